This design comes from an exercise in tuning for small area, a short achievable clock period and few clock cycles on the open sky130 flow, not from production work.
RTL that was checked went through simulation tests only; none was proved equivalent to the original.
Order is by start time. A run may have started before the one above it ended, and the first run may already hold edits.
The series may have gaps, and a smaller design here may also do less where the tests do not look.
Only the layout flow was run in run 3; the RTL was not checked for function there.
Power and IR drop assume default switching activity.

==> flow/design.v <==
`timescale 1ns/1ps
`timescale 1ns/1ps
module instruction_fetch (
    input  wire        clk,
    input  wire        rst_n,
    input  wire        stall,            
    input  wire        branch_taken,     
    input  wire [31:0] branch_target,    
    output reg  [31:0] pc_out,           
    output reg  [31:0] instruction,      
    output reg         valid,            
    output wire [31:0] imem_addr,
    input  wire [31:0] imem_rdata
);
    reg [31:0] pc;
    assign imem_addr = pc;
    always @(posedge clk or negedge rst_n) begin
        if (!rst_n) begin
            pc <= 32'h00000000;
        end else if (branch_taken) begin
            pc <= branch_target;
        end else if (!stall) begin
            pc <= pc + 4;
        end
    end
    always @(posedge clk or negedge rst_n) begin
        if (!rst_n) begin
            pc_out <= 32'h00000000;
            instruction <= 32'h00000013;   
            valid <= 1'b0;
        end else if (branch_taken) begin
            pc_out <= branch_target;
            instruction <= 32'h00000013;   
            valid <= 1'b0;
        end else if (!stall) begin
            pc_out <= pc;
            instruction <= imem_rdata;
            valid <= 1'b1;
        end
    end
endmodule
`timescale 1ns/1ps
 `timescale 1ns/1ps
module instruction_decode (
    input  wire        clk,
    input  wire        rst_n,
    input  wire        stall,
    input  wire        flush,
    input  wire [31:0] pc_in,
    input  wire [31:0] instruction_in,
    input  wire        valid_in,
    input  wire        wb_enable,
    input  wire [4:0]  wb_rd,
    input  wire [31:0] wb_data,
    output reg  [31:0] pc_out,
    output reg  [31:0] rs1_data,
    output reg  [31:0] rs2_data,
    output reg  [31:0] imm_out,
    output reg  [4:0]  rd_out,
    output reg  [4:0]  rs1_addr_out,
    output reg  [4:0]  rs2_addr_out,
    output reg  [3:0]  alu_op,
    output reg         alu_src,          
    output reg         pc_src,           
    output reg         mem_read,
    output reg         mem_write,
    output reg         reg_write,
    output reg         mem_to_reg,
    output reg         branch,
    output reg         jump,
    output reg  [2:0]  funct3_out,
    output reg         valid_out
);
    reg [31:0] regfile [0:31];
    wire [6:0]  opcode;
    wire [4:0]  rd, rs1, rs2;
    wire [2:0]  funct3;
    wire [6:0]  funct7;
    wire [31:0] imm_i, imm_s, imm_b, imm_u, imm_j;
    assign opcode = instruction_in[6:0];
    assign rd     = instruction_in[11:7];
    assign funct3 = instruction_in[14:12];
    assign rs1    = instruction_in[19:15];
    assign rs2    = instruction_in[24:20];
    assign funct7 = instruction_in[31:25];
    assign imm_i = {{20{instruction_in[31]}}, instruction_in[31:20]};
    assign imm_s = {{20{instruction_in[31]}}, instruction_in[31:25], instruction_in[11:7]};
    assign imm_b = {{19{instruction_in[31]}}, instruction_in[31], instruction_in[7], 
                   instruction_in[30:25], instruction_in[11:8], 1'b0};
    assign imm_u = {instruction_in[31:12], 12'b0};
    assign imm_j = {{11{instruction_in[31]}}, instruction_in[31], instruction_in[19:12],
                   instruction_in[20], instruction_in[30:21], 1'b0};
    always @(posedge clk) begin
        if (wb_enable && wb_rd != 5'b0) begin
            regfile[wb_rd] <= wb_data;
        end
    end
    always @(posedge clk or negedge rst_n) begin
        if (!rst_n) begin
            pc_out <= 32'b0;
            rs1_data <= 32'b0;
            rs2_data <= 32'b0;
            imm_out <= 32'b0;
            rd_out <= 5'b0;
            rs1_addr_out <= 5'b0;
            rs2_addr_out <= 5'b0;
            alu_op <= 4'b0;
            alu_src <= 1'b0;
            pc_src <= 1'b0;
            mem_read <= 1'b0;
            mem_write <= 1'b0;
            reg_write <= 1'b0;
            mem_to_reg <= 1'b0;
            branch <= 1'b0;
            jump <= 1'b0;
            funct3_out <= 3'b0;
            valid_out <= 1'b0;
        end else if (flush) begin
            pc_src <= 1'b0;
            pc_out <= 32'b0;
            rs1_data <= 32'b0;
            rs2_data <= 32'b0;
            imm_out <= 32'b0;
            rd_out <= 5'b0;
            rs1_addr_out <= 5'b0;
            rs2_addr_out <= 5'b0;
            alu_op <= 4'b0;
            alu_src <= 1'b0;
            mem_read <= 1'b0;
            mem_write <= 1'b0;
            reg_write <= 1'b0;
            mem_to_reg <= 1'b0;
            branch <= 1'b0;
            jump <= 1'b0;
            funct3_out <= 3'b0;
            valid_out <= 1'b0;
        end else if (!stall) begin
            pc_out <= pc_in;
            rs1_addr_out <= rs1;
            rs2_addr_out <= rs2;
            rd_out <= rd;
            funct3_out <= funct3;
            valid_out <= valid_in;
            rs1_data <= (rs1 == 5'b0) ? 32'b0 :
                        (wb_enable && wb_rd == rs1) ? wb_data : regfile[rs1];
            rs2_data <= (rs2 == 5'b0) ? 32'b0 :
                        (wb_enable && wb_rd == rs2) ? wb_data : regfile[rs2];
            pc_src <= (opcode == 7'b0010111) || (opcode == 7'b1101111);
            case (opcode)
                7'b0110111: begin
                    imm_out <= imm_u;
                    alu_op <= 4'b1010;
                    alu_src <= 1'b1;
                    mem_read <= 1'b0;
                    mem_write <= 1'b0;
                    reg_write <= 1'b1;
                    mem_to_reg <= 1'b0;
                    branch <= 1'b0;
                    jump <= 1'b0;
                end
                7'b0010111: begin
                    imm_out <= imm_u;
                    alu_op <= 4'b0000;
                    alu_src <= 1'b1;
                    mem_read <= 1'b0;
                    mem_write <= 1'b0;
                    reg_write <= 1'b1;
                    mem_to_reg <= 1'b0;
                    branch <= 1'b0;
                    jump <= 1'b0;
                end
                7'b1101111: begin
                    imm_out <= imm_j;
                    alu_op <= 4'b0000;
                    alu_src <= 1'b1;
                    mem_read <= 1'b0;
                    mem_write <= 1'b0;
                    reg_write <= 1'b1;
                    mem_to_reg <= 1'b0;
                    branch <= 1'b0;
                    jump <= 1'b1;
                end
                7'b1100111: begin
                    imm_out <= imm_i;
                    alu_op <= 4'b0000;
                    alu_src <= 1'b1;
                    mem_read <= 1'b0;
                    mem_write <= 1'b0;
                    reg_write <= 1'b1;
                    mem_to_reg <= 1'b0;
                    branch <= 1'b0;
                    jump <= 1'b1;
                end
                7'b1100011: begin
                    imm_out <= imm_b;
                    alu_op <= 4'b0001;
                    alu_src <= 1'b0;
                    mem_read <= 1'b0;
                    mem_write <= 1'b0;
                    reg_write <= 1'b0;
                    mem_to_reg <= 1'b0;
                    branch <= 1'b1;
                    jump <= 1'b0;
                end
                7'b0000011: begin
                    imm_out <= imm_i;
                    alu_op <= 4'b0000;
                    alu_src <= 1'b1;
                    mem_read <= 1'b1;
                    mem_write <= 1'b0;
                    reg_write <= 1'b1;
                    mem_to_reg <= 1'b1;
                    branch <= 1'b0;
                    jump <= 1'b0;
                end
                7'b0100011: begin
                    imm_out <= imm_s;
                    alu_op <= 4'b0000;
                    alu_src <= 1'b1;
                    mem_read <= 1'b0;
                    mem_write <= 1'b1;
                    reg_write <= 1'b0;
                    mem_to_reg <= 1'b0;
                    branch <= 1'b0;
                    jump <= 1'b0;
                end
                7'b0010011: begin
                    imm_out <= imm_i;
                    alu_src <= 1'b1;
                    mem_read <= 1'b0;
                    mem_write <= 1'b0;
                    reg_write <= 1'b1;
                    mem_to_reg <= 1'b0;
                    branch <= 1'b0;
                    jump <= 1'b0;
                    case (funct3)
                        3'b000: alu_op <= 4'b0000;    
                        3'b010: alu_op <= 4'b0011;    
                        3'b011: alu_op <= 4'b0100;   
                        3'b100: alu_op <= 4'b0101;    
                        3'b110: alu_op <= 4'b1000;     
                        3'b111: alu_op <= 4'b1001;    
                        3'b001: alu_op <= 4'b0010;    
                        3'b101: alu_op <= (funct7[5]) ? 4'b0111 : 4'b0110;   
                        default: alu_op <= 4'b0000;
                    endcase
                end
                7'b0110011: begin
                    imm_out <= 32'b0;
                    alu_src <= 1'b0;
                    mem_read <= 1'b0;
                    mem_write <= 1'b0;
                    reg_write <= 1'b1;
                    mem_to_reg <= 1'b0;
                    branch <= 1'b0;
                    jump <= 1'b0;
                    case (funct3)
                        3'b000: alu_op <= (funct7[5]) ? 4'b0001 : 4'b0000;
                        3'b001: alu_op <= 4'b0010;
                        3'b010: alu_op <= 4'b0011;
                        3'b011: alu_op <= 4'b0100;
                        3'b100: alu_op <= 4'b0101;
                        3'b101: alu_op <= (funct7[5]) ? 4'b0111 : 4'b0110;
                        3'b110: alu_op <= 4'b1000;
                        3'b111: alu_op <= 4'b1001;
                        default: alu_op <= 4'b0000;
                    endcase
                end
                default: begin
                    imm_out <= 32'b0;
                    alu_op <= 4'b0000;
                    alu_src <= 1'b0;
                    mem_read <= 1'b0;
                    mem_write <= 1'b0;
                    reg_write <= 1'b0;
                    mem_to_reg <= 1'b0;
                    branch <= 1'b0;
                    jump <= 1'b0;
                end
            endcase
        end
    end
endmodule
`timescale 1ns/1ps
 `timescale 1ns/1ps
module execute (
    input  wire        clk,
    input  wire        rst_n,
    input  wire        flush,
    input  wire [31:0] pc_in,
    input  wire [31:0] rs1_data_in,
    input  wire [31:0] rs2_data_in,
    input  wire [31:0] imm_in,
    input  wire [4:0]  rd_in,
    input  wire [4:0]  rs1_addr_in,
    input  wire [4:0]  rs2_addr_in,
    input  wire [3:0]  alu_op_in,
    input  wire        alu_src_in,
    input  wire        pc_src_in,        
    input  wire        mem_read_in,
    input  wire        mem_write_in,
    input  wire        reg_write_in,
    input  wire        mem_to_reg_in,
    input  wire        branch_in,
    input  wire        jump_in,
    input  wire [2:0]  funct3_in,
    input  wire        valid_in,
    input  wire [1:0]  forward_a,
    input  wire [1:0]  forward_b,
    input  wire [31:0] ex_mem_result,
    input  wire [31:0] mem_wb_result,
    output reg  [31:0] alu_result,
    output reg  [31:0] rs2_data_out,
    output reg  [4:0]  rd_out,
    output reg         mem_read_out,
    output reg         mem_write_out,
    output reg         reg_write_out,
    output reg         mem_to_reg_out,
    output reg  [2:0]  funct3_out,
    output reg         valid_out,
    output wire        branch_taken,
    output wire [31:0] branch_target,
    output wire [1:0]  fwd_a_sel,
    output wire [1:0]  fwd_b_sel
);
    reg [31:0] alu_operand_a;
    reg [31:0] alu_operand_b;
    reg [31:0] rs2_forwarded;
    reg [31:0] alu_out;
    reg branch_cmp;
    assign fwd_a_sel = forward_a;
    assign fwd_b_sel = forward_b;
    always @(*) begin
        case (forward_a)
            2'b01: alu_operand_a = ex_mem_result;
            2'b10: alu_operand_a = mem_wb_result;
            default:     alu_operand_a = rs1_data_in;
        endcase
        if (pc_src_in) alu_operand_a = pc_in;
    end
    always @(*) begin
        case (forward_b)
            2'b01: rs2_forwarded = ex_mem_result;
            2'b10: rs2_forwarded = mem_wb_result;
            default:     rs2_forwarded = rs2_data_in;
        endcase
    end
    always @(*) begin
        alu_operand_b = alu_src_in ? imm_in : rs2_forwarded;
    end
    always @(*) begin
        case (alu_op_in)
            4'b0000:    alu_out = alu_operand_a + alu_operand_b;
            4'b0001:    alu_out = alu_operand_a - alu_operand_b;
            4'b0010:    alu_out = alu_operand_a << alu_operand_b[4:0];
            4'b0011:    alu_out = ($signed(alu_operand_a) < $signed(alu_operand_b)) ? 32'd1 : 32'd0;
            4'b0100:   alu_out = (alu_operand_a < alu_operand_b) ? 32'd1 : 32'd0;
            4'b0101:    alu_out = alu_operand_a ^ alu_operand_b;
            4'b0110:    alu_out = alu_operand_a >> alu_operand_b[4:0];
            4'b0111:    alu_out = $signed(alu_operand_a) >>> alu_operand_b[4:0];
            4'b1000:     alu_out = alu_operand_a | alu_operand_b;
            4'b1001:    alu_out = alu_operand_a & alu_operand_b;
            4'b1010: alu_out = alu_operand_b;
            default:     alu_out = 32'b0;
        endcase
    end
    always @(*) begin
        case (funct3_in)
            3'b000:  branch_cmp = (alu_operand_a == rs2_forwarded);
            3'b001:  branch_cmp = (alu_operand_a != rs2_forwarded);
            3'b100:  branch_cmp = ($signed(alu_operand_a) < $signed(rs2_forwarded));
            3'b101:  branch_cmp = ($signed(alu_operand_a) >= $signed(rs2_forwarded));
            3'b110: branch_cmp = (alu_operand_a < rs2_forwarded);
            3'b111: branch_cmp = (alu_operand_a >= rs2_forwarded);
            default:  branch_cmp = 1'b0;
        endcase
    end
    assign branch_taken = valid_in && (jump_in || (branch_in && branch_cmp));
    assign branch_target = jump_in ? alu_out : (pc_in + imm_in);
    always @(posedge clk or negedge rst_n) begin
        if (!rst_n) begin
            alu_result <= 32'b0;
            rs2_data_out <= 32'b0;
            rd_out <= 5'b0;
            mem_read_out <= 1'b0;
            mem_write_out <= 1'b0;
            reg_write_out <= 1'b0;
            mem_to_reg_out <= 1'b0;
            funct3_out <= 3'b0;
            valid_out <= 1'b0;
        end else if (flush) begin
            alu_result <= 32'b0;
            rs2_data_out <= 32'b0;
            rd_out <= 5'b0;
            mem_read_out <= 1'b0;
            mem_write_out <= 1'b0;
            reg_write_out <= 1'b0;
            mem_to_reg_out <= 1'b0;
            funct3_out <= 3'b0;
            valid_out <= 1'b0;
        end else begin
            alu_result <= jump_in ? (pc_in + 4) : alu_out;   
            rs2_data_out <= rs2_forwarded;
            rd_out <= rd_in;
            mem_read_out <= mem_read_in;
            mem_write_out <= mem_write_in;
            reg_write_out <= reg_write_in;
            mem_to_reg_out <= mem_to_reg_in;
            funct3_out <= funct3_in;
            valid_out <= valid_in;   
        end
    end
endmodule
`timescale 1ns/1ps
module memory_stage (
    input  wire        clk,
    input  wire        rst_n,
    input  wire [31:0] alu_result_in,
    input  wire [31:0] rs2_data_in,
    input  wire [4:0]  rd_in,
    input  wire        mem_read_in,
    input  wire        mem_write_in,
    input  wire        reg_write_in,
    input  wire        mem_to_reg_in,
    input  wire [2:0]  funct3_in,
    input  wire        valid_in,
    output reg  [31:0] alu_result_out,
    output reg  [31:0] mem_data_out,
    output reg  [4:0]  rd_out,
    output reg         reg_write_out,
    output reg         mem_to_reg_out,
    output reg         valid_out,
    output wire [31:0] mem_result,
    output wire [31:0] dmem_addr,
    output wire [31:0] dmem_wdata,
    output wire [1:0]  dmem_size,
    output wire        dmem_we,
    input  wire [31:0] dmem_rdata
);
    reg [31:0] read_data;
    assign mem_result = alu_result_in;
    assign dmem_addr  = alu_result_in;
    assign dmem_wdata = rs2_data_in;
    assign dmem_size  = funct3_in[1:0];
    assign dmem_we    = mem_write_in && valid_in &&
                        (funct3_in == 3'b000 || funct3_in == 3'b001 || funct3_in == 3'b010);
    always @(*) begin
        if (mem_read_in && valid_in) begin
            case (funct3_in)
                3'b000: read_data = {{24{dmem_rdata[7]}}, dmem_rdata[7:0]};      
                3'b001: read_data = {{16{dmem_rdata[15]}}, dmem_rdata[15:0]};    
                3'b010: read_data = dmem_rdata;                                  
                3'b100: read_data = {24'b0, dmem_rdata[7:0]};                    
                3'b101: read_data = {16'b0, dmem_rdata[15:0]};                   
                default: read_data = 32'b0;
            endcase
        end else begin
            read_data = 32'b0;
        end
    end
    always @(posedge clk or negedge rst_n) begin
        if (!rst_n) begin
            alu_result_out <= 32'b0;
            mem_data_out <= 32'b0;
            rd_out <= 5'b0;
            reg_write_out <= 1'b0;
            mem_to_reg_out <= 1'b0;
            valid_out <= 1'b0;
        end else begin
            alu_result_out <= alu_result_in;
            mem_data_out <= read_data;
            rd_out <= rd_in;
            reg_write_out <= reg_write_in;
            mem_to_reg_out <= mem_to_reg_in;
            valid_out <= valid_in;
        end
    end
endmodule
`timescale 1ns/1ps
module writeback (
    input  wire [31:0] alu_result_in,
    input  wire [31:0] mem_data_in,
    input  wire [4:0]  rd_in,
    input  wire        reg_write_in,
    input  wire        mem_to_reg_in,
    input  wire        valid_in,
    output wire        wb_enable,
    output wire [4:0]  wb_rd,
    output wire [31:0] wb_data
);
    assign wb_data = mem_to_reg_in ? mem_data_in : alu_result_in;
    assign wb_enable = reg_write_in && valid_in && (rd_in != 5'b0);
    assign wb_rd = rd_in;
endmodule
`timescale 1ns/1ps
module hazard_unit (
    input  wire [4:0] if_id_rs1,
    input  wire [4:0] if_id_rs2,
    input  wire [4:0] id_ex_rd,
    input  wire       id_ex_mem_read,
    input  wire       id_ex_valid,
    output wire       stall_if,
    output wire       stall_id,
    output wire       flush_id
);
    wire load_use_hazard;
    assign load_use_hazard = id_ex_mem_read && id_ex_valid && (id_ex_rd != 5'b0) &&
                            ((id_ex_rd == if_id_rs1) || (id_ex_rd == if_id_rs2));
    assign stall_if = load_use_hazard;
    assign stall_id = 1'b0;
    assign flush_id = load_use_hazard;
endmodule
`timescale 1ns/1ps
 `timescale 1ns/1ps
module forwarding_unit (
    input  wire [4:0] id_ex_rs1,
    input  wire [4:0] id_ex_rs2,
    input  wire [4:0] ex_mem_rd,
    input  wire       ex_mem_reg_write,
    input  wire       ex_mem_valid,
    input  wire [4:0] mem_wb_rd,
    input  wire       mem_wb_reg_write,
    input  wire       mem_wb_valid,
    output reg  [1:0] forward_a,
    output reg  [1:0] forward_b
);
    always @(*) begin
        if (ex_mem_reg_write && ex_mem_valid && 
            (ex_mem_rd != 5'b0) && (ex_mem_rd == id_ex_rs1)) begin
            forward_a = 2'b01;
        end else if (mem_wb_reg_write && mem_wb_valid && 
                    (mem_wb_rd != 5'b0) && (mem_wb_rd == id_ex_rs1)) begin
            forward_a = 2'b10;
        end else begin
            forward_a = 2'b00;
        end
    end
    always @(*) begin
        if (ex_mem_reg_write && ex_mem_valid && 
            (ex_mem_rd != 5'b0) && (ex_mem_rd == id_ex_rs2)) begin
            forward_b = 2'b01;
        end else if (mem_wb_reg_write && mem_wb_valid && 
                    (mem_wb_rd != 5'b0) && (mem_wb_rd == id_ex_rs2)) begin
            forward_b = 2'b10;
        end else begin
            forward_b = 2'b00;
        end
    end
endmodule
`timescale 1ns/1ps
module riscv_cpu (
    input  wire        clk,
    input  wire        rst_n,
    output wire [31:0] imem_addr,
    input  wire [31:0] imem_rdata,
    output wire [31:0] dmem_addr,
    output wire [31:0] dmem_wdata,
    output wire [1:0]  dmem_size,
    output wire        dmem_we,
    input  wire [31:0] dmem_rdata
);
    wire [31:0] if_pc;
    wire [31:0] if_instruction;
    wire        if_valid;
    wire [31:0] id_pc;
    wire [31:0] id_rs1_data;
    wire [31:0] id_rs2_data;
    wire [31:0] id_imm;
    wire [4:0]  id_rd;
    wire [4:0]  id_rs1_addr;
    wire [4:0]  id_rs2_addr;
    wire [3:0]  id_alu_op;
    wire        id_alu_src;
    wire        id_pc_src;
    wire        id_mem_read;
    wire        id_mem_write;
    wire        id_reg_write;
    wire        id_mem_to_reg;
    wire        id_branch;
    wire        id_jump;
    wire [2:0]  id_funct3;
    wire        id_valid;
    wire [31:0] ex_alu_result;
    wire [31:0] ex_rs2_data;
    wire [4:0]  ex_rd;
    wire        ex_mem_read;
    wire        ex_mem_write;
    wire        ex_reg_write;
    wire        ex_mem_to_reg;
    wire [2:0]  ex_funct3;
    wire        ex_valid;
    wire        branch_taken;
    wire [31:0] branch_target;
    wire [1:0]  fwd_a_sel;
    wire [1:0]  fwd_b_sel;
    wire [31:0] mem_alu_result;
    wire [31:0] mem_mem_data;
    wire [4:0]  mem_rd;
    wire        mem_reg_write;
    wire        mem_mem_to_reg;
    wire        mem_valid;
    wire [31:0] mem_forward_result;
    wire        wb_enable;
    wire [4:0]  wb_rd;
    wire [31:0] wb_data;
    wire        stall_if;
    wire        stall_id;
    wire        flush_id;
    wire [1:0]  forward_a;
    wire [1:0]  forward_b;
    instruction_fetch u_if (
        .clk           (clk),
        .rst_n         (rst_n),
        .stall         (stall_if),
        .branch_taken  (branch_taken),
        .branch_target (branch_target),
        .pc_out        (if_pc),
        .instruction   (if_instruction),
        .valid         (if_valid),
        .imem_addr     (imem_addr),
        .imem_rdata    (imem_rdata)
    );
    instruction_decode u_id (
        .clk            (clk),
        .rst_n          (rst_n),
        .stall          (stall_id),
        .flush          (branch_taken | flush_id),
        .pc_in          (if_pc),
        .instruction_in (if_instruction),
        .valid_in       (if_valid),
        .wb_enable      (wb_enable),
        .wb_rd          (wb_rd),
        .wb_data        (wb_data),
        .pc_out         (id_pc),
        .rs1_data       (id_rs1_data),
        .rs2_data       (id_rs2_data),
        .imm_out        (id_imm),
        .rd_out         (id_rd),
        .rs1_addr_out   (id_rs1_addr),
        .rs2_addr_out   (id_rs2_addr),
        .alu_op         (id_alu_op),
        .alu_src        (id_alu_src),
        .pc_src         (id_pc_src),
        .mem_read       (id_mem_read),
        .mem_write      (id_mem_write),
        .reg_write      (id_reg_write),
        .mem_to_reg     (id_mem_to_reg),
        .branch         (id_branch),
        .jump           (id_jump),
        .funct3_out     (id_funct3),
        .valid_out      (id_valid)
    );
    execute u_ex (
        .clk            (clk),
        .rst_n          (rst_n),
        .flush          (1'b0),
        .pc_in          (id_pc),
        .rs1_data_in    (id_rs1_data),
        .rs2_data_in    (id_rs2_data),
        .imm_in         (id_imm),
        .rd_in          (id_rd),
        .rs1_addr_in    (id_rs1_addr),
        .rs2_addr_in    (id_rs2_addr),
        .alu_op_in      (id_alu_op),
        .alu_src_in     (id_alu_src),
        .pc_src_in      (id_pc_src),
        .mem_read_in    (id_mem_read),
        .mem_write_in   (id_mem_write),
        .reg_write_in   (id_reg_write),
        .mem_to_reg_in  (id_mem_to_reg),
        .branch_in      (id_branch),
        .jump_in        (id_jump),
        .funct3_in      (id_funct3),
        .valid_in       (id_valid),
        .forward_a      (forward_a),
        .forward_b      (forward_b),
        .ex_mem_result  (mem_forward_result),
        .mem_wb_result  (wb_data),
        .alu_result     (ex_alu_result),
        .rs2_data_out   (ex_rs2_data),
        .rd_out         (ex_rd),
        .mem_read_out   (ex_mem_read),
        .mem_write_out  (ex_mem_write),
        .reg_write_out  (ex_reg_write),
        .mem_to_reg_out (ex_mem_to_reg),
        .funct3_out     (ex_funct3),
        .valid_out      (ex_valid),
        .branch_taken   (branch_taken),
        .branch_target  (branch_target),
        .fwd_a_sel      (fwd_a_sel),
        .fwd_b_sel      (fwd_b_sel)
    );
    memory_stage u_mem (
        .clk            (clk),
        .rst_n          (rst_n),
        .alu_result_in  (ex_alu_result),
        .rs2_data_in    (ex_rs2_data),
        .rd_in          (ex_rd),
        .mem_read_in    (ex_mem_read),
        .mem_write_in   (ex_mem_write),
        .reg_write_in   (ex_reg_write),
        .mem_to_reg_in  (ex_mem_to_reg),
        .funct3_in      (ex_funct3),
        .valid_in       (ex_valid),
        .alu_result_out (mem_alu_result),
        .mem_data_out   (mem_mem_data),
        .rd_out         (mem_rd),
        .reg_write_out  (mem_reg_write),
        .mem_to_reg_out (mem_mem_to_reg),
        .valid_out      (mem_valid),
        .mem_result     (mem_forward_result),
        .dmem_addr      (dmem_addr),
        .dmem_wdata     (dmem_wdata),
        .dmem_size      (dmem_size),
        .dmem_we        (dmem_we),
        .dmem_rdata     (dmem_rdata)
    );
    writeback u_wb (
        .alu_result_in  (mem_alu_result),
        .mem_data_in    (mem_mem_data),
        .rd_in          (mem_rd),
        .reg_write_in   (mem_reg_write),
        .mem_to_reg_in  (mem_mem_to_reg),
        .valid_in       (mem_valid),
        .wb_enable      (wb_enable),
        .wb_rd          (wb_rd),
        .wb_data        (wb_data)
    );
    hazard_unit u_hazard (
        .if_id_rs1      (if_instruction[19:15]),
        .if_id_rs2      (if_instruction[24:20]),
        .id_ex_rd       (id_rd),
        .id_ex_mem_read (id_mem_read),
        .id_ex_valid    (id_valid),
        .stall_if       (stall_if),
        .stall_id       (stall_id),
        .flush_id       (flush_id)
    );
    forwarding_unit u_forward (
        .id_ex_rs1        (id_rs1_addr),
        .id_ex_rs2        (id_rs2_addr),
        .ex_mem_rd        (ex_rd),
        .ex_mem_reg_write (ex_reg_write),
        .ex_mem_valid     (ex_valid),
        .mem_wb_rd        (mem_rd),
        .mem_wb_reg_write (mem_reg_write),
        .mem_wb_valid     (mem_valid),
        .forward_a        (forward_a),
        .forward_b        (forward_b)
    );
endmodule
==> flow/run.sh <==
#!/bin/bash
# synth_recipe.tcl (not shown) runs the flow's synth.tcl, then flattens the netlist and writes it again
# the make line also repeats each setting of config.mk as NAME=value (left out here)
make -C /OpenROAD-flow-scripts/flow DESIGN_CONFIG=/design/flow/config.mk WORK_HOME=/design/flow/orfs CLKGATE_MAP_FILE= SYNTH_SCRIPT=/design/flow/synth_recipe.tcl finish
==> flow/config.mk <==
export PLATFORM = sky130hd
export DESIGN_NAME = riscv_cpu
export DESIGN_NICKNAME = riscv_cpu
export VERILOG_FILES = /design/flow/design.v
export SDC_FILE = /design/flow/constraint.sdc
export NUM_CORES = 4
export LEC_CHECK = 0
export CAP_MARGIN = 20
export CORE_MARGIN = 2
export CORE_UTILIZATION = 40
export PLACE_DENSITY = 0.6
export SLEW_MARGIN = 20
==> flow/constraint.sdc <==
create_clock -name core_clock -period 9.0 [get_ports {clk}]
set_input_delay 1.8000 -clock core_clock [delete_from_list [all_inputs] [get_ports {clk}]]
set_output_delay 1.8000 -clock core_clock [all_outputs]
set_load 0.01 [all_outputs]
==> run notes, run 1 <==
startpoint types register; Top Layer Used met5; count of cell types in the netlist 108; Total Routing Usage GR 0.2932; min cycle time layout between 7000 and 8000 ps; critical path class reg -> reg; clock power share 0.303; most area-consuming cells after synthesis edfxtp_1 (40%), mux4_2 (18%), dfrtp_1 (13%); proportion of layout cells with a drive suffix above 1 0.2051; Core Region between 150,000 and 200,000 sq um; vias per cell approximately 6.5; Power Density roughly 250 nW/um^2; YS warnings 5; Root Buffer clkbuf_16; Main synth FF type edfxtp_1; Total Die Area 196,400 sq um; EDFF count, synth approximately 1,000; # IOs between 150 and 200; worst endpoint data arrival time 8310 ps; largest net degree at the start of global routing 147; post-route cell area a little under 90,000 sq um; Die Y 443.2 microns; Clock transition at path regs 60 ps; post-synthesis cell count about 5,600; Syn Area/Cell 13.75 sq um; CP max-delay cell or3_1; Area growth, synth to finish 13.12%; P_leak 31.24 nW; GP Congestion about 1.1; initial antenna violation count 8; fin crit share 0.8391; FMAX 132.4 MHz; # setup viols final 0; worst-path fanout max 35; sequential power share 0.429; P_int 14.02 mW; Worst-Margin Slew around 1300 ps; Max Clock Skew between 80 and 90 ps; Sw Share 0.3491; Slew headroom 0.1543; Max clock buf depth 3; Final Hold Viols 0; CP Capture Type register; htree depth 4; nets@finish 5,945; total of max-cap violations 0; worst vdd ir about 0.00021 V; Inserted Clock Buffers between 150 and 200; # DRC 0; clk sinks ~1,400; non-filler cells in the finished layout about 8,400; hold path startpoint u_id.reg_write; status timing/DRC/antenna clean; Switch Pwr roughly 7.5 mW; cell mode on critical path nand2_1; Detail Route Antenna Nets 0; CTS tree yes; critical-path cell list or3_1 > o311a_1 > nand2_2 > buf_4 > a21oi_1 > o21ai_0 > inv_1 > ha_1 > nand2_1 > nor4_1 > o311ai_0 > and4_1 > nor3_1 > o211ai_1 > nand2_4 > nand2_1 > nor2_1 > and2_1 > a21o_1; detailed router's first-iteration violation count roughly 6,400; width of the chip approximately 440 microns; GRT Residual Overflow 0; WL met1 109.2 mm; DRT Wirelength between 200 and 300 mm; reg-to-reg startpoint u_mem.rd_out[2]; Worst Hold Path Cells 0; DP Cell Count 8,080; met3 WL post-DR about 25 mm; Largest Register u_id.regfile; WL met2 135.7 mm; latest clock arrival within the worst-skew pair between 800 and 900 ps; RSZ-0062 raised after global routing no; WHS Endpoint u_ex.reg_write_out; flop-to-flop setup slack about 1400 ps; Mapped Area about 77,000 sq um; setup total negative slack 0 ps; Synth top area share 0.3985; Starting Density 0.4015; Worst Path Required 9760 ps; Via Count ~54,000; Max Slew Vio Count 0; via count of the first global-routing pass 53,530; Combinational Power Share 0.269; Initial DRT Pass Iterations 6; first-pass GRT wire length roughly 400 mm; Synth area leader edfxtp_1; #FFs+latches synth around 1,400; CTS-repair resized insts 0; post-DP HPWL between 150 and 200 mm; Avg WL per Cell about 35 microns; number of flip-flops in the largest register around 1,000; hold crit path type reg -> reg; num rows around 160; post-CTS setup buffers 0; post-cts hold buffer count 0; sequential cell area fraction in the yosys report 0.5293; # port buffers around 160; Placed Instance Area 82,000 sq um; reg2reg end u_id.imm_out[21]; max incr delay on CP roughly 660 ps; asr flop ratio synth 0.2824; Reg2Reg Depth 19
## power groups by stage
stage | registers, mW | clock network (mW) | logic (mW)
2_1_floorplan | 8.76 | 0 | 3.33
3_3_place_gp | 9.31 | 0 | 5.58
3_5_place_dp | 9.30 | 0 | 5.63
4_1_cts | 9.17 | 6.61 | 5.65
5_1_grt | 9.22 | 6.88 | 6.12
6_report | 9.23 | 6.52 | 5.79
## Yosys cell counts (all sizes together), types with 25 or more instances
library cell	instances
a21oi	324
a31oi	38
mux4	612
inv	171
o211ai	50
a22oi	62
dfrtp	400
nand2	362
buf	141
xnor2	71
a211oi	164
clkbuf	265
nor3	86
xor2	57
and2	32
nor2b	54
o22ai	32
edfxtp	1024
mux2i	277
o221ai	25
nand4	38
nor2	347
mux2	66
a21o	56
ha	162
nand3	72
and3	87
o21ai	178
## routing by layer
| layer | track usage | vias up |
|---|---|---|
| li1 | - | 22390 |
| met1 | 0.3719 | 28170 |
| met2 | 0.4620 | 2886 |
| met3 | 0.05643 | 769 |
| met4 | 0.1885 | 6 |
| met5 | 0 | - |
## metrics by stage
step                        util  hold WS [ps]  power [mW]  worst slack (ps)
after global placement    0.4266         339.5       14.89              1769
after CTS                 0.4539         359.3       21.43              1610
after floorplan                -         331.2       12.09              3204
after detailed placement  0.4267         340.2       14.93              1582
final                     0.4542         355.1       21.54              1448
after global routing      0.4541         375.2       22.22              1051
## critical path, delay by kind of cell, from the launching register on
kind	cells	cell delay [ps]
fa+ha+maj	1	400
flops	1	520
compound gates	6	2120
simple gates	10	4100
buf+inv	2	340
## worst max-delay path by stage
stage                                from          endpoint  slack (ps)  depth (start not counted)
after detailed placement  u_mem.rd_out[2]  u_id.imm_out[21]        1580                         19
after floorplan            u_ex.rd_out[0]   u_if.pc_out[25]        3200                         23
after global placement    u_mem.rd_out[2]   u_if.pc_out[31]        1770                         22
after CTS                 u_mem.rd_out[2]  u_id.imm_out[21]        1610                         19
final                     u_mem.rd_out[2]  u_id.imm_out[21]        1450                         19
after global routing      u_mem.rd_out[2]  u_id.imm_out[30]        1050                         19
## layout make-up
type                       count  area (sq um)
sequential                  1427         40880
tap                         2526          3161
fill                       16950        104900
multi-input combinational   3637         34450
timing repair buffer         320          2912
antenna                        3         7.507
inverter                     172         650.6
clock inverter                92          1074
clock buffer                 198          4154
## cell usage in the layout, fill, tap and decap left out, types with 61 or more instances in the layout
| cell type | n |
|---|---|
| clkbuf_16 | 158 |
| o21ai_0 | 148 |
| nand2_1 | 359 |
| ha_1 | 162 |
| edfxtp_1 | 1024 |
| nor3_1 | 82 |
| buf_4 | 147 |
| a211oi_1 | 162 |
| a21oi_1 | 324 |
| dfrtp_1 | 388 |
| a22oi_1 | 61 |
| nand3_1 | 71 |
| and3_1 | 86 |
| nor2_1 | 314 |
| xnor2_1 | 71 |
| inv_1 | 164 |
| mux4_2 | 612 |
| mux2i_1 | 275 |
| mux2_2 | 65 |
| clkdlybuf4s50_1 | 163 |
## cells by family (layout without fill, tap and decap cells)
group | Yosys count | in the layout | synth area share
flops | 1427 | 1427 | 0.5293
simple gates | 1195 | 1195 | 0.07292
compound gates | 1162 | 1162 | 0.1016
mux | 955 | 955 | 0.2243
buf+inv | 578 | 782 | 0.03023
fa+ha+maj | 165 | 165 | 0.02705
xor+xnor | 128 | 128 | 0.01453
other cells | 1 | 35 | 0.00004860
Testbench counts, summed over its fixed seeds: cycles 58,680.
==> run 2, diff against run 1 <==
==> flow/design.v (replaced) <==
`timescale 1ns/1ps
module riscv_cpu (
    input  wire        clk,
    input  wire        rst_n,
    output wire [31:0] imem_addr,
    input  wire [31:0] imem_rdata,
    output wire [31:0] dmem_addr,
    output wire [31:0] dmem_wdata,
    output wire [1:0]  dmem_size,
    output wire        dmem_we,
    input  wire [31:0] dmem_rdata
);
    reg  [31:0] pc;
    reg         x_valid;
    reg  [31:0] x_a, x_b;         
    reg  [11:0] x_imm;            
    reg  [31:0] x_alt;            
    reg  [4:0]  x_rd;
    reg         x_wen;            
    reg         x_fa, x_fb;       
    reg         x_use_imm;
    reg         x_sub;            
    reg  [2:0]  x_f3;             
    reg  [2:0]  x_fn;             
    reg         x_f7;             
    reg         x_alu;            
    reg         x_load, x_store, x_br, x_jalr, x_pred;
    reg         m_valid;
    reg  [31:0] m_res;
    reg  [31:0] m_sdata;
    reg  [4:0]  m_rd;
    reg         m_wen;
    reg         m_load, m_store;
    reg  [2:0]  m_f3;
    wire [31:0] rf [0:31];
    assign rf[0] = 32'b0;
    reg  [31:0] ld_data;
    always @(*) begin
        case (m_f3)
            3'b000:  ld_data = {{24{dmem_rdata[7]}}, dmem_rdata[7:0]};
            3'b001:  ld_data = {{16{dmem_rdata[15]}}, dmem_rdata[15:0]};
            3'b100:  ld_data = {24'b0, dmem_rdata[7:0]};
            3'b101:  ld_data = {16'b0, dmem_rdata[15:0]};
            default: ld_data = dmem_rdata;
        endcase
    end
    wire [31:0] wb_data = m_load ? ld_data : m_res;
    assign imem_addr  = pc;
    assign dmem_addr  = m_res;
    assign dmem_wdata = m_sdata;
    assign dmem_size  = m_f3[1:0];
    assign dmem_we    = m_valid & m_store;
    genvar gi;
    generate
        for (gi = 1; gi < 32; gi = gi + 1) begin : g_rf
            reg [31:0] r;
            always @(posedge clk)
                if (m_wen && m_rd == gi) r <= wb_data;
            assign rf[gi] = r;
        end
    endgenerate
    wire [31:0] a  = x_fa ? m_res : x_a;
    wire [31:0] b  = x_fb ? m_res : x_b;
    wire [31:0] bi = x_use_imm ? {{20{x_imm[11]}}, x_imm} : b;
    wire [32:0] sum = {1'b0, a} + {1'b0, bi ^ {32{x_sub}}} + {32'b0, x_sub};
    wire        ltu = ~sum[32];
    wire        lts = (a[31] ^ bi[31]) ? a[31] : sum[31];
    wire        eq  = (a == b);
    wire        sl = (x_fn == 3'b001);
    wire [4:0]  shamt = bi[4:0];
    reg  [31:0] a_rev, sh_rev;
    integer j;
    always @(*) for (j = 0; j < 32; j = j + 1) a_rev[j] = a[31 - j];
    wire [31:0] sh_in = sl ? a_rev : a;
    wire signed [32:0] sh_ext = {x_f7 & ~sl & a[31], sh_in};
    wire [31:0] sh_out = sh_ext >>> shamt;
    always @(*) for (j = 0; j < 32; j = j + 1) sh_rev[j] = sh_out[31 - j];
    reg  [31:0] alu_out;
    always @(*) begin
        case (x_fn)
            3'b000:  alu_out = sum[31:0];
            3'b001:  alu_out = sh_rev;
            3'b010:  alu_out = {31'b0, lts};
            3'b011:  alu_out = {31'b0, ltu};
            3'b100:  alu_out = a ^ bi;
            3'b101:  alu_out = sh_out;
            3'b110:  alu_out = a | bi;
            default: alu_out = a & bi;
        endcase
    end
    reg taken;
    always @(*) begin
        case (x_f3)
            3'b000:  taken = eq;
            3'b001:  taken = ~eq;
            3'b100:  taken = lts;
            3'b101:  taken = ~lts;
            3'b110:  taken = ltu;
            default: taken = ~ltu;
        endcase
    end
    wire        redirect    = x_valid & ((x_br & (taken ^ x_pred)) | x_jalr);
    wire [31:0] redirect_pc = x_jalr ? {sum[31:1], 1'b0} : x_alt;
    always @(posedge clk or negedge rst_n) begin
        if (!rst_n) begin
            m_valid <= 1'b0;
            m_wen   <= 1'b0;
            m_load  <= 1'b0;
            m_store <= 1'b0;
        end else begin
            m_valid <= x_valid;
            m_wen   <= x_valid & x_wen;
            m_load  <= x_valid & x_load;
            m_store <= x_valid & x_store;
        end
    end
    always @(posedge clk) begin
        m_res   <= x_alu ? alu_out : x_alt;
        m_sdata <= b;
        m_rd    <= x_rd;
        m_f3    <= x_f3;
    end
    wire [31:0] ins = imem_rdata;
    wire [4:0]  opc = ins[6:2];
    wire [4:0]  rs1 = ins[19:15];
    wire [4:0]  rs2 = ins[24:20];
    wire [4:0]  rd  = ins[11:7];
    wire [2:0]  f3  = ins[14:12];
    wire op_lui   = (opc == 5'b01101);
    wire op_auipc = (opc == 5'b00101);
    wire op_jal   = (opc == 5'b11011);
    wire op_jalr  = (opc == 5'b11001);
    wire op_br    = (opc == 5'b11000);
    wire op_load  = (opc == 5'b00000);
    wire op_store = (opc == 5'b01000);
    wire op_imm   = (opc == 5'b00100);
    wire op_reg   = (opc == 5'b01100);
    wire use_rs1 = op_jalr | op_br | op_load | op_store | op_imm | op_reg;
    wire use_rs2 = op_br | op_store | op_reg;
    wire wr_rd   = (op_lui | op_auipc | op_jal | op_jalr | op_load | op_imm | op_reg) & (rd != 5'd0);
    reg  [31:0] timm;
    always @(*) begin
        timm = 32'b0;
        if (op_br)
            timm = {{20{ins[31]}}, ins[7], ins[30:25], ins[11:8], 1'b0};
        else if (op_jal)
            timm = {{12{ins[31]}}, ins[19:12], ins[20], ins[30:21], 1'b0};
        else
            timm = {ins[31:12], 12'b0};
    end
    wire [31:0] tgt = (op_lui ? 32'b0 : pc) + timm;
    wire [31:0] pc4 = pc + 32'd4;
    wire pred = op_jal | (op_br & ins[31]);
    wire [31:0] rf1 = rf[rs1];
    wire [31:0] rf2 = rf[rs2];
    wire [31:0] ra  = (m_wen && m_rd == rs1) ? wb_data : rf1;
    wire [31:0] rb  = (m_wen && m_rd == rs2) ? wb_data : rf2;
    wire stall = x_valid & x_load & x_wen &
                 ((use_rs1 & (rs1 == x_rd)) | (use_rs2 & (rs2 == x_rd)));
    always @(posedge clk or negedge rst_n) begin
        if (!rst_n) begin
            pc      <= 32'b0;
            x_valid <= 1'b0;
        end else begin
            if (redirect)
                pc <= redirect_pc;
            else if (!stall)
                pc <= pred ? tgt : pc4;
            x_valid <= ~redirect & ~stall;
        end
    end
    always @(posedge clk) begin
        x_a       <= ra;
        x_b       <= rb;
        x_imm     <= op_store ? {ins[31:25], ins[11:7]} : ins[31:20];
        x_alt     <= ((op_br & ~ins[31]) | op_auipc | op_lui) ? tgt : pc4;
        x_rd      <= rd;
        x_wen     <= wr_rd;
        x_fa      <= x_valid & x_wen & (rs1 == x_rd);
        x_fb      <= x_valid & x_wen & (rs2 == x_rd);
        x_use_imm <= ~(op_reg | op_br);
        x_sub     <= op_br | (op_reg & ins[30] & (f3 == 3'b000)) |
                     ((op_reg | op_imm) & (f3 == 3'b010 || f3 == 3'b011));
        x_f3      <= f3;
        x_fn      <= (op_imm | op_reg) ? f3 : 3'b000;
        x_f7      <= ins[30];
        x_alu     <= ~(op_lui | op_auipc | op_jal | op_jalr);
        x_load    <= op_load;
        x_store   <= op_store & ~f3[2] & ~(f3[1] & f3[0]);
        x_br      <= op_br;
        x_jalr    <= op_jalr;
        x_pred    <= pred;
    end
endmodule
==> run notes, run 2 <==
status timing/DRC/antenna clean; Worst-Margin Slew roughly 1300 ps; #FFs+latches synth approximately 1,200; Area growth, synth to finish 16.13%; Die Y 392.4 microns; largest net degree at the start of global routing 49; Clock transition at path regs around 60 ps; P_leak approximately 24 nW; Sequential Area roughly 35,000 sq um; worst-path fanout max 13; # DRC 0; leading cell type in the layout, fill and taps excluded edfxtp_1; min cycle time layout 6815 ps; detailed router's first-iteration violation count between 10,000 and 15,000; DP Cell Count around 7,000; latest clock arrival within the worst-skew pair around 800 ps; via count of the first global-routing pass just under 50,000; startpoint types input pin; Largest Register g_rf.r; nets@finish roughly 5,300; post-CTS setup buffers 0; Initial DRT Pass Iterations 8; first-pass GRT wire length slightly above 400 mm; GP Congestion approximately 1; reg2reg end pc[5]; Synth top area share 0.4936; sequential cell area fraction in the yosys report 0.5760; Mapped Area ~60,000 sq um; YS warnings 1; count of cell types in the netlist 99; Slew headroom 0.09663; Starting Density 0.4029; GRT met2 Usage 0.5516; commonest cells after routing, fill and taps aside edfxtp_1 (992), a22oi_1 (425), a221oi_1 (249); Inserted Clock Buffers 133; DRT Wirelength between 300 and 400 mm; top cells by count, synth edfxtp_1 (992), a22oi_1 (425), clkbuf_1 (287); CTS tree yes; setup total negative slack 0 ps; Syn Area/Cell 12.09 sq um; non-filler cells in the finished layout 7,268; WHS Endpoint m_rd[4]; width of the chip roughly 390 microns; EDFF count, synth around 990; GRT Residual Overflow 0; critical path class in -> reg; fin crit share 0.7572; CP max-delay cell o41ai_1; # port buffers 162; flop-to-flop setup slack around 2700 ps; post-cts hold buffer count 0; hold path startpoint x_rd[4]; Worst Hold Path Cells 0; CTS-repair resized insts 0; reg-to-reg startpoint x_fb; FMAX 146.7 MHz; Main synth FF type edfxtp_1; total of max-cap violations 0; max incr delay on CP 850 ps; RSZ-0062 raised after global routing no; worst endpoint data arrival time 7480 ps; proportion of layout cells with a drive suffix above 1 0.1221; critical-path cell list clkdlybuf4s50_1 > nand3b_1 > or3_1 > clkinv_1 > nor2_1 > buf_4 > nor2b_1 > ha_1 > a21o_1 > a21o_1 > o41ai_1 > o211ai_1 > o21ai_0 > o221ai_1 > a21oi_1 > xnor2_1 > o21ai_0 > a221o_1; number of flip-flops in the largest register between 900 and 1,000; initial antenna violation count 18; Core Region between 100,000 and 150,000 sq um; Power Density about 260 nW/um^2; clk sinks 1,231; # setup viols final 0; vias per cell roughly 7.3; asr flop ratio synth 0.03006; post-synthesis cell count ~5,000; Total Die Area 154,000 sq um; Filler cells 13,420; Avg WL per Cell roughly 42 microns; CP Capture Type register; Max Slew Vio Count 0; htree depth 4; Worst Path Required between 9000 and 10,000 ps; met3 Usage GRT 0.1581; Detail Route Antenna Nets 0; worst vdd ir between 0.0002 and 0.00025 V; Max Clock Skew 66.23 ps; hold crit path type reg -> reg; Final Hold Viols 0; # IOs roughly 170; Total Routing Usage GR 0.3829; Root Buffer clkbuf_16; met1 Use GR 0.4677; most area-consuming cells after synthesis edfxtp_1 (49%), dfxtp_1 (6.7%), a22oi_1 (5.3%); cell with the most instances after synthesis edfxtp_1; Via Count 52,960; Reg2Reg Depth 16; num rows about 140; Multi-input gate area 24,540 sq um; post-DP HPWL roughly 190 mm; Synth area leader edfxtp_1; Max clock buf depth 3; GRT busiest layer met2
==> run 2: cell count changes after synthesis, moves of 71 or more <==
cell | before | now
mux4_2 | 612 | 2
a22oi_1 | 61 | 425
dfrtp_1 | 400 | 37
a22o_1 | 12 | 247
a221oi_1 | 20 | 249
dfxtp_1 | 0 | 202
a21oi_1 | 324 | 160
nand2_1 | 361 | 197
a211oi_1 | 162 | 25
mux2i_1 | 275 | 153
nand3_1 | 72 | 179
and3_1 | 87 | 14
xnor2_1 | 71 | 143
nor2_1 | 346 | 275
==> run 2: how the worst max path moves through the flow <==
stage              to          start  slack [ps]  cells after the start
6_report       pc[31]  imem_rdata[5]        2180                     18
5_1_grt        pc[31]  imem_rdata[4]        1850                     18
4_1_cts        pc[31]  imem_rdata[4]        2320                     18
3_5_place_dp   pc[31]  imem_rdata[4]        1520                     18
3_3_place_gp   pc[31]  imem_rdata[4]        1620                     18
2_1_floorplan  pc[31]  imem_rdata[4]        3330                     18
==> run 2: routing by layer <==
layer,vias up,wire (microns)
li1,20340,-
met1,25530,102100
met2,5453,125000
met3,1615,49790
met4,22,25820
met5,-,188
==> run 2: critical path, delay by kind of cell <==
| family | cells | cell delay [ps] |
|---|---|---|
| buffers and inverters | 3 | 1250 |
| AND/OR/NAND/NOR | 4 | 1080 |
| AO/OA/AOI/OAI | 9 | 2820 |
| adder cells (fa/ha/maj) | 1 | 340 |
| XOR/XNOR | 1 | 180 |
==> run 2: cell type report <==
| type | count | share of cell area |
|---|---|---|
| multi-input cells | 3276 | 0.3502 |
| flip-flops and latches | 1231 | 0.4961 |
| diodes | 11 | 0.0003928 |
| inverters | 135 | 0.007231 |
| well taps | 2016 | 0.03599 |
| repair buffers | 355 | 0.04506 |
| clock buffers | 164 | 0.05019 |
| clock inverters | 80 | 0.01485 |
==> run 2: metrics by stage <==
step | util | setup slack (ps) | total power, mW | area, sq um | hold WS, ps
floorplan | - | 3330 | 9.946 | 60350 | 351.9
global placement | 0.4369 | 1618 | 12.02 | 65430 | 390.8
detailed placement | 0.4369 | 1520 | 12.03 | 65440 | 389.9
CTS | 0.4673 | 2325 | 17.70 | 70000 | 403.0
global route | 0.4677 | 1854 | 18.35 | 70060 | 414.9
finish | 0.4679 | 2185 | 17.93 | 70080 | 401.9
==> run 2: logic make-up after synthesis <==
| kind of cell | synth area share |
|---|---|
| AOI/OAI and AO/OA | 0.2074 |
| xor gates and xnor gates | 0.02990 |
| adders and majority gates | 0.02679 |
| buffers and inverters | 0.03127 |
| DFF | 0.5760 |
| muxes | 0.04559 |
| and+or+nand+nor | 0.08310 |
==> run 2: power breakdown <==
group | total (mW) | internal [mW] | switching [mW]
registers | 7.78 | 7.14 | 0.641
logic | 4.36 | 1.48 | 2.89
clock network | 5.79 | 3.30 | 2.49
total | 17.9 | 11.9 | 6.02
Testbench counts for the RTL of run 2, summed over its fixed seeds: cycles 49,879.
==> run 3, diff against run 2 <==
--- a/flow/design.v
+++ b/flow/design.v
@@ -17,7 +17,6 @@
     reg  [31:0] x_alt;            
     reg  [4:0]  x_rd;
     reg         x_wen;            
-    reg         x_fa, x_fb;       
     reg         x_use_imm;
     reg         x_sub;            
     reg  [2:0]  x_f3;             
@@ -32,8 +31,8 @@
     reg         m_wen;
     reg         m_load, m_store;
     reg  [2:0]  m_f3;
-    wire [31:0] rf [0:31];
-    assign rf[0] = 32'b0;
+    wire [32*32-1:0] rf_q;
+    assign rf_q[31:0] = 32'b0;
     reg  [31:0] ld_data;
     always @(*) begin
         case (m_f3)
@@ -56,11 +55,11 @@
             reg [31:0] r;
             always @(posedge clk)
                 if (m_wen && m_rd == gi) r <= wb_data;
-            assign rf[gi] = r;
+            assign rf_q[gi*32 +: 32] = r;
         end
     endgenerate
-    wire [31:0] a  = x_fa ? m_res : x_a;
-    wire [31:0] b  = x_fb ? m_res : x_b;
+    wire [31:0] a  = x_a;
+    wire [31:0] b  = x_b;
     wire [31:0] bi = x_use_imm ? {{20{x_imm[11]}}, x_imm} : b;
     wire [32:0] sum = {1'b0, a} + {1'b0, bi ^ {32{x_sub}}} + {32'b0, x_sub};
     wire        ltu = ~sum[32];
@@ -114,8 +113,9 @@
             m_store <= x_valid & x_store;
         end
     end
+    wire [31:0] x_res = x_alu ? alu_out : x_alt;
     always @(posedge clk) begin
-        m_res   <= x_alu ? alu_out : x_alt;
+        m_res   <= x_res;
         m_sdata <= b;
         m_rd    <= x_rd;
         m_f3    <= x_f3;
@@ -138,23 +138,35 @@
     wire use_rs1 = op_jalr | op_br | op_load | op_store | op_imm | op_reg;
     wire use_rs2 = op_br | op_store | op_reg;
     wire wr_rd   = (op_lui | op_auipc | op_jal | op_jalr | op_load | op_imm | op_reg) & (rd != 5'd0);
-    reg  [31:0] timm;
-    always @(*) begin
-        timm = 32'b0;
-        if (op_br)
-            timm = {{20{ins[31]}}, ins[7], ins[30:25], ins[11:8], 1'b0};
-        else if (op_jal)
-            timm = {{12{ins[31]}}, ins[19:12], ins[20], ins[30:21], 1'b0};
-        else
-            timm = {ins[31:12], 12'b0};
-    end
-    wire [31:0] tgt = (op_lui ? 32'b0 : pc) + timm;
+    wire        sj = ins[3];
+    wire        su = ins[2] & ~ins[3];
+    wire        sg = ins[31];
+    wire [31:0] timm;
+    assign timm[0]     = 1'b0;
+    assign timm[4:1]   = su ? 4'b0 : sj ? ins[24:21] : ins[11:8];
+    assign timm[10:5]  = su ? 6'b0 : ins[30:25];
+    assign timm[11]    = su ? 1'b0 : sj ? ins[20] : ins[7];
+    assign timm[19:12] = (sj | su) ? ins[19:12] : {8{sg}};
+    assign timm[30:20] = su ? ins[30:20] : {11{sg}};
+    assign timm[31]    = sg;
+    wire [31:0] tgt = pc + timm;
     wire [31:0] pc4 = pc + 32'd4;
     wire pred = op_jal | (op_br & ins[31]);
-    wire [31:0] rf1 = rf[rs1];
-    wire [31:0] rf2 = rf[rs2];
-    wire [31:0] ra  = (m_wen && m_rd == rs1) ? wb_data : rf1;
-    wire [31:0] rb  = (m_wen && m_rd == rs2) ? wb_data : rf2;
+    wire [31:0] sel1, sel2;
+    genvar gs;
+    generate
+        for (gs = 0; gs < 32; gs = gs + 1) begin : g_sel
+            assign sel1[gs] = (rs1 == gs);
+            assign sel2[gs] = (rs2 == gs);
+        end
+    endgenerate
+    wire [31:0] rf1, rf2;
+    rf_rd u_rd1 (.q(rf_q), .sel(sel1), .y(rf1));
+    rf_rd u_rd2 (.q(rf_q), .sel(sel2), .y(rf2));
+    wire [31:0] ra  = (x_valid && x_wen && x_rd == rs1) ? x_res :
+                      (m_wen && m_rd == rs1) ? wb_data : rf1;
+    wire [31:0] rb  = (x_valid && x_wen && x_rd == rs2) ? x_res :
+                      (m_wen && m_rd == rs2) ? wb_data : rf2;
     wire stall = x_valid & x_load & x_wen &
                  ((use_rs1 & (rs1 == x_rd)) | (use_rs2 & (rs2 == x_rd)));
     always @(posedge clk or negedge rst_n) begin
@@ -173,11 +185,10 @@
         x_a       <= ra;
         x_b       <= rb;
         x_imm     <= op_store ? {ins[31:25], ins[11:7]} : ins[31:20];
-        x_alt     <= ((op_br & ~ins[31]) | op_auipc | op_lui) ? tgt : pc4;
+        x_alt     <= op_lui ? {ins[31:12], 12'b0} :
+                     ((op_br & ~ins[31]) | op_auipc) ? tgt : pc4;
         x_rd      <= rd;
         x_wen     <= wr_rd;
-        x_fa      <= x_valid & x_wen & (rs1 == x_rd);
-        x_fb      <= x_valid & x_wen & (rs2 == x_rd);
         x_use_imm <= ~(op_reg | op_br);
         x_sub     <= op_br | (op_reg & ins[30] & (f3 == 3'b000)) |
                      ((op_reg | op_imm) & (f3 == 3'b010 || f3 == 3'b011));
@@ -192,3 +203,15 @@
         x_pred    <= pred;
     end
 endmodule
+module rf_rd (
+    input  wire [32*32-1:0] q,
+    input  wire [31:0]      sel,
+    output reg  [31:0]      y
+);
+    integer i;
+    always @(*) begin
+        y = 32'b0;
+        for (i = 1; i < 32; i = i + 1)
+            y = y | ({32{sel[i]}} & q[i*32 +: 32]);
+    end
+endmodule
==> run notes, run 3 <==
critical path class reg -> reg; sequential power share 0.438; Worst-Margin Slew 1285 ps; post-DP HPWL about 180 mm; post-synthesis cell count between 4,000 and 5,000; Root Buffer clkbuf_16; worst vdd ir around 0.00022 V; Max Slew Vio Count 0; leading cell type in the layout, fill and taps excluded edfxtp_1; Combinational Power Share 0.251; CP Capture Type register; vias per cell about 7.3; Synth area leader edfxtp_1; sequential cell area fraction in the yosys report 0.5834; status timing/DRC/antenna clean; worst-path fanout max 40; Core Region between 100,000 and 150,000 sq um; Worst Setup Slack, final 2383 ps; Clock transition at path regs about 60 ps; DRT Wirelength 295.3 mm; # DRC 0; Slew headroom 0.1414; Power Density ~250 nW/um^2; Die Y 389.7 microns; flop-to-flop setup slack around 2400 ps; Mapped Area a little under 60,000 sq um; GRT Residual Overflow 0; min cycle time layout 6617 ps; # setup viols final 0; Max Clock Skew about 42 ps; Area growth, synth to finish 15.80%; Inserted Clock Buffers ~130; Syn Area/Cell 12.05 sq um; fin crit share 0.7352; Reg2Reg Depth 18; Max clock buf depth 3; Filler cells roughly 13,000; Switch Pwr between 5 and 6 mW; P_leak between 20 and 25 nW; count of cell types in the netlist 82; Total Die Area about 150,000 sq um; Worst Path Required just under 10,000 ps; P_int 11.63 mW; asr flop ratio synth 0.03011; GP Congestion 1.005; RSZ-0062 raised after global routing no; via count of the first global-routing pass approximately 49,000; Via Count ~52,000; Starting Density 0.4030; # port buffers 162; YS warnings 2; largest net degree at the start of global routing 66; Critical Path Start x_use_imm; setup total negative slack 0 ps; CTS tree yes; post-route cell area approximately 70,000 sq um; most area-consuming cells after synthesis edfxtp_1 (50%), dfxtp_1 (6.7%), a22oi_1 (6.5%); total of max-cap violations 0; CTS-repair resized insts 0; Placed Instance Area approximately 65,000 sq um; htree depth 4; crit path capture pc[13]; Synth top area share 0.5005; Sw Share 0.3352; Initial DRT Pass Iterations 10; hold crit path type reg -> reg; cell with the most instances after synthesis edfxtp_1; FMAX around 150 MHz; Final Hold Viols 0; num rows approximately 140; Largest Register g_rf.r; reg-to-reg startpoint x_use_imm; # IOs about 170; Main synth FF type edfxtp_1; worst endpoint data arrival time between 7000 and 8000 ps; Total Routing Usage GR 0.3772; width of the chip 389.7 microns; Detail Route Antenna Nets 0; non-filler cells in the finished layout around 7,000; first-pass GRT wire length 396.4 mm; post-cts hold buffer count 0; nets@finish between 5,000 and 6,000; EDFF count, synth 992; latest clock arrival within the worst-skew pair 800 ps; commonest cells after routing, fill and taps aside edfxtp_1 (992), a22oi_1 (517), nor2_1 (279); reg2reg end pc[13]; #FFs+latches synth around 1,200; top cells by count, synth edfxtp_1 (992), a22oi_1 (517), nor2_1 (374); number of flip-flops in the largest register 992; initial antenna violation count 12; pre-CTS setup slack approximately 2400 ps; clk sinks approximately 1,200; DP Cell Count approximately 6,900; clock power share 0.311; Avg WL per Cell just over 40 microns; detailed router's first-iteration violation count roughly 10,000; worst hold margin roughly 370 ps; startpoint types register; proportion of layout cells with a drive suffix above 1 0.1189; post-CTS setup buffers 0
-- run 3: layout make-up --
class | count | area [sq um] | share of cell area
Clock buffer | 169 | 3640 | 0.05282
Inverter | 118 | 442.9 | 0.006427
Timing Repair Buffer | 371 | 3248 | 0.04713
Multi-Input combinational cell | 3229 | 23850 | 0.3460
Sequential cell | 1229 | 34720 | 0.5038
Tap cell | 1930 | 2415 | 0.03504
Antenna cell | 8 | 20.02 | 0.0002905
Clock inverter | 67 | 580.6 | 0.008424
-- run 3: worst min-delay path by stage --
stage,from,endpoint,cells after the start
final,x_f3[2],m_f3[2],0
after global routing,x_f3[2],m_f3[2],0
after CTS,x_f3[2],m_f3[2],0
after detailed placement,x_f3[2],m_f3[2],0
after global placement,x_f3[2],m_f3[2],0
after floorplan,x_f3[2],m_f3[2],0
-- run 3: cell families (layout without fill, tap and decap cells) --
logic type,Yosys count,in the layout,share of synthesized area
DFF,1229,1229,0.5834
adders and majority gates,128,128,0.02716
and+or+nand+nor,1030,1030,0.08141
xor gates and xnor gates,171,171,0.02517
buffers and inverters,481,725,0.03128
AOI/OAI and AO/OA,1670,1670,0.2058
muxes,230,230,0.04577
other,0,8,0
-- run 3: layer usage --
layer / track usage / wire (microns) / up-vias
met5: 0 / 187 / -
met4: 0.2795 / 29100 / 28
met3: 0.1639 / 48230 / 1667
met2: 0.5393 / 119800 / 5268
met1: 0.4490 / 98020 / 25170
li1: - / - / 20090
-- run 3: metrics by stage --
step,util,total power [mW]
2_1_floorplan,-,9.869
3_3_place_gp,0.4379,11.94
3_5_place_dp,0.4380,11.97
4_1_cts,0.4666,17.29
5_1_grt,0.4666,17.91
6_report,0.4667,17.49
-- run 3: power by group through the flow --
stage	Combinational [mW]	Clock, mW	Sequential [mW]
2_1_floorplan	2.31	0	7.56
3_3_place_gp	4.18	0	7.76
3_5_place_dp	4.21	0	7.76
4_1_cts	4.23	5.42	7.65
5_1_grt	4.60	5.64	7.67
6_report	4.39	5.43	7.67
-- run 3: worst max-delay path, stage by stage (launching register included) --
cell	delay (ps)
dfxtp_1	990
mux2i_4	370
buf_4	510
nor2_1	80
a21oi_1	190
fa_1	240
nor2b_1	70
o31a_1	280
o311ai_0	600
a31oi_1	270
nand4b_1	290
a21oi_1	210
nor2_1	130
xnor2_1	150
mux2i_1	270
mux2i_1	320
a21o_1	740
buf_4	500
mux2i_1	270
==> run 4, diff against run 3 <==
--- a/flow/design.v
+++ b/flow/design.v
@@ -19,11 +19,13 @@
     reg         x_wen;            
     reg         x_use_imm;
     reg         x_sub;            
+    reg         x_uns;            
+    reg         x_sra;            
+    reg         x_sl;             
+    reg         x_r_add, x_r_slt, x_r_xor, x_r_or, x_r_and, x_r_sh, x_r_alt;
     reg  [2:0]  x_f3;             
-    reg  [2:0]  x_fn;             
-    reg         x_f7;             
-    reg         x_alu;            
-    reg         x_load, x_store, x_br, x_jalr, x_pred;
+    reg         x_load, x_store, x_br, x_jalr;
+    reg         x_blt, x_bsg, x_binv;
     reg         m_valid;
     reg  [31:0] m_res;
     reg  [31:0] m_sdata;
@@ -64,41 +66,27 @@
     wire [32:0] sum = {1'b0, a} + {1'b0, bi ^ {32{x_sub}}} + {32'b0, x_sub};
     wire        ltu = ~sum[32];
     wire        lts = (a[31] ^ bi[31]) ? a[31] : sum[31];
+    wire        slt = x_uns ? ltu : lts;
     wire        eq  = (a == b);
-    wire        sl = (x_fn == 3'b001);
+    wire        lt  = $signed({x_bsg & a[31], a}) < $signed({x_bsg & b[31], b});
+    wire        taken = (x_blt ? lt : eq) ^ x_binv;
     wire [4:0]  shamt = bi[4:0];
     reg  [31:0] a_rev, sh_rev;
     integer j;
     always @(*) for (j = 0; j < 32; j = j + 1) a_rev[j] = a[31 - j];
-    wire [31:0] sh_in = sl ? a_rev : a;
-    wire signed [32:0] sh_ext = {x_f7 & ~sl & a[31], sh_in};
+    wire [31:0] sh_in = x_sl ? a_rev : a;
+    wire signed [32:0] sh_ext = {x_sra & a[31], sh_in};
     wire [31:0] sh_out = sh_ext >>> shamt;
     always @(*) for (j = 0; j < 32; j = j + 1) sh_rev[j] = sh_out[31 - j];
-    reg  [31:0] alu_out;
-    always @(*) begin
-        case (x_fn)
-            3'b000:  alu_out = sum[31:0];
-            3'b001:  alu_out = sh_rev;
-            3'b010:  alu_out = {31'b0, lts};
-            3'b011:  alu_out = {31'b0, ltu};
-            3'b100:  alu_out = a ^ bi;
-            3'b101:  alu_out = sh_out;
-            3'b110:  alu_out = a | bi;
-            default: alu_out = a & bi;
-        endcase
-    end
-    reg taken;
-    always @(*) begin
-        case (x_f3)
-            3'b000:  taken = eq;
-            3'b001:  taken = ~eq;
-            3'b100:  taken = lts;
-            3'b101:  taken = ~lts;
-            3'b110:  taken = ltu;
-            default: taken = ~ltu;
-        endcase
-    end
-    wire        redirect    = x_valid & ((x_br & (taken ^ x_pred)) | x_jalr);
+    wire [31:0] sh_res = x_sl ? sh_rev : sh_out;
+    wire [31:0] x_res = ({32{x_r_add}} & sum[31:0]) |
+                        ({32{x_r_slt}} & {31'b0, slt}) |
+                        ({32{x_r_xor}} & (a ^ bi)) |
+                        ({32{x_r_or}}  & (a | bi)) |
+                        ({32{x_r_and}} & (a & bi)) |
+                        ({32{x_r_sh}}  & sh_res) |
+                        ({32{x_r_alt}} & x_alt);
+    wire        redirect    = x_valid & ((x_br & taken) | x_jalr);
     wire [31:0] redirect_pc = x_jalr ? {sum[31:1], 1'b0} : x_alt;
     always @(posedge clk or negedge rst_n) begin
         if (!rst_n) begin
@@ -113,7 +101,6 @@
             m_store <= x_valid & x_store;
         end
     end
-    wire [31:0] x_res = x_alu ? alu_out : x_alt;
     always @(posedge clk) begin
         m_res   <= x_res;
         m_sdata <= b;
@@ -135,9 +122,10 @@
     wire op_store = (opc == 5'b01000);
     wire op_imm   = (opc == 5'b00100);
     wire op_reg   = (opc == 5'b01100);
-    wire use_rs1 = op_jalr | op_br | op_load | op_store | op_imm | op_reg;
+    wire op_alu   = op_imm | op_reg;
+    wire use_rs1 = op_jalr | op_br | op_load | op_store | op_alu;
     wire use_rs2 = op_br | op_store | op_reg;
-    wire wr_rd   = (op_lui | op_auipc | op_jal | op_jalr | op_load | op_imm | op_reg) & (rd != 5'd0);
+    wire wr_rd   = (op_lui | op_auipc | op_jal | op_jalr | op_load | op_alu) & (rd != 5'd0);
     wire        sj = ins[3];
     wire        su = ins[2] & ~ins[3];
     wire        sg = ins[31];
@@ -160,9 +148,16 @@
             assign sel2[gs] = (rs2 == gs);
         end
     endgenerate
-    wire [31:0] rf1, rf2;
-    rf_rd u_rd1 (.q(rf_q), .sel(sel1), .y(rf1));
-    rf_rd u_rd2 (.q(rf_q), .sel(sel2), .y(rf2));
+    reg  [31:0] rf1, rf2;
+    integer i;
+    always @(*) begin
+        rf1 = 32'b0;
+        rf2 = 32'b0;
+        for (i = 1; i < 32; i = i + 1) begin
+            rf1 = rf1 | ({32{sel1[i]}} & rf_q[i*32 +: 32]);
+            rf2 = rf2 | ({32{sel2[i]}} & rf_q[i*32 +: 32]);
+        end
+    end
     wire [31:0] ra  = (x_valid && x_wen && x_rd == rs1) ? x_res :
                       (m_wen && m_rd == rs1) ? wb_data : rf1;
     wire [31:0] rb  = (x_valid && x_wen && x_rd == rs2) ? x_res :
@@ -190,28 +185,25 @@
         x_rd      <= rd;
         x_wen     <= wr_rd;
         x_use_imm <= ~(op_reg | op_br);
-        x_sub     <= op_br | (op_reg & ins[30] & (f3 == 3'b000)) |
-                     ((op_reg | op_imm) & (f3 == 3'b010 || f3 == 3'b011));
+        x_sub     <= op_reg & ins[30] & (f3 == 3'b000) |
+                     op_alu & (f3 == 3'b010 || f3 == 3'b011);
+        x_uns     <= f3[0];
+        x_sra     <= ins[30];
+        x_sl      <= ~f3[2];
+        x_r_add   <= (op_alu & (f3 == 3'b000)) | op_load | op_store;
+        x_r_slt   <= op_alu & (f3 == 3'b010 || f3 == 3'b011);
+        x_r_xor   <= op_alu & (f3 == 3'b100);
+        x_r_or    <= op_alu & (f3 == 3'b110);
+        x_r_and   <= op_alu & (f3 == 3'b111);
+        x_r_sh    <= op_alu & (f3 == 3'b001 || f3 == 3'b101);
+        x_r_alt   <= op_lui | op_auipc | op_jal | op_jalr;
         x_f3      <= f3;
-        x_fn      <= (op_imm | op_reg) ? f3 : 3'b000;
-        x_f7      <= ins[30];
-        x_alu     <= ~(op_lui | op_auipc | op_jal | op_jalr);
         x_load    <= op_load;
         x_store   <= op_store & ~f3[2] & ~(f3[1] & f3[0]);
         x_br      <= op_br;
         x_jalr    <= op_jalr;
-        x_pred    <= pred;
+        x_blt     <= f3[2];
+        x_bsg     <= ~f3[1];
+        x_binv    <= f3[0] ^ ins[31];    
     end
 endmodule
-module rf_rd (
-    input  wire [32*32-1:0] q,
-    input  wire [31:0]      sel,
-    output reg  [31:0]      y
-);
-    integer i;
-    always @(*) begin
-        y = 32'b0;
-        for (i = 1; i < 32; i = i + 1)
-            y = y | ({32{sel[i]}} & q[i*32 +: 32]);
-    end
-endmodule
--- a/flow/config.mk
+++ b/flow/config.mk
@@ -9,4 +9,5 @@
 export CORE_MARGIN = 2
 export CORE_UTILIZATION = 40
 export PLACE_DENSITY = 0.6
+export SETUP_SLACK_MARGIN = 3.5
 export SLEW_MARGIN = 20
==> run notes, run 4 <==
status timing/DRC/antenna clean; Synth area leader edfxtp_1; post-synthesis cell count ~5,400; GP Congestion just over 1; count of cell types in the netlist 87; via count of the first global-routing pass between 50,000 and 60,000; flop-to-flop setup slack 3660 ps; # setup viols final 0; FMAX between 150 and 200 MHz; initial antenna violation count 21; Detail Route Antenna Nets 0; worst-path fanout max 28; Worst Hold Path Cells 0; Root Buffer clkbuf_16; clk sinks between 1,000 and 1,500; worst vdd ir 0.0001871 V; largest net degree at the start of global routing 50; fin crit share 0.6292; DRT Wirelength between 300 and 400 mm; sequential cell area fraction in the yosys report 0.5693; latest clock arrival within the worst-skew pair approximately 830 ps; Core Region ~150,000 sq um; RSZ-0062 raised after global routing no; # port buffers approximately 160; hold path startpoint x_f3[1]; Die Y 395.0 microns; Max clock buf depth 3; Synth top area share 0.4871; # IOs about 170; Avg WL per Cell approximately 40 microns; #FFs+latches synth roughly 1,200; P_leak ~26 nW; Max Clock Skew around 53 ps; Power Density 229.3 nW/um^2; commonest cells after routing, fill and taps aside edfxtp_1 (992), a22oi_1 (847), nand2_1 (623); Reg2Reg Depth 17; Filler cells approximately 14,000; total of max-cap violations 0; startpoint types input pin; post-cts hold buffer count 0; detailed router's first-iteration violation count 11,040; XOR/XNOR Fraction of Synth Area 0.01919; critical path class in -> reg; GRT Residual Overflow 0; worst endpoint data arrival time about 6400 ps; top cells by count, synth edfxtp_1 (992), a22oi_1 (847), nand2_1 (623); Synth Area in Adders 0.03298; WHS Endpoint m_f3[1]; setup total negative slack 0 ps; Initial DRT Pass Iterations 9; Syn Area/Cell approximately 11 sq um; Total Die Area between 150,000 and 200,000 sq um; post-DP HPWL between 150 and 200 mm; first-pass GRT wire length approximately 420 mm; Slew headroom 0.1290; power after layout 16.28 mW; asr flop ratio synth 0.02998; nets@finish a little under 6,000; pre-CTS setup slack 2332 ps; # DRC 0; post-route cell area around 71,000 sq um; Final Hold Viols 0; Worst-Margin Slew roughly 1300 ps; Post-Synth Simple-Gate Area 0.1057; number of flip-flops in the largest register between 900 and 1,000; Area growth, synth to finish 16.09%; Via Count 55,140; YS warnings 1; Mapped Area between 60,000 and 70,000 sq um; reg2reg end m_res[0]; Largest Register g_rf.r; Synth Area in Compound Gates 0.2046; cell with the most instances after synthesis edfxtp_1; htree depth 4; width of the chip roughly 400 microns; Worst Setup Slack, final approximately 3300 ps; proportion of layout cells with a drive suffix above 1 0.1131; leading cell type in the layout, fill and taps excluded edfxtp_1; Main synth FF type edfxtp_1; hold crit path type reg -> reg; Max Slew Vio Count 0; Starting Density 0.4026; Clock transition at path regs approximately 60 ps; Critical Path Start imem_rdata[20]; num rows between 100 and 150; reg-to-reg startpoint x_use_imm; largest family of logic cells by synthesized area compound AO/OA/AOI/OAI gates; most area-consuming cells after synthesis edfxtp_1 (49%), a22oi_1 (10%), dfxtp_1 (6.7%); post-synthesis mux area share 0.03412; Placed Instance Area between 60,000 and 70,000 sq um; Inserted Clock Buffers roughly 130; min cycle time layout between 5000 and 6000 ps; vias per cell about 7.2; Worst Path Required around 9700 ps; CTS tree yes; Total Routing Usage GR 0.3851; EDFF count, synth between 900 and 1,000; CP Capture Type register
-- run 4: changes by cell type in the layout (fill, tap and decap cells not counted), moves of 61 or more --
cell      before  now
a22o_1       200   41
nand3_1      172   94
nand2_1      189  623
nand4_1      145   53
nor4_1         7   68
a22oi_1      517  847
mux2i_1      171  104
a221oi_1     199   53
-- run 4: per-layer routing --
metal  share of wire  track usage
met1            0.33       0.4545
met2            0.42       0.5697
met3            0.15       0.1432
met4           0.098       0.2921
met5         0.00081     0.003079
-- run 4: timing repair --
item | CTS | global route
pin swaps | 0 | 3
gates resized for setup | 5 | 9
endpoints found under the setup margin | 11 | 31
setup buffers | 0 | 12
-- run 4: area by class of cell --
class,count,area (sq um),area share
Sequential cell,1234,34820,0.4905
Multi-Input combinational cell,3643,25210,0.3551
Clock buffer,176,3627,0.05109
Timing Repair Buffer,373,3413,0.04808
Tap cell,2030,2540,0.03577
Clock inverter,66,734.5,0.01034
Inverter,168,630.6,0.008882
Antenna cell,8,20.02,0.0002820
-- run 4: critical path, stage by stage --
cell,delay [ps]
clkdlybuf4s50_1,1100
or3b_2,640
nor2_4,390
buf_4,780
a22oi_1,160
nand2_1,130
nor4_1,50
and3_1,180
a31oi_1,890
nor2_1,80
a21oi_1,140
-- run 4: power breakdown --
part / total (mW) / internal, mW / switching (mW)
Combinational: 3.56 / 1.28 / 2.28
Sequential: 7.14 / 6.57 / 0.570
Clock: 5.58 / 3.16 / 2.42
Total: 16.3 / 11.0 / 5.27
-- run 4: kinds of logic (layout without fill, tap and decap cells) --
| logic type | after synthesis | count (layout) |
|---|---|---|
| AOI/OAI and AO/OA | 1737 | 1737 |
| and+or+nand+nor | 1451 | 1451 |
| other | 0 | 8 |
| buffers and inverters | 535 | 783 |
| DFF | 1234 | 1234 |
| muxes | 161 | 161 |
| xor gates and xnor gates | 134 | 134 |
| adders and majority gates | 160 | 160 |
-- run 4: per-stage QoR --
step,utilization,instances,hold slack [ps]
floorplan,-,5412,309.6
finish,0.4674,7698,329.1
global route,0.4673,7690,344.6
global placement,0.4372,7434,316.2
CTS,0.4661,7677,331.1
detailed placement,0.4373,7435,318.8
-- run 4: worst max-delay path by stage --
stage               endpoint  slack (ps)  cells past startpoint
finish               x_b[31]        3340                     11
floorplan             pc[28]        3860                     15
detailed placement    pc[28]        2330                     14
CTS                 m_res[0]        3530                     17
global route          x_b[1]        3500                     10
global placement      pc[28]        2400                     14
Testbench counts for the RTL of run 4, summed over its fixed seeds: cycles 49,879.
==> run 5, diff against run 4 <==
--- a/flow/design.v
+++ b/flow/design.v
@@ -13,11 +13,10 @@
     reg  [31:0] pc;
     reg         x_valid;
     reg  [31:0] x_a, x_b;         
-    reg  [11:0] x_imm;            
+    reg  [31:0] x_bi;             
     reg  [31:0] x_alt;            
     reg  [4:0]  x_rd;
     reg         x_wen;            
-    reg         x_use_imm;
     reg         x_sub;            
     reg         x_uns;            
     reg         x_sra;            
@@ -33,19 +32,17 @@
     reg         m_wen;
     reg         m_load, m_store;
     reg  [2:0]  m_f3;
+    reg         m_res_sel, m_lbh, m_lh, m_lw, m_lbs, m_lhs;
     wire [32*32-1:0] rf_q;
     assign rf_q[31:0] = 32'b0;
-    reg  [31:0] ld_data;
-    always @(*) begin
-        case (m_f3)
-            3'b000:  ld_data = {{24{dmem_rdata[7]}}, dmem_rdata[7:0]};
-            3'b001:  ld_data = {{16{dmem_rdata[15]}}, dmem_rdata[15:0]};
-            3'b100:  ld_data = {24'b0, dmem_rdata[7:0]};
-            3'b101:  ld_data = {16'b0, dmem_rdata[15:0]};
-            default: ld_data = dmem_rdata;
-        endcase
-    end
-    wire [31:0] wb_data = m_load ? ld_data : m_res;
+    wire        s7  = dmem_rdata[7];
+    wire        s15 = dmem_rdata[15];
+    wire [31:0] wb_data;
+    assign wb_data[7:0]   = ({8{m_lbh}}  & dmem_rdata[7:0])   | ({8{m_res_sel}} & m_res[7:0]);
+    assign wb_data[15:8]  = ({8{m_lh}}   & dmem_rdata[15:8])  | ({8{m_lbs}} & {8{s7}}) |
+                            ({8{m_res_sel}} & m_res[15:8]);
+    assign wb_data[31:16] = ({16{m_lw}}  & dmem_rdata[31:16]) | ({16{m_lbs}} & {16{s7}}) |
+                            ({16{m_lhs}} & {16{s15}}) | ({16{m_res_sel}} & m_res[31:16]);
     assign imem_addr  = pc;
     assign dmem_addr  = m_res;
     assign dmem_wdata = m_sdata;
@@ -62,7 +59,7 @@
     endgenerate
     wire [31:0] a  = x_a;
     wire [31:0] b  = x_b;
-    wire [31:0] bi = x_use_imm ? {{20{x_imm[11]}}, x_imm} : b;
+    wire [31:0] bi = x_bi;
     wire [32:0] sum = {1'b0, a} + {1'b0, bi ^ {32{x_sub}}} + {32'b0, x_sub};
     wire        ltu = ~sum[32];
     wire        lts = (a[31] ^ bi[31]) ? a[31] : sum[31];
@@ -106,6 +103,12 @@
         m_sdata <= b;
         m_rd    <= x_rd;
         m_f3    <= x_f3;
+        m_res_sel <= ~x_load;
+        m_lbh     <= x_load;                                    
+        m_lh      <= x_load & (x_f3[1:0] != 2'b00);             
+        m_lw      <= x_load & x_f3[1];                          
+        m_lbs     <= x_load & (x_f3 == 3'b000);                 
+        m_lhs     <= x_load & (x_f3 == 3'b001);                 
     end
     wire [31:0] ins = imem_rdata;
     wire [4:0]  opc = ins[6:2];
@@ -126,19 +129,20 @@
     wire use_rs1 = op_jalr | op_br | op_load | op_store | op_alu;
     wire use_rs2 = op_br | op_store | op_reg;
     wire wr_rd   = (op_lui | op_auipc | op_jal | op_jalr | op_load | op_alu) & (rd != 5'd0);
-    wire        sj = ins[3];
-    wire        su = ins[2] & ~ins[3];
     wire        sg = ins[31];
-    wire [31:0] timm;
-    assign timm[0]     = 1'b0;
-    assign timm[4:1]   = su ? 4'b0 : sj ? ins[24:21] : ins[11:8];
-    assign timm[10:5]  = su ? 6'b0 : ins[30:25];
-    assign timm[11]    = su ? 1'b0 : sj ? ins[20] : ins[7];
-    assign timm[19:12] = (sj | su) ? ins[19:12] : {8{sg}};
-    assign timm[30:20] = su ? ins[30:20] : {11{sg}};
-    assign timm[31]    = sg;
-    wire [31:0] tgt = pc + timm;
-    wire [31:0] pc4 = pc + 32'd4;
+    wire [20:0] immb = {{9{sg}}, ins[7], ins[30:25], ins[11:8], 1'b0};
+    wire [20:0] immj = {sg, ins[19:12], ins[20], ins[30:21], 1'b0};
+    wire [21:0] tb_lo  = {1'b0, pc[20:0]} + {1'b0, immb};
+    wire [21:0] tj_lo  = {1'b0, pc[20:0]} + {1'b0, immj};
+    wire [10:0] pc_hi  = pc[31:21];
+    wire [10:0] pc_inc, pc_dec;
+    incdec u_incdec (.x(pc_hi), .inc(pc_inc), .dec(pc_dec));
+    wire [10:0] tb_hi  = (tb_lo[21] == sg) ? pc_hi : tb_lo[21] ? pc_inc : pc_dec;
+    wire [10:0] tj_hi  = (tj_lo[21] == sg) ? pc_hi : tj_lo[21] ? pc_inc : pc_dec;
+    wire [31:0] tgt_b  = {tb_hi, tb_lo[20:0]};
+    wire [31:0] tgt_j  = {tj_hi, tj_lo[20:0]};
+    wire [31:0] tu     = {pc[31:12] + ins[31:12], pc[11:0]};
+    wire [31:0] pc4    = pc + 32'd4;
     wire pred = op_jal | (op_br & ins[31]);
     wire [31:0] sel1, sel2;
     genvar gs;
@@ -160,8 +164,13 @@
     end
     wire [31:0] ra  = (x_valid && x_wen && x_rd == rs1) ? x_res :
                       (m_wen && m_rd == rs1) ? wb_data : rf1;
-    wire [31:0] rb  = (x_valid && x_wen && x_rd == rs2) ? x_res :
-                      (m_wen && m_rd == rs2) ? wb_data : rf2;
+    wire        fx2 = x_valid && x_wen && x_rd == rs2;
+    wire [31:0] rb0 = (m_wen && m_rd == rs2) ? wb_data : rf2;
+    wire [31:0] rb  = fx2 ? x_res : rb0;
+    wire        use_imm = ~(op_reg | op_br);
+    wire [31:0] imm_is  = op_store ? {{20{ins[31]}}, ins[31:25], ins[11:7]} :
+                                     {{20{ins[31]}}, ins[31:20]};
+    wire [31:0] rbi = (fx2 & ~use_imm) ? x_res : use_imm ? imm_is : rb0;
     wire stall = x_valid & x_load & x_wen &
                  ((use_rs1 & (rs1 == x_rd)) | (use_rs2 & (rs2 == x_rd)));
     always @(posedge clk or negedge rst_n) begin
@@ -172,19 +181,19 @@
             if (redirect)
                 pc <= redirect_pc;
             else if (!stall)
-                pc <= pred ? tgt : pc4;
+                pc <= op_jal ? tgt_j : (op_br & sg) ? tgt_b : pc4;
             x_valid <= ~redirect & ~stall;
         end
     end
     always @(posedge clk) begin
         x_a       <= ra;
         x_b       <= rb;
-        x_imm     <= op_store ? {ins[31:25], ins[11:7]} : ins[31:20];
-        x_alt     <= op_lui ? {ins[31:12], 12'b0} :
-                     ((op_br & ~ins[31]) | op_auipc) ? tgt : pc4;
+        x_bi      <= rbi;
+        x_alt     <= op_lui   ? {ins[31:12], 12'b0} :
+                     op_auipc ? tu :
+                     (op_br & ~ins[31]) ? tgt_b : pc4;
         x_rd      <= rd;
         x_wen     <= wr_rd;
-        x_use_imm <= ~(op_reg | op_br);
         x_sub     <= op_reg & ins[30] & (f3 == 3'b000) |
                      op_alu & (f3 == 3'b010 || f3 == 3'b011);
         x_uns     <= f3[0];
@@ -207,3 +216,11 @@
         x_binv    <= f3[0] ^ ins[31];    
     end
 endmodule
+module incdec (
+    input  wire [10:0] x,
+    output wire [10:0] inc,
+    output wire [10:0] dec
+);
+    assign inc = x + 1'b1;
+    assign dec = x - 1'b1;
+endmodule
--- a/flow/config.mk
+++ b/flow/config.mk
@@ -8,6 +8,8 @@
 export CAP_MARGIN = 20
 export CORE_MARGIN = 2
 export CORE_UTILIZATION = 40
+export CTS_BUF_LIST = sky130_fd_sc_hd__clkbuf_4 sky130_fd_sc_hd__clkbuf_8
 export PLACE_DENSITY = 0.6
-export SETUP_SLACK_MARGIN = 3.5
+export SETUP_SLACK_MARGIN = 3.8
 export SLEW_MARGIN = 20
+export SYNTH_HIERARCHICAL = 1
==> run notes, run 5 <==
max incr delay on CP 940 ps; leading cell type in the layout, fill and taps excluded edfxtp_1; sequential power share 0.434; Max Slew Vio Count 0; post-synthesis cell count between 5,000 and 6,000; # DRC 0; CTS tree yes; post-route cell area 72,930 sq um; Core Region ~160,000 sq um; P_leak approximately 27 nW; cell with the most instances after synthesis edfxtp_1; Switch Pwr slightly below 6 mW; Via Count about 58,000; clk sinks approximately 1,300; Final Hold Viols 0; Starting Density 0.4038; htree depth 4; top cells by count, synth edfxtp_1 (992), a22oi_1 (865), nand2_1 (572); Power Density about 230 nW/um^2; # IOs ~170; Initial DRT Pass Iterations 10; CP max-delay cell nor2_4; Avg WL per Cell 39.56 microns; Die Y roughly 400 microns; asr flop ratio synth 0.02862; Filler cells ~14,000; Area growth, synth to finish 15.22%; detailed router's first-iteration violation count 11,820; latest clock arrival within the worst-skew pair 1000 ps; CP Capture Type register; total of max-cap violations 0; Mapped Area ~63,000 sq um; Slew headroom 0.1593; Clock transition at path regs 60 ps; Worst-Margin Slew about 1300 ps; worst vdd ir approximately 0.00016 V; number of flip-flops in the largest register approximately 990; post-synthesis mux area share 0.03673; post-DP HPWL around 190 mm; fin crit share 0.5984; clock power share 0.313; EDFF count, synth 992; Post-Synth Simple-Gate Area 0.1040; sequential cell area fraction in the yosys report 0.5576; Combinational Power Share 0.253; RSZ-0062 raised after global routing yes; initial antenna violation count 14; Synth area leader edfxtp_1; YS warnings 7; Max Clock Skew 62.12 ps; Main synth FF type edfxtp_1; first-pass GRT wire length between 400 and 500 mm; XOR/XNOR Fraction of Synth Area 0.02159; Total Routing Usage GR 0.3792; FMAX between 150 and 200 MHz; count of cell types in the netlist 86; Total Die Area around 160,000 sq um; Synth Area in Adders 0.03566; Detail Route Antenna Nets 0; worst endpoint data arrival time ~6300 ps; Placed Instance Area approximately 68,000 sq um; nets@finish around 6,000; proportion of layout cells with a drive suffix above 1 0.1346; most area-consuming cells after synthesis edfxtp_1 (47%), a22oi_1 (10%), dfxtp_1 (7.3%); Synth top area share 0.4706; Worst Path Required ~9900 ps; # setup viols final 0; GRT Residual Overflow 0; startpoint types input pin; status timing/DRC/antenna clean; DRT Wirelength roughly 320 mm; num rows 145; largest net degree at the start of global routing ~60; vias per cell approximately 7.2; critical path class in -> reg; P_int ~11 mW; largest family of logic cells by synthesized area compound AO/OA/AOI/OAI gates; min cycle time layout approximately 5400 ps; width of the chip between 400 and 500 microns; commonest cells after routing, fill and taps aside edfxtp_1 (992), a22oi_1 (865), nand2_1 (568); Syn Area/Cell 11.32 sq um; GP Congestion between 1 and 1.5; Max clock buf depth 3; Sw Share 0.3467; setup total negative slack 0 ps; # port buffers roughly 160; #FFs+latches synth about 1,300; Synth Area in Compound Gates 0.2096; hold crit path type reg -> reg; Root Buffer clkbuf_8; critical-path cell list clkdlybuf4s50_1 > buf_4 > nand2_1 > nor2_4 > buf_4 > a22oi_1 > nand2_1 > nor3_1 > a31oi_1 > a21o_1 > o21a_1; Largest Register g_rf.r; Inserted Clock Buffers ~200; worst-path fanout max 18; via count of the first global-routing pass around 54,000
## run 5: cell types whose count changed in the layout (fill, tap and decap cells not counted), sizes merged, moves of 21 or more
cell / delta
a31oi: -26
o21a: +23
inv: +23
clkinv: +29
xnor2: -24
nand2: -51
nor2: -43
dfxtp: +25
o21ai: +21
nand3: +40
clkbuf: +96
xor2: +46
mux2i: -25
a21oi: -23
## run 5: cells by family (layout without fill, tap and decap cells)
kind of cell,after synthesis,count (layout)
buffers and inverters,575,950
other,0,11
AOI/OAI and AO/OA,1824,1824
adders and majority gates,178,178
xor gates and xnor gates,156,156
DFF,1258,1258
muxes,164,164
and+or+nand+nor,1435,1435
## run 5: routing by layer
| layer | wire length [microns] | track usage | vias up |
|---|---|---|---|
| li1 | - | - | 22440 |
| met1 | 106200 | 0.4541 | 27660 |
| met2 | 130300 | 0.5492 | 5719 |
| met3 | 50220 | 0.1519 | 1710 |
| met4 | 30740 | 0.2792 | 23 |
| met5 | 290 | 0.002974 | - |
## run 5: what timing repair did
action                     in CTS  in global routing
gates cloned                    0                  0
gates resized for setup         3                  9
hold buffers                    0                  0
setup endpoints to repair       7                 32
buffers inserted                0                 31
pin swaps                       0                 12
## run 5: critical path: cells and delay by family
kind | cells | cell delay (ps)
simple gates | 4 | 1630
buf+inv | 3 | 1620
compound gates | 4 | 1160
## run 5: final cells by class
type / count / area (sq um) / area share
clock inverter: 102 / 839.6 / 0.01151
clock buffer: 273 / 3357 / 0.04603
antenna: 11 / 27.53 / 0.0003774
timing repair buffer: 392 / 3523 / 0.04831
sequential: 1258 / 35300 / 0.4840
inverter: 183 / 686.9 / 0.009419
tap: 2058 / 2575 / 0.03531
multi-input combinational: 3757 / 26620 / 0.3650
## run 5: final timing paths
kind                                start     endpoint  slack, ps  cells after the start
max reg2reg                        x_a[6]       pc[18]       4200                     11
min reg2reg                       x_b[18]  m_sdata[18]        350                      0
max in group asynchronous           rst_n      m_valid       7700                      1
max                        imem_rdata[24]     x_bi[29]       3610                     11
min in group asynchronous           rst_n       pc[23]        800                      1
min                               x_b[18]  m_sdata[18]        350                      0
## run 5: power groups by stage
stage / sequential (mW) / clock [mW] / combinational [mW]
after floorplan: 7.09 / 0 / 2.55
after global placement: 7.37 / 0 / 4.02
after detailed placement: 7.37 / 0 / 4.05
after CTS: 7.25 / 5.22 / 4.07
after global routing: 7.28 / 5.46 / 4.49
final: 7.28 / 5.25 / 4.25
## run 5: metrics by stage
step | hold slack, ps | power (mW) | setup slack, ps | cells | util
after floorplan | 330.8 | 9.634 | 4199 | 5590 | -
after global placement | 345.6 | 11.39 | 2614 | 7617 | 0.4358
after global routing | 363.1 | 17.23 | 3734 | 8026 | 0.4651
after detailed placement | 345.1 | 11.42 | 2606 | 7617 | 0.4359
final | 353.3 | 16.77 | 3614 | 8034 | 0.4652
after CTS | 355.3 | 16.54 | 3808 | 7992 | 0.4627
## run 5: Yosys stat by module (local to each module, per instance)
module	area, sq um	cells inside	flip-flops and latches	copies in the design
riscv_cpu	62910	5538	1258	1
incdec	387.9	52	0	1
Testbench counts for the RTL of run 5, summed over its fixed seeds: cycles 49,879.
==> run 6, diff against run 5 <==
--- a/flow/design.v
+++ b/flow/design.v
@@ -10,7 +10,8 @@
     output wire        dmem_we,
     input  wire [31:0] dmem_rdata
 );
-    reg  [31:0] pc;
+    reg  [31:2] pc_q;             
+    wire [31:0] pc = {pc_q, 2'b00};
     reg         x_valid;
     reg  [31:0] x_a, x_b;         
     reg  [31:0] x_bi;             
@@ -18,7 +19,6 @@
     reg  [4:0]  x_rd;
     reg         x_wen;            
     reg         x_sub;            
-    reg         x_uns;            
     reg         x_sra;            
     reg         x_sl;             
     reg         x_r_add, x_r_slt, x_r_xor, x_r_or, x_r_and, x_r_sh, x_r_alt;
@@ -60,12 +60,9 @@
     wire [31:0] a  = x_a;
     wire [31:0] b  = x_b;
     wire [31:0] bi = x_bi;
-    wire [32:0] sum = {1'b0, a} + {1'b0, bi ^ {32{x_sub}}} + {32'b0, x_sub};
-    wire        ltu = ~sum[32];
-    wire        lts = (a[31] ^ bi[31]) ? a[31] : sum[31];
-    wire        slt = x_uns ? ltu : lts;
-    wire        eq  = (a == b);
-    wire        lt  = $signed({x_bsg & a[31], a}) < $signed({x_bsg & b[31], b});
+    wire [31:0] sum = a + (bi ^ {32{x_sub}}) + {31'b0, x_sub};
+    wire        eq  = (a == bi);
+    wire        lt  = $signed({x_bsg & a[31], a}) < $signed({x_bsg & bi[31], bi});
     wire        taken = (x_blt ? lt : eq) ^ x_binv;
     wire [4:0]  shamt = bi[4:0];
     reg  [31:0] a_rev, sh_rev;
@@ -77,14 +74,14 @@
     always @(*) for (j = 0; j < 32; j = j + 1) sh_rev[j] = sh_out[31 - j];
     wire [31:0] sh_res = x_sl ? sh_rev : sh_out;
     wire [31:0] x_res = ({32{x_r_add}} & sum[31:0]) |
-                        ({32{x_r_slt}} & {31'b0, slt}) |
+                        ({32{x_r_slt}} & {31'b0, lt}) |
                         ({32{x_r_xor}} & (a ^ bi)) |
                         ({32{x_r_or}}  & (a | bi)) |
                         ({32{x_r_and}} & (a & bi)) |
                         ({32{x_r_sh}}  & sh_res) |
                         ({32{x_r_alt}} & x_alt);
     wire        redirect    = x_valid & ((x_br & taken) | x_jalr);
-    wire [31:0] redirect_pc = x_jalr ? {sum[31:1], 1'b0} : x_alt;
+    wire [31:0] redirect_pc = x_jalr ? {sum[31:2], 2'b0} : x_alt;
     always @(posedge clk or negedge rst_n) begin
         if (!rst_n) begin
             m_valid <= 1'b0;
@@ -141,7 +138,6 @@
     wire [10:0] tj_hi  = (tj_lo[21] == sg) ? pc_hi : tj_lo[21] ? pc_inc : pc_dec;
     wire [31:0] tgt_b  = {tb_hi, tb_lo[20:0]};
     wire [31:0] tgt_j  = {tj_hi, tj_lo[20:0]};
-    wire [31:0] tu     = {pc[31:12] + ins[31:12], pc[11:0]};
     wire [31:0] pc4    = pc + 32'd4;
     wire pred = op_jal | (op_br & ins[31]);
     wire [31:0] sel1, sel2;
@@ -162,26 +158,30 @@
             rf2 = rf2 | ({32{sel2[i]}} & rf_q[i*32 +: 32]);
         end
     end
-    wire [31:0] ra  = (x_valid && x_wen && x_rd == rs1) ? x_res :
+    wire        upper = op_lui | op_auipc;
+    wire        fx1 = x_valid && x_wen && x_rd == rs1 && !upper;
+    wire [31:0] ra0 = upper ? (op_lui ? 32'b0 : pc) :
                       (m_wen && m_rd == rs1) ? wb_data : rf1;
+    wire [31:0] ra  = fx1 ? x_res : ra0;
     wire        fx2 = x_valid && x_wen && x_rd == rs2;
     wire [31:0] rb0 = (m_wen && m_rd == rs2) ? wb_data : rf2;
     wire [31:0] rb  = fx2 ? x_res : rb0;
     wire        use_imm = ~(op_reg | op_br);
-    wire [31:0] imm_is  = op_store ? {{20{ins[31]}}, ins[31:25], ins[11:7]} :
+    wire [31:0] imm_x   = upper    ? {ins[31:12], 12'b0} :
+                          op_store ? {{20{ins[31]}}, ins[31:25], ins[11:7]} :
                                      {{20{ins[31]}}, ins[31:20]};
-    wire [31:0] rbi = (fx2 & ~use_imm) ? x_res : use_imm ? imm_is : rb0;
+    wire [31:0] rbi = (fx2 & ~use_imm) ? x_res : use_imm ? imm_x : rb0;
     wire stall = x_valid & x_load & x_wen &
                  ((use_rs1 & (rs1 == x_rd)) | (use_rs2 & (rs2 == x_rd)));
     always @(posedge clk or negedge rst_n) begin
         if (!rst_n) begin
-            pc      <= 32'b0;
+            pc_q    <= 30'b0;
             x_valid <= 1'b0;
         end else begin
             if (redirect)
-                pc <= redirect_pc;
+                pc_q <= redirect_pc[31:2];
             else if (!stall)
-                pc <= op_jal ? tgt_j : (op_br & sg) ? tgt_b : pc4;
+                pc_q <= op_jal ? tgt_j[31:2] : (op_br & sg) ? tgt_b[31:2] : pc4[31:2];
             x_valid <= ~redirect & ~stall;
         end
     end
@@ -189,30 +189,26 @@
         x_a       <= ra;
         x_b       <= rb;
         x_bi      <= rbi;
-        x_alt     <= op_lui   ? {ins[31:12], 12'b0} :
-                     op_auipc ? tu :
-                     (op_br & ~ins[31]) ? tgt_b : pc4;
+        x_alt     <= (op_br & ~ins[31]) ? {tgt_b[31:2], 2'b00} : pc4;
         x_rd      <= rd;
         x_wen     <= wr_rd;
-        x_sub     <= op_reg & ins[30] & (f3 == 3'b000) |
-                     op_alu & (f3 == 3'b010 || f3 == 3'b011);
-        x_uns     <= f3[0];
+        x_sub     <= op_reg & ins[30] & (f3 == 3'b000);
         x_sra     <= ins[30];
         x_sl      <= ~f3[2];
-        x_r_add   <= (op_alu & (f3 == 3'b000)) | op_load | op_store;
+        x_r_add   <= (op_alu & (f3 == 3'b000)) | op_load | op_store | upper;
         x_r_slt   <= op_alu & (f3 == 3'b010 || f3 == 3'b011);
         x_r_xor   <= op_alu & (f3 == 3'b100);
         x_r_or    <= op_alu & (f3 == 3'b110);
         x_r_and   <= op_alu & (f3 == 3'b111);
         x_r_sh    <= op_alu & (f3 == 3'b001 || f3 == 3'b101);
-        x_r_alt   <= op_lui | op_auipc | op_jal | op_jalr;
+        x_r_alt   <= op_jal | op_jalr;
         x_f3      <= f3;
         x_load    <= op_load;
         x_store   <= op_store & ~f3[2] & ~(f3[1] & f3[0]);
         x_br      <= op_br;
         x_jalr    <= op_jalr;
         x_blt     <= f3[2];
-        x_bsg     <= ~f3[1];
+        x_bsg     <= op_br ? ~f3[1] : ~f3[0];
         x_binv    <= f3[0] ^ ins[31];    
     end
 endmodule
--- a/flow/config.mk
+++ b/flow/config.mk
@@ -10,6 +10,6 @@
 export CORE_UTILIZATION = 40
 export CTS_BUF_LIST = sky130_fd_sc_hd__clkbuf_4 sky130_fd_sc_hd__clkbuf_8
 export PLACE_DENSITY = 0.6
-export SETUP_SLACK_MARGIN = 3.8
+export SETUP_SLACK_MARGIN = 4.3
 export SLEW_MARGIN = 20
 export SYNTH_HIERARCHICAL = 1
==> run notes, run 6 <==
Combinational Power Share 0.233; Root Buffer clkbuf_8; Final Hold Viols 0; worst endpoint data arrival time between 5000 and 6000 ps; hold path startpoint x_b[11]; hold crit path type reg -> reg; Synth top area share 0.4863; latest clock arrival within the worst-skew pair 1030 ps; Initial DRT Pass Iterations 13; YS warnings 7; reg2reg end x_bi[5]; CTS tree yes; clock power share 0.321; P_int 10.86 mW; worst vdd ir 0.0001494 V; #FFs+latches synth 1,254; fin crit share 0.5439; Worst Hold Path Cells 0; Sequential Area between 30,000 and 40,000 sq um; FMAX 204.3 MHz; Total Die Area ~160,000 sq um; Slew headroom 0.1140; Worst Path Required about 10000 ps; RSZ-0062 raised after global routing yes; CP top delay family simple AND/OR/NAND/NOR gates; sequential cell area fraction in the yosys report 0.5747; via count of the first global-routing pass approximately 52,000; WHS Endpoint m_sdata[11]; cell with the most instances after synthesis edfxtp_1; critical path class in -> reg; min cycle time layout roughly 4900 ps; Multi-input gate area about 25,000 sq um; Max Slew Vio Count 0; top cells by count, synth edfxtp_1 (992), a22oi_1 (606), nand2_1 (416); setup total negative slack 0 ps; GRT Residual Overflow 0; initial antenna violation count 26; proportion of layout cells with a drive suffix above 1 0.1612; sequential power share 0.446; EDFF count, synth about 990; vias per cell 7.384; critical-path cell list clkdlybuf4s50_1 > buf_4 > nand2b_2 > nor2_4 > buf_4 > buf_4 > a22oi_1 > nand4_1 > nor4_1 > a21oi_1 > a22oi_1 > o21ai_0; # DRC 0; most area-consuming cells after synthesis edfxtp_1 (49%), dfxtp_1 (7.5%), a22oi_1 (7.4%); flop-to-flop setup slack roughly 4200 ps; num rows around 140; Filler cells between 10,000 and 15,000; Avg WL per Cell roughly 42 microns; commonest cells after routing, fill and taps aside edfxtp_1 (992), a22oi_1 (606), nand2_1 (409); Worst-Margin Slew 1319 ps; width of the chip around 400 microns; number of flip-flops in the largest register 992; post-DP HPWL approximately 190 mm; Max clock buf depth 3; Core Region around 150,000 sq um; CP Capture Type register; # IOs roughly 170; GP Congestion ~1.0; Max Clock Skew between 70 and 80 ps; Placed Instance Area 66,340 sq um; count of cell types in the netlist around 100; DRT Wirelength roughly 320 mm; clk sinks 1,254; Total Routing Usage GR 0.3991; Detail Route Antenna Nets 0; Via Count 56,560; Reg2Reg Depth 12; CP max-delay cell nor4_1; htree depth 4; leading cell type in the layout, fill and taps excluded edfxtp_1; Inserted Clock Buffers 196; Synth area leader edfxtp_1; startpoint types input pin; # port buffers 160; Switch Pwr 5.452 mW; Starting Density 0.4028; max incr delay on CP between 700 and 800 ps; first-pass GRT wire length approximately 430 mm; Sw Share 0.3343; detailed router's first-iteration violation count about 13,000; post-synthesis cell count 5,169; Die Y roughly 400 microns; Main synth FF type edfxtp_1; cell mode on critical path buf_4; status timing/DRC/antenna clean; P_leak roughly 26 nW; Worst Path Buf+Inv 4; Syn Area/Cell 11.85 sq um; Largest Register g_rf.r; Area growth, synth to finish 17.08%; Mapped Area 61,250 sq um; power after layout around 16 mW; DP Cell Count between 7,000 and 8,000; largest net degree at the start of global routing 58; post-route cell area a little over 70,000 sq um; non-filler cells in the finished layout between 7,000 and 8,000; Clock transition at path regs approximately 60 ps; asr flop ratio synth 0.02711; Power Density between 200 and 250 nW/um^2; worst-path fanout max 13; # setup viols final 0; reg-to-reg startpoint x_bi[0]; total of max-cap violations 0; worst hold margin about 330 ps; nets@finish 5,685
[run 6: worst max-delay path by stage]
stage               slack (ps)  depth (start not counted)           start       end
finish                    4100                         12  imem_rdata[18]   x_a[29]
global route              4200                         13  imem_rdata[20]   x_bi[0]
CTS                       4250                         13  imem_rdata[21]  x_bi[20]
detailed placement        2580                          9  imem_rdata[22]  x_bi[21]
global placement          2550                          9  imem_rdata[22]  x_bi[21]
floorplan                 4570                         12  imem_rdata[30]  pc_q[25]
[run 6: cell type report]
class | count | share of cell area
sequential | 1254 | 0.4910
multi-input combinational | 3393 | 0.3495
timing repair buffer | 454 | 0.05731
clock buffer | 266 | 0.04634
tap | 2030 | 0.03542
clock inverter | 91 | 0.01169
inverter | 157 | 0.008235
antenna | 15 | 0.0005234
[run 6: Yosys stat by module (local to each module, per instance)]
module     times used  cells
incdec              1     52
riscv_cpu           1   5117
[run 6: cells by family (layout without fill, tap and decap cells)]
kind of cell    Yosys count  in the layout  share of synthesized area
other cells               1             17                 0.00006122
buf+inv                 525            968                    0.03380
mux                     145            145                    0.03276
fa+ha+maj               163            163                    0.03366
flops                  1254           1254                     0.5747
compound gates         1737           1737                     0.2129
simple gates           1199           1201                    0.09139
xor+xnor                145            145                    0.02073
[run 6: per-stage QoR]
step,utilization,setup slack [ps]
final,0.4716,4104
after global routing,0.4714,4205
after CTS,0.4685,4247
after detailed placement,0.4362,2580
after global placement,0.4362,2549
after floorplan,-,4567
[run 6: layer usage]
metal / GRT usage / part of all wire / up-vias
met2: 0.5397 / 0.39 / 6216
met3: 0.2086 / 0.18 / 1885
li1: - / - / 21260
met5: 0.01478 / 0.0014 / -
met1: 0.4772 / 0.33 / 27160
met4: 0.2956 / 0.10 / 35
[run 6: timing repair]
item / in CTS / in global routing
resized for setup: 40 / 32
gates cloned: 2 / 0
setup buffers: 72 / 11
hold buffers: 0 / 0
pin swaps: 24 / 4
setup endpoints to repair: 106 / 72
[run 6: power groups by stage]
stage | sequential, mW | clock (mW) | combinational, mW
detailed placement | 7.38 | 0 | 3.52
floorplan | 7.10 | 0 | 2.20
global placement | 7.37 | 0 | 3.48
global route | 7.28 | 5.45 | 3.99
finish | 7.27 | 5.23 | 3.81
CTS | 7.25 | 5.20 | 3.58
Testbench counts for the RTL of run 6, summed over its fixed seeds: cycles 49,879.
==> run 7, diff against run 6 <==
==> flow/flow/run.sh (new file) <==
#!/bin/bash
set -euo pipefail
bash standard.sh BUFFER_PORTS_ARGS="-buffer_cell sky130_fd_sc_hd__buf_4" finish > flow_make.log 2>&1
==> flow/standard.sh (new file) <==
#!/bin/bash
# synth_recipe.tcl (not shown) runs the flow's synth.tcl, then flattens the netlist and writes it again
# the make line also repeats each setting of config.mk as NAME=value (left out here)
make -C /OpenROAD-flow-scripts/flow DESIGN_CONFIG=/design/flow/config.mk WORK_HOME=/design/flow/orfs CLKGATE_MAP_FILE= SYNTH_SCRIPT=/design/flow/synth_recipe.tcl "${@:-finish}"
--- a/flow/config.mk
+++ b/flow/config.mk
@@ -8,7 +8,8 @@
 export CAP_MARGIN = 20
 export CORE_MARGIN = 2
 export CORE_UTILIZATION = 40
-export CTS_BUF_LIST = sky130_fd_sc_hd__clkbuf_4 sky130_fd_sc_hd__clkbuf_8
+export CTS_CLUSTER_DIAMETER = 75
+export CTS_CLUSTER_SIZE = 30
 export PLACE_DENSITY = 0.6
 export SETUP_SLACK_MARGIN = 4.3
 export SLEW_MARGIN = 20
removed: flow/run.sh
==> run notes, run 7 <==
Switch Pwr between 5 and 6 mW; Via Count around 55,000; # port buffers 160; number of flip-flops in the largest register approximately 990; Starting Density 0.4028; Worst-Margin Slew between 1000 and 1500 ps; top cells by count, synth edfxtp_1 (992), a22oi_1 (606), nand2_1 (416); Slew headroom 0.1198; P_leak roughly 25 nW; Largest Register g_rf.r; RSZ-0062 raised after global routing yes; status timing/DRC/antenna clean; YS warnings 7; CP top delay family compound AO/OA/AOI/OAI gates; worst vdd ir 0.0001455 V; Post-Synth Simple-Gate Area 0.09139; worst endpoint data arrival time approximately 5500 ps; largest family of logic cells by synthesized area compound AO/OA/AOI/OAI gates; first-pass GRT wire length between 400 and 500 mm; post-DP HPWL roughly 180 mm; Max clock buf depth 3; commonest cells after routing, fill and taps aside edfxtp_1 (992), a22oi_1 (606), nand2_1 (413); largest net degree at the start of global routing 62; power after layout 15.11 mW; Clock transition at path regs ~90 ps; Main synth FF type edfxtp_1; min cycle time layout about 5000 ps; worst-path fanout max 34; GP Congestion between 1 and 1.5; GRT Residual Overflow 0; initial antenna violation count 22; DP Cell Count approximately 7,200; Power Density approximately 220 nW/um^2; detailed router's first-iteration violation count between 10,000 and 15,000; most area-consuming cells after synthesis edfxtp_1 (49%), dfxtp_1 (7.5%), a22oi_1 (7.4%); Synth Area in Compound Gates 0.2129; P_int 9.796 mW; total of max-cap violations 0; Max Clock Skew 73.07 ps; hold crit path type reg -> reg; proportion of layout cells with a drive suffix above 1 0.1441; startpoint types input pin; XOR/XNOR Fraction of Synth Area 0.02073; asr flop ratio synth 0.02711; Core Region ~150,000 sq um; Combinational Power Share 0.246; CTS tree yes; leading cell type in the layout, fill and taps excluded edfxtp_1; clock power share 0.272; post-synthesis cell count a little over 5,000; cell with the most instances after synthesis edfxtp_1; Area growth, synth to finish 12.72%; Mapped Area between 60,000 and 70,000 sq um; Root Buffer clkbuf_16; post-synthesis mux area share 0.03276; non-filler cells in the finished layout 7,365; Max Slew Vio Count 0; Final Hold Viols 0; Sw Share 0.3516; critical-path cell list buf_4 > xor2_1 > nor4_1 > nand3_4 > buf_4 > o211ai_1 > o21ai_0; CP Capture Type register; setup total negative slack 0 ps; Synth area leader edfxtp_1; count of cell types in the netlist 104; flop-to-flop setup slack between 4000 and 5000 ps; sequential power share 0.482; via count of the first global-routing pass 50,160; Synth top area share 0.4863; clk sinks 1,254; Total Die Area 156,300 sq um; Worst Path Buf+Inv 2; Inserted Clock Buffers 74; cell mode on critical path buf_4; EDFF count, synth around 990; Die Y between 300 and 400 microns; latest clock arrival within the worst-skew pair between 700 and 800 ps; worst hold margin around 330 ps; CP max-delay cell o211ai_1; Detail Route Antenna Nets 0; Syn Area/Cell 11.85 sq um; # setup viols final 0; FMAX 205.1 MHz; Filler cells ~14,000; htree depth 3; # DRC 0; sequential cell area fraction in the yosys report 0.5747; max incr delay on CP ~1100 ps; Avg WL per Cell about 42 microns; num rows roughly 140; nets@finish ~5,500; fin crit share 0.5418; vias per cell approximately 7.4; width of the chip around 400 microns; DRT Wirelength around 310 mm; #FFs+latches synth ~1,300; Synth Area in Adders 0.03366; post-cts hold buffer count 0; # IOs 165; Worst Path Required about 9600 ps; Initial DRT Pass Iterations 12; critical path class in -> reg; Total Routing Usage GR 0.3849
==> run 7: cell types whose count changed in the layout (fill, tap and decap cells not counted), sizes merged <==
cell           delta
buf              +92
bufinv           -10
clkbuf          -187
clkdlybuf4s15     -1
clkdlybuf4s50   -148
clkinv           -50
diode             -1
dlygate4sd2       -6
dlymetal6s2s      -2
inv              +20
nand3             -1
nor2              -1
==> run 7: what timing repair did <==
action / in CTS / in global routing
setup buffers: 13 / 41
gates resized for setup: 13 / 16
gates cloned: 0 / 0
setup endpoints to repair: 50 / 50
pin swaps: 6 / 9
==> run 7: kinds of logic after synthesis <==
logic type      Yosys count
compound gates         1737
xor+xnor                145
fa+ha+maj               163
buf+inv                 525
flops                  1254
mux                     145
other cells               1
simple gates           1199
==> run 7: Yosys stat by module (local to each module, per instance) <==
module / cells inside / copies in the design
riscv_cpu: 5117 / 1
incdec: 52 / 1
==> run 7: area by class of cell <==
cell class / instances / area [sq um] / area share
Clock buffer: 82 / 1903 / 0.02756
Sequential cell: 1254 / 35220 / 0.5101
Timing Repair Buffer: 386 / 3045 / 0.04411
Clock inverter: 51 / 802.0 / 0.01162
Multi-Input combinational cell: 3391 / 24910 / 0.3608
Antenna cell: 14 / 35.03 / 0.0005074
Tap cell: 2030 / 2540 / 0.03679
Inverter: 157 / 590.6 / 0.008554
==> run 7: worst paths after layout <==
path	start	to	depth (start not counted)
max	imem_rdata[22]	x_b[1]	7
max in group asynchronous	rst_n	pc_q[8]	1
min in group asynchronous	rst_n	m_valid	1
min	x_b[28]	m_sdata[28]	0
min reg2reg	x_b[28]	m_sdata[28]	0
max reg2reg	x_sl	x_bi[4]	11
==> run 7: stage by stage <==
stage / area (sq um) / utilization / worst slack (ps)
6_report: 69040 / 0.4540 / 4124
5_1_grt: 69010 / 0.4538 / 4087
4_1_cts: 68400 / 0.4498 / 4287
3_5_place_dp: 65530 / 0.4309 / 3241
3_3_place_gp: 65500 / 0.4307 / 3241
2_1_floorplan: 61260 / - / 4567
==> run 7: power groups by stage <==
stage / Sequential [mW] / Clock, mW / Combinational [mW]
5_1_grt: 7.29 / 4.28 / 3.90
3_3_place_gp: 7.39 / 0 / 3.41
4_1_cts: 7.26 / 4.07 / 3.47
3_5_place_dp: 7.39 / 0 / 3.44
2_1_floorplan: 7.10 / 0 / 2.20
6_report: 7.28 / 4.11 / 3.72
==> run 7: layer usage <==
metal / GRT usage / vias to the layer above / routed length [microns]
met3: 0.1789 / 1750 / 53210
met2: 0.5256 / 5734 / 121600
met1: 0.4746 / 26260 / 104700
met5: 0.01447 / - / 523
met4: 0.2753 / 40 / 30270
li1: - / 20800 / -
==> run 8, diff against run 7 <==
--- a/flow/config.mk
+++ b/flow/config.mk
@@ -8,9 +8,9 @@
 export CAP_MARGIN = 20
 export CORE_MARGIN = 2
 export CORE_UTILIZATION = 40
-export CTS_CLUSTER_DIAMETER = 75
+export CTS_CLUSTER_DIAMETER = 70
 export CTS_CLUSTER_SIZE = 30
 export PLACE_DENSITY = 0.6
-export SETUP_SLACK_MARGIN = 4.3
+export SETUP_SLACK_MARGIN = 4.6
 export SLEW_MARGIN = 20
 export SYNTH_HIERARCHICAL = 1
==> run notes, run 8 <==
top cells by count, synth edfxtp_1 (992), a22oi_1 (606), nand2_1 (416); Total Die Area about 160,000 sq um; YS warnings 7; Synth top area share 0.4863; Inserted Clock Buffers 81; post-cts hold buffer count 0; Via Count about 55,000; Avg WL per Cell approximately 43 microns; Max Slew Vio Count 0; #FFs+latches synth approximately 1,300; first-pass GRT wire length 422.6 mm; Main synth FF type edfxtp_1; status timing/DRC/antenna clean; leading cell type in the layout, fill and taps excluded edfxtp_1; critical path class in -> reg; XOR/XNOR Fraction of Synth Area 0.02073; Total Routing Usage GR 0.3910; detailed router's first-iteration violation count 12,790; Syn Area/Cell between 10 and 15 sq um; worst hold margin 323.5 ps; htree depth 3; GRT Residual Overflow 0; Detail Route Antenna Nets 0; vias per cell about 7.4; proportion of layout cells with a drive suffix above 1 0.1631; GP Congestion between 1 and 1.5; non-filler cells in the finished layout approximately 7,400; EDFF count, synth about 990; worst vdd ir roughly 0.00015 V; Core Region 152,100 sq um; Max clock buf depth 3; Max Clock Skew about 110 ps; via count of the first global-routing pass between 50,000 and 60,000; post-DP HPWL roughly 190 mm; setup total negative slack 0 ps; # DRC 0; DP Cell Count 7,184; Synth area leader edfxtp_1; Area growth, synth to finish 14.63%; min cycle time layout around 4700 ps; clk sinks 1,254; Final Hold Viols 0; RSZ-0062 raised after global routing yes; nets@finish 5,558; FMAX about 210 MHz; total of max-cap violations 0; Clock transition at path regs between 100 and 150 ps; Die Y ~400 microns; fin util 0.4617; largest net degree at the start of global routing between 50 and 60; Root Buffer clkbuf_16; fin crit share 0.5200; CP Capture Type register; worst-path fanout max 32; Starting Density 0.4028; Worst Path Required roughly 9600 ps; Mapped Area around 61,000 sq um; CTS tree yes; Worst-Margin Slew around 1200 ps; count of cell types in the netlist roughly 100; initial antenna violation count 20; # port buffers between 150 and 200; latest clock arrival within the worst-skew pair around 830 ps; power after layout about 16 mW; startpoint types input pin; hold crit path type reg -> reg; num rows ~140; P_leak about 25 nW; # setup viols final 0; # IOs about 170; DRT Wirelength between 300 and 400 mm; Initial DRT Pass Iterations 14; largest family of logic cells by synthesized area compound AO/OA/AOI/OAI gates; post-synthesis cell count between 5,000 and 6,000; Largest Register g_rf.r; sequential cell area fraction in the yosys report 0.5747; Filler cells around 14,000; cell with the most instances after synthesis edfxtp_1; asr flop ratio synth 0.02711; post-synthesis mux area share 0.03276; number of flip-flops in the largest register around 990; Synth Area in Adders 0.03366; Slew headroom 0.1655; Synth Area in Compound Gates 0.2129; width of the chip between 300 and 400 microns; Power Density around 220 nW/um^2; most area-consuming cells after synthesis edfxtp_1 (49%), dfxtp_1 (7.5%), a22oi_1 (7.4%); commonest cells after routing, fill and taps aside edfxtp_1 (992), a22oi_1 (605), buf_4 (419); Post-Synth Simple-Gate Area 0.09139; worst endpoint data arrival time between 5000 and 6000 ps
## run 8: cells by family (layout without fill, tap and decap cells)
family / count (synthesis) / count (layout)
compound gates: 1737 / 1737
flops: 1254 / 1254
simple gates: 1199 / 1201
buf+inv: 525 / 750
fa+ha+maj: 163 / 163
xor+xnor: 145 / 145
mux: 145 / 145
other cells: 1 / 14
## run 8: stage by stage
step | cell area (sq um) | setup slack, ps
CTS | 69440 | 4495
global route | 70190 | 4559
global placement | 65720 | 3359
finish | 70220 | 4320
floorplan | 61260 | 4612
detailed placement | 65750 | 3359
## run 8: area by class of cell
class	count	area, sq um	area share
antenna	12	30.03	0.0004277
tap	2030	2540	0.03617
clock buffer	84	2059	0.02933
inverter	157	589.3	0.008393
timing repair buffer	442	3505	0.04991
clock inverter	67	1134	0.01614
multi-input combinational	3393	25140	0.3581
sequential	1254	35220	0.5016
## run 8: path summary, 6_finish.rpt
path / slack, ps / cells after the start / start / endpoint
max: 4320 / 11 / imem_rdata[22] / x_bi[11]
min: 320 / 0 / x_b[29] / m_sdata[29]
max reg2reg: 4690 / 12 / x_bi[3] / x_b[15]
min reg2reg: 320 / 0 / x_b[29] / m_sdata[29]
max in group asynchronous: 7550 / 1 / rst_n / pc_q[4]
min in group asynchronous: 990 / 1 / rst_n / m_valid
## run 8: timing repair
item / in CTS / in global routing
setup endpoints to repair: 95 / 84
buffers inserted: 35 / 51
gates resized for setup: 41 / 55
pin swaps: 12 / 20
cloned: 1 / 2
hold endpoints to repair: 0 / 0
## run 8: metal layers
metal | track usage | vias up | wire length [microns]
met4 | 0.2753 | 28 | 30810
met3 | 0.1820 | 1796 | 56200
met1 | 0.4873 | 26520 | 107400
met5 | 0.01170 | - | 382
met2 | 0.5298 | 5977 | 122300
li1 | - | 20950 | -
## run 8: modules after synthesis, one instance, submodules excluded
module	flip-flops and latches	copies in the design	cells	cell area, sq um
riscv_cpu	1254	1	5117	60870
incdec	0	1	52	387.9
## run 8: worst max-delay path, cell delays in order
cell and delay (ps):
buf_4 290, or3b_2 610, nor2_4 140, buf_4 830
a22oi_1 230, nand4_1 120, nor3_1 70, nand2_1 260
o211ai_1 350, clkbuf_4 350, o221ai_1 190
## run 8: where the power goes
group / switching, mW / internal, mW
combinational: 2.40 / 1.37
sequential: 0.580 / 6.68
clock: 2.58 / 1.95
total: 5.56 / 10.0
==> run 9, diff against run 8 <==
--- a/flow/config.mk
+++ b/flow/config.mk
@@ -11,6 +11,6 @@
 export CTS_CLUSTER_DIAMETER = 70
 export CTS_CLUSTER_SIZE = 30
 export PLACE_DENSITY = 0.6
-export SETUP_SLACK_MARGIN = 4.6
+export SETUP_SLACK_MARGIN = 5.0
 export SLEW_MARGIN = 20
 export SYNTH_HIERARCHICAL = 1
==> run notes, run 9 <==
startpoint types input pin; htree depth 3; via count of the first global-routing pass 50,870; Die Y between 300 and 400 microns; Total Die Area 156,300 sq um; first-pass GRT wire length 415.7 mm; Synth top area share 0.4863; CP Capture Type register; critical-path cell list buf_4 > nand3b_1 > buf_4 > nor2_4 > buf_6 > a221oi_1 > nand4_1 > nor3_1 > nand2_1 > o211ai_1 > o221ai_1; CTS tree yes; sequential cell area fraction in the yosys report 0.5747; met1 Use GR 0.4403; hold crit path type reg -> reg; Root Buffer clkbuf_16; num rows 143; #FFs+latches synth around 1,300; worst vdd ir roughly 0.00017 V; Core Region about 150,000 sq um; GRT Residual Overflow 0; cell with the most instances after synthesis edfxtp_1; Main synth FF type edfxtp_1; Clock transition at path regs 90 ps; clk sinks ~1,300; nets@finish between 5,000 and 6,000; worst-path fanout max 26; commonest cells after routing, fill and taps aside edfxtp_1 (992), a22oi_1 (604), buf_4 (426); top cells by count, synth edfxtp_1 (992), a22oi_1 (606), nand2_1 (416); Max Slew Vio Count 0; met3 Usage GRT 0.1548; P_leak approximately 25 nW; critical path class in -> reg; Syn Area/Cell about 12 sq um; EDFF count, synth ~990; max incr delay on CP 590 ps; number of flip-flops in the largest register roughly 1,000; Via Count approximately 55,000; GP Congestion approximately 1; Slew headroom 0.1969; Total Routing Usage GR 0.3828; fin crit share 0.4645; largest net degree at the start of global routing 65; Mapped Area between 60,000 and 70,000 sq um; Worst Path Required between 9000 and 10,000 ps; GRT met2 Usage 0.5581; Worst Path Buf+Inv 3; GRT busiest layer met2; status timing/DRC/antenna clean; YS warnings 7; # setup viols final 0; worst hold margin 331.8 ps; Starting Density 0.4028; # port buffers between 150 and 200; worst endpoint data arrival time about 4800 ps; Max Clock Skew ~66 ps; RSZ-0062 raised after global routing yes; initial antenna violation count 17; # DRC 0; Largest Register g_rf.r; width of the chip roughly 400 microns; setup total negative slack 0 ps; Avg WL per Cell around 42 microns; Max clock buf depth 3; latest clock arrival within the worst-skew pair 790 ps; # IOs between 150 and 200; Initial DRT Pass Iterations 10; Synth area leader edfxtp_1; Final Hold Viols 0; Power Density ~220 nW/um^2; Detail Route Antenna Nets 0; asr flop ratio synth 0.02711; post-synthesis cell count 5,169; Area growth, synth to finish 15.59%; FMAX roughly 240 MHz; vias per cell about 7.4; CP top delay family compound AO/OA/AOI/OAI gates; proportion of layout cells with a drive suffix above 1 0.1786; detailed router's first-iteration violation count approximately 11,000; count of cell types in the netlist between 100 and 150; post-DP HPWL about 190 mm; min cycle time layout between 4000 and 5000 ps; leading cell type in the layout, fill and taps excluded edfxtp_1; Filler cells between 10,000 and 15,000; Inserted Clock Buffers 75; cell mode on critical path buf_4; Worst-Margin Slew 1202 ps; DRT Wirelength between 300 and 400 mm; total of max-cap violations 0; CP max-delay cell o221ai_1; most area-consuming cells after synthesis edfxtp_1 (49%), dfxtp_1 (7.5%), a22oi_1 (7.4%)
[run 9: cell counts after synthesis]
Identical to the previous run, type by type.
[run 9: cells by family (layout without fill, tap and decap cells)]
group           after synthesis  in the layout  synth area share
fa+ha+maj                   163            163           0.03366
other cells                   1              8        0.00006122
mux                         145            145           0.03276
xor+xnor                    145            145           0.02073
compound gates             1737           1737            0.2129
flops                      1254           1254            0.5747
simple gates               1199           1199           0.09139
buf+inv                     525            770           0.03380
[run 9: area by class of cell]
type                       instances  area (sq um)  area share
timing repair buffer             476          3930     0.05551
multi-input combinational       3391         25680      0.3627
clock buffer                      80          1959     0.02767
antenna                            6         15.01   0.0002121
tap                             2030          2540     0.03587
inverter                         157         594.3    0.008394
clock inverter                    57         845.8     0.01195
sequential                      1254         35240      0.4977
[run 9: final timing paths]
kind | startpoint | endpoint | slack [ps] | cells past startpoint
worst min register to register | x_b[10] | m_sdata[10] | 330 | 0
max in group asynchronous | rst_n | pc_q[5] | 7620 | 1
worst min-delay path | x_b[10] | m_sdata[10] | 330 | 0
min in group asynchronous | rst_n | pc_q[27] | 980 | 1
worst max-delay path | imem_rdata[24] | x_bi[2] | 4820 | 11
worst max register to register | x_bi[0] | x_b[3] | 4970 | 9
[run 9: per-module statistics from Yosys, one instance, submodules excluded]
| module | copies in the design | cells | flops+latches | area, sq um |
|---|---|---|---|---|
| incdec | 1 | 52 | 0 | 387.9 |
| riscv_cpu | 1 | 5117 | 1254 | 60870 |
[run 9: repair_timing]
action / in CTS / in global routing
gates resized for setup: 118 / 121
cloned: 0 / 1
hold buffers: 0 / 0
pin swaps: 34 / 23
endpoints found under the hold margin: 0 / 0
setup buffers: 65 / 43
setup endpoints to repair: 159 / 101
[run 9: per-stage QoR]
stage | cell area (sq um) | util | std cells | setup WS, ps | total power [mW]
after CTS | 69860 | 0.4594 | 7401 | 4989 | 15.16
final | 70800 | 0.4656 | 7451 | 4819 | 15.47
after floorplan | 61440 | - | 5170 | 4885 | 9.387
after global placement | 66010 | 0.4341 | 7197 | 3461 | 11.01
after global routing | 70790 | 0.4655 | 7445 | 4799 | 15.87
after detailed placement | 66050 | 0.4343 | 7199 | 3409 | 11.04
[run 9: power by group]
group | switching, mW | internal, mW
Clock | 2.37 | 1.80
Sequential | 0.564 | 6.68
Combinational | 2.56 | 1.49
Total | 5.50 | 9.97
[run 9: layer usage]
metal / up-vias / routed length [microns]
li1: 20980 / -
met1: 26430 / 98730
met2: 5628 / 127900
met3: 1918 / 49200
met4: 17 / 35010
met5: - / 192
[run 9: worst reg2reg max path: stages, from the launching register on]
cell and delay, ps:
dfxtp_2 360, buf_8 290, mux4_1 670, mux2_2 330, mux2i_4 210, mux2i_1 230
a21oi_1 470, mux2i_1 300, a221oi_4 680, o21ai_0 280
==> run 10, diff against run 9 <==
--- a/flow/design.v
+++ b/flow/design.v
@@ -13,7 +13,8 @@
     reg  [31:2] pc_q;             
     wire [31:0] pc = {pc_q, 2'b00};
     reg         x_valid;
-    reg  [31:0] x_a, x_b;         
+    reg  [31:0] x_a;              
+    reg         x_fb;             
     reg  [31:0] x_bi;             
     reg  [31:0] x_alt;            
     reg  [4:0]  x_rd;
@@ -30,7 +31,7 @@
     reg  [31:0] m_sdata;
     reg  [4:0]  m_rd;
     reg         m_wen;
-    reg         m_load, m_store;
+    reg         m_store;
     reg  [2:0]  m_f3;
     reg         m_res_sel, m_lbh, m_lh, m_lw, m_lbs, m_lhs;
     wire [32*32-1:0] rf_q;
@@ -58,7 +59,7 @@
         end
     endgenerate
     wire [31:0] a  = x_a;
-    wire [31:0] b  = x_b;
+    wire [31:0] b  = x_fb ? m_res : x_alt;
     wire [31:0] bi = x_bi;
     wire [31:0] sum = a + (bi ^ {32{x_sub}}) + {31'b0, x_sub};
     wire        eq  = (a == bi);
@@ -86,12 +87,10 @@
         if (!rst_n) begin
             m_valid <= 1'b0;
             m_wen   <= 1'b0;
-            m_load  <= 1'b0;
             m_store <= 1'b0;
         end else begin
             m_valid <= x_valid;
             m_wen   <= x_valid & x_wen;
-            m_load  <= x_valid & x_load;
             m_store <= x_valid & x_store;
         end
     end
@@ -165,7 +164,6 @@
     wire [31:0] ra  = fx1 ? x_res : ra0;
     wire        fx2 = x_valid && x_wen && x_rd == rs2;
     wire [31:0] rb0 = (m_wen && m_rd == rs2) ? wb_data : rf2;
-    wire [31:0] rb  = fx2 ? x_res : rb0;
     wire        use_imm = ~(op_reg | op_br);
     wire [31:0] imm_x   = upper    ? {ins[31:12], 12'b0} :
                           op_store ? {{20{ins[31]}}, ins[31:25], ins[11:7]} :
@@ -187,9 +185,10 @@
     end
     always @(posedge clk) begin
         x_a       <= ra;
-        x_b       <= rb;
+        x_fb      <= fx2;
         x_bi      <= rbi;
-        x_alt     <= (op_br & ~ins[31]) ? {tgt_b[31:2], 2'b00} : pc4;
+        x_alt     <= op_store ? rb0 :
+                     (op_br & ~ins[31]) ? {tgt_b[31:2], 2'b00} : pc4;
         x_rd      <= rd;
         x_wen     <= wr_rd;
         x_sub     <= op_reg & ins[30] & (f3 == 3'b000);
==> run notes, run 10 <==
nets@finish approximately 5,800; via count of the first global-routing pass ~51,000; Synth Area in Adders 0.03329; startpoint types input pin; first-pass GRT wire length 430.3 mm; reg-to-reg startpoint x_bi[24]; fin crit share 0.4723; leading cell type in the layout, fill and taps excluded edfxtp_1; sequential cell area fraction in the yosys report 0.5590; Final Hold Viols 0; number of flip-flops in the largest register 992; GRT Residual Overflow 0; worst hold margin roughly 400 ps; Syn Area/Cell between 10 and 15 sq um; worst endpoint data arrival time 4920 ps; num rows 144; largest net degree at the start of global routing 66; detailed router's first-iteration violation count between 10,000 and 15,000; htree depth 3; status timing/DRC/antenna clean; worst-path fanout max 12; most area-consuming cells after synthesis edfxtp_1 (48%), a22oi_1 (11%), dfxtp_1 (6.4%); critical path class in -> reg; Filler cells around 14,000; reg2reg end pc_q[7]; Worst Hold Path Cells 0; GP Congestion roughly 1.0; EDFF count, synth a little under 1,000; FMAX 235.2 MHz; # DRC 0; XOR/XNOR Fraction of Synth Area 0.01951; min cycle time layout approximately 4300 ps; #FFs+latches synth roughly 1,200; hold path startpoint x_rd[1]; Starting Density 0.4026; post-synthesis cell count between 5,000 and 6,000; Via Count ~57,000; post-synthesis mux area share 0.04381; Initial DRT Pass Iterations 10; Max clock buf depth 3; # IOs approximately 170; width of the chip 397.5 microns; Area growth, synth to finish 15.56%; Worst Path Required between 9000 and 10,000 ps; flop-to-flop setup slack between 5000 and 6000 ps; post-cts hold buffer count 0; worst vdd ir 0.0002184 V; proportion of layout cells with a drive suffix above 1 0.1721; Mapped Area 61,940 sq um; Slew headroom 0.1749; Power Density around 220 nW/um^2; Inserted Clock Buffers slightly below 80; RSZ-0062 raised after global routing yes; total of max-cap violations 0; YS warnings 7; vias per cell 7.377; asr flop ratio synth 0.02776; Synth Area in Compound Gates 0.2093; Clock transition at path regs roughly 90 ps; clk sinks about 1,200; power after layout about 16 mW; Reg2Reg Depth 13; P_leak roughly 25 nW; hold crit path type reg -> reg; Avg WL per Cell 42.24 microns; Largest Register g_rf.r; WHS Endpoint m_rd[1]; commonest cells after routing, fill and taps aside edfxtp_1 (992), a22oi_1 (889), nand2_1 (432); CTS tree yes; # setup viols final 0; Detail Route Antenna Nets 0; Synth top area share 0.4809; setup total negative slack 0 ps; Max Clock Skew roughly 60 ps; # port buffers 160; CP Capture Type register; cell with the most instances after synthesis edfxtp_1; Max Slew Vio Count 0; Die Y between 300 and 400 microns; Core Region 153,900 sq um; Root Buffer clkbuf_16; Total Routing Usage GR 0.3953; initial antenna violation count 22; count of cell types in the netlist between 90 and 100; Synth area leader edfxtp_1; largest family of logic cells by synthesized area compound AO/OA/AOI/OAI gates; Worst-Margin Slew approximately 1200 ps; Main synth FF type edfxtp_1; DRT Wirelength between 300 and 400 mm; latest clock arrival within the worst-skew pair between 700 and 800 ps; top cells by count, synth edfxtp_1 (992), a22oi_1 (890), nand2_1 (434); post-DP HPWL between 150 and 200 mm; Post-Synth Simple-Gate Area 0.1016; Total Die Area approximately 160,000 sq um
run 10: cells by family after synthesis:
kind of cell               Yosys count
adders and majority gates          163
AOI/OAI and AO/OA                 1791
muxes                              178
xor gates and xnor gates           138
DFF                               1225
other                                1
buffers and inverters              537
and+or+nand+nor                   1348
run 10: timing repair:
| item | in CTS | in global routing |
|---|---|---|
| gates cloned | 1 | 2 |
| pin swaps | 49 | 19 |
| buffers inserted | 65 | 30 |
| endpoints found under the setup margin | 134 | 101 |
| gates resized for setup | 142 | 92 |
run 10: worst max-delay path, stage by stage:
cell and delay (ps):
buf_4 170, xnor2_1 920, nand3_2 920, a31oi_4 710, o21ai_0 170, a21oi_1 200
run 10: power breakdown:
part | total, mW | switching, mW | leakage, nW | internal, mW
clock network | 4.24 | 2.34 | 1.40 | 1.90
registers | 7.25 | 0.679 | 11.2 | 6.57
logic | 4.28 | 2.70 | 12.7 | 1.58
run 10: worst max path at each step:
stage | slack, ps | end | depth (start not counted) | start
2_1_floorplan | 4950 | pc_q[31] | 12 | imem_rdata[28]
3_3_place_gp | 3230 | x_a[16] | 10 | imem_rdata[19]
4_1_cts | 4950 | x_a[12] | 10 | imem_rdata[16]
3_5_place_dp | 3230 | x_a[16] | 10 | imem_rdata[19]
6_report | 4750 | x_bi[11] | 6 | imem_rdata[21]
5_1_grt | 4860 | x_a[10] | 11 | imem_rdata[16]
run 10: per-module statistics from Yosys (local to each module, per instance):
| module | cells inside | flops+latches | times used |
|---|---|---|---|
| riscv_cpu | 5329 | 1225 | 1 |
| incdec | 52 | 0 | 1 |
run 10: layout make-up:
| cell class | count | area, sq um | share of cell area |
|---|---|---|---|
| clock buffers | 85 | 2052 | 0.02867 |
| repair buffers | 460 | 3946 | 0.05513 |
| multi-input cells | 3621 | 26870 | 0.3754 |
| diodes | 20 | 50.05 | 0.0006992 |
| well taps | 2044 | 2557 | 0.03573 |
| inverters | 153 | 580.6 | 0.008110 |
| flip-flops and latches | 1225 | 34650 | 0.4841 |
| clock inverters | 58 | 872.1 | 0.01218 |
run 10: per-layer routing:
layer | vias up | GRT usage | wire (microns)
met3 | 1711 | 0.1846 | 56200
met5 | - | 0.01483 | 444
met1 | 27270 | 0.4701 | 104400
met4 | 26 | 0.2865 | 31490
met2 | 5893 | 0.5573 | 131200
li1 | 21650 | - | -
run 10: stage by stage:
stage,instance area [sq um],instances,util,worst slack [ps]
after floorplan,61990,5382,-,4948
after global placement,66540,7403,0.4325,3229
after detailed placement,66550,7403,0.4325,3226
after CTS,70790,7612,0.4601,4945
after global routing,71530,7647,0.4649,4860
final,71580,7666,0.4652,4749
Testbench counts for the RTL of run 10, summed over its fixed seeds: cycles 49,879.
==> run 11, diff against run 10 <==
--- a/flow/design.v
+++ b/flow/design.v
@@ -139,22 +139,21 @@
     wire [31:0] tgt_j  = {tj_hi, tj_lo[20:0]};
     wire [31:0] pc4    = pc + 32'd4;
     wire pred = op_jal | (op_br & ins[31]);
-    wire [31:0] sel1, sel2;
-    genvar gs;
-    generate
-        for (gs = 0; gs < 32; gs = gs + 1) begin : g_sel
-            assign sel1[gs] = (rs1 == gs);
-            assign sel2[gs] = (rs2 == gs);
-        end
-    endgenerate
+    wire [31:0] sel1a, sel1b, sel2a, sel2b;
+    dec5 u_dec1a (.s(rs1), .oh(sel1a));
+    dec5 u_dec1b (.s(rs1), .oh(sel1b));
+    dec5 u_dec2a (.s(rs2), .oh(sel2a));
+    dec5 u_dec2b (.s(rs2), .oh(sel2b));
     reg  [31:0] rf1, rf2;
     integer i;
     always @(*) begin
         rf1 = 32'b0;
         rf2 = 32'b0;
         for (i = 1; i < 32; i = i + 1) begin
-            rf1 = rf1 | ({32{sel1[i]}} & rf_q[i*32 +: 32]);
-            rf2 = rf2 | ({32{sel2[i]}} & rf_q[i*32 +: 32]);
+            rf1[15:0]  = rf1[15:0]  | ({16{sel1a[i]}} & rf_q[i*32 +: 16]);
+            rf1[31:16] = rf1[31:16] | ({16{sel1b[i]}} & rf_q[i*32+16 +: 16]);
+            rf2[15:0]  = rf2[15:0]  | ({16{sel2a[i]}} & rf_q[i*32 +: 16]);
+            rf2[31:16] = rf2[31:16] | ({16{sel2b[i]}} & rf_q[i*32+16 +: 16]);
         end
     end
     wire        upper = op_lui | op_auipc;
@@ -219,3 +218,14 @@
     assign inc = x + 1'b1;
     assign dec = x - 1'b1;
 endmodule
+module dec5 (
+    input  wire [4:0]  s,
+    output wire [31:0] oh
+);
+    genvar k;
+    generate
+        for (k = 0; k < 32; k = k + 1) begin : g
+            assign oh[k] = (s == k);
+        end
+    endgenerate
+endmodule
==> run notes, run 11 <==
status timing/DRC/antenna clean; critical path class in -> reg; GRT Residual Overflow 0; min cycle time layout roughly 4200 ps; P_int 9.849 mW; largest net degree at the start of global routing 52; RSZ-0062 raised after global routing yes; via count of the first global-routing pass 50,490; Mapped Area around 62,000 sq um; width of the chip between 300 and 400 microns; worst-path fanout max 20; FMAX roughly 240 MHz; # DRC 0; post-synthesis cell count 5,196; Largest Register g_rf.r; GRT met2 Usage 0.5569; htree depth 3; Initial DRT Pass Iterations 13; crit path capture x_a[8]; Slew headroom 0.1733; Area growth, synth to finish 15.74%; detailed router's first-iteration violation count 11,120; WP depth 10; Starting Density 0.4017; Max Slew Vio Count 0; setup total negative slack 0 ps; Clock transition at path regs approximately 100 ps; Avg WL per Cell about 43 microns; power after layout about 15 mW; GRT busiest layer met2; sequential power share 0.467; Via Count 55,660; Die Y just under 400 microns; YS warnings 7; clock power share 0.261; Reg2Reg Depth 13; Total Routing Usage GR 0.3863; Max Clock Skew a little over 80 ps; Critical Path Start imem_rdata[18]; Worst-Margin Slew between 1000 and 1500 ps; # setup viols final 0; Power Density about 210 nW/um^2; CP max-delay cell nor2_4; # port buffers between 150 and 200; P_leak 24.62 nW; fin crit share 0.4654; proportion of layout cells with a drive suffix above 1 0.2012; worst vdd ir roughly 0.00018 V; nets@finish about 5,500; flop-to-flop setup slack between 4000 and 5000 ps; leading cell type in the layout, fill and taps excluded edfxtp_1; critical-path cell list buf_8 > or3_1 > nor2_4 > a22o_1 > a221oi_1 > nand4_1 > nor3_4 > a211oi_1 > a21oi_1 > o21ai_1; Total Die Area ~160,000 sq um; CP Capture Type register; met3 Usage GRT 0.1670; Worst Path Buf+Inv 1; Filler cells roughly 14,000; Sequential Area between 30,000 and 40,000 sq um; reg-to-reg startpoint x_sub; hold crit path type reg -> reg; Worst Path Required 9650 ps; Combinational Power Share 0.273; Max clock buf depth 3; max incr delay on CP 840 ps; CP top delay family simple AND/OR/NAND/NOR gates; initial antenna violation count 12; Detail Route Antenna Nets 0; Switch Pwr approximately 5.5 mW; met1 Use GR 0.4651; DRT Wirelength around 320 mm; Root Buffer clkbuf_16; Inserted Clock Buffers 71; total of max-cap violations 0; Final Hold Viols 0; GP Congestion between 0.9 and 1; # IOs between 150 and 200; post-cts hold buffer count 0; hold path startpoint x_load; worst endpoint data arrival time 4840 ps; first-pass GRT wire length 420.8 mm; clk sinks between 1,000 and 1,500; number of flip-flops in the largest register about 1,000; CTS tree yes; vias per cell ~7.5; Multi-input gate area 26,990 sq um; Syn Area/Cell approximately 12 sq um; startpoint types input pin; post-DP HPWL ~190 mm; Core Region ~150,000 sq um; Sw Share 0.3574; commonest cells after routing, fill and taps aside edfxtp_1 (992), buf_4 (434), a221oi_1 (327); latest clock arrival within the worst-skew pair 760 ps; num rows between 100 and 150; reg2reg end x_a[12]
[run 11: power by group through the flow]
stage          clock [mW]  combinational [mW]  sequential, mW
2_1_floorplan           0                2.23            7.02
3_3_place_gp            0                3.74            7.25
3_5_place_dp            0                3.75            7.25
4_1_cts              4.00                3.87            7.13
5_1_grt              4.17                4.36            7.17
6_report             3.99                4.18            7.15
[run 11: per-layer routing]
layer / vias to the layer above / part of all wire / wire length [microns]
li1: 21160 / - / -
met1: 27090 / 0.33 / 104800
met2: 5777 / 0.41 / 130200
met3: 1627 / 0.17 / 52820
met4: 15 / 0.090 / 28470
met5: - / 0.00073 / 231
[run 11: worst reg2reg max path: stages, from the launching register on]
cell	delay (ps)
dfxtp_4	380
buf_12	140
buf_4	170
xor2_1	150
ha_1	360
a21o_1	220
nor2b_1	350
a211oi_1	140
a311o_1	350
xor2_1	190
a21oi_1	540
o211ai_1	530
a21oi_1	270
a21oi_1	100
[run 11: cell type report]
type / count / area share
diodes: 9 / 0.0003155
clock buffers: 78 / 0.02570
clock inverters: 48 / 0.01090
inverters: 132 / 0.006977
multi-input cells: 3395 / 0.3782
flip-flops and latches: 1225 / 0.4856
well taps: 2044 / 0.03583
repair buffers: 479 / 0.05652
[run 11: worst min path at each step]
stage	to	slack, ps	cells past startpoint
finish	m_lbh	380	0
global route	m_lbh	380	0
CTS	m_lbh	370	0
detailed placement	m_lbh	350	0
global placement	m_lbh	350	0
floorplan	m_lbh	340	0
[run 11: what timing repair did]
action | CTS | global route
pin swaps | 16 | 39
gates resized for setup | 158 | 112
endpoints found under the setup margin | 144 | 95
setup buffers | 42 | 81
cloned | 2 | 1
[run 11: per-stage QoR]
stage	std cells	instance area, sq um	setup slack, ps	util	hold WS (ps)
after floorplan	5197	61850	4843	-	343.9
after global placement	7147	66210	3482	0.4313	355.0
after detailed placement	7149	66250	3432	0.4316	353.9
after CTS	7319	70040	4908	0.4563	368.9
after global routing	7403	71360	4894	0.4648	379.2
final	7410	71370	4812	0.4650	377.2
Testbench counts for the RTL of run 11, summed over its fixed seeds: cycles 49,879.

## re-timing with driven ports
The results above use ideal ports. As a check the final layouts listed here were re-extracted and re-timed, cells and wires unchanged. Step 1 sets driving cells, clkbuf_16 on the clock port and buf_2 on the other inputs (assumed; they add their load-dependent delay and slew). Step 2 moves the port delays by t, midway between the first and last clock arrival at a register: inputs arrive t later, outputs are due t later. That takes back most of the time a late clock gives input paths. a / b / c = ideal / step 1 / step 2; a / b = the first two.
run | t, ns | setup WS [ns] | latest minus earliest clock arrival (ns) | slew at the worst register clock pin (ns) | worst data-port slew with drivers (ns)
run 1 | 0.873 | 1.448 / 1.448 / 1.448 | 0.090 / 0.090 | 0.07 / 0.07 | 0.05
run 2 | 0.866 | 2.185 / 2.226 / 1.360 | 0.068 / 0.068 | 0.07 / 0.07 | 0.10
run 3 | 0.855 | 2.383 / 2.383 / 2.330 | 0.044 / 0.044 | 0.09 / 0.09 | 0.09
run 4 | 0.888 | 3.337 / 3.394 / 2.506 | 0.056 / 0.056 | 0.07 / 0.07 | 0.07
run 5 | 1.030 | 3.614 / 3.630 / 2.601 | 0.094 / 0.095 | 0.08 / 0.08 | 0.12
run 6 | 1.077 | 4.104 / 4.169 / 3.093 | 0.077 / 0.077 | 0.08 / 0.08 | 0.08
run 7 | 0.855 | 4.124 / 4.166 / 3.344 | 0.077 / 0.077 | 0.12 / 0.12 | 0.23
run 8 | 0.871 | 4.320 / 4.397 / 3.527 | 0.121 / 0.121 | 0.12 / 0.12 | 0.25
run 9 | 0.843 | 4.819 / 4.880 / 4.038 | 0.069 / 0.069 | 0.12 / 0.12 | 0.06
run 10 | 0.821 | 4.749 / 4.761 / 3.940 | 0.059 / 0.058 | 0.12 / 0.12 | 0.13
run 11 | 0.803 | 4.812 / 4.856 / 4.053 | 0.089 / 0.089 | 0.12 / 0.12 | 0.10
After both steps setup and hold are still met in every run listed. The setup slack of run 5, which loses most, moves by +0.016 ns with the drivers and by -1.013 ns with both steps.
